Source: an optimization exercise on an open RTL-to-GDS flow (aim: a short achievable clock period and few clock cycles). Production flows keep margins and buffers that such runs may drop.
Function was checked by simulation only, so behaviour that the tests miss may differ from the original.
The runs stand in the order in which they began. Some may have run side by side, so a run need not build on the results above it, and the first need not be the original design.
Some runs may be left out. An edit can pass the tests and still lose a function that they never use.
The clock input has no modelled driver; a real chip could not lean on it and would need a root buffer or a full tree.
Power and IR drop assume default switching activity.

### flow/constraint.sdc
create_clock -name core_clock -period 5.0 [get_ports {clock}]
set_input_delay 1.0000 -clock core_clock [delete_from_list [all_inputs] [get_ports {clock}]]
set_output_delay 1.0000 -clock core_clock [all_outputs]
set_load 0.01 [all_outputs]
### flow/design.v
module ALU(
    input [8 - 1:0] a,
    input [8 - 1:0] b,
    output reg [8 - 1:0] z,
    input [2:0] func,
    input enable
);
    always @(*) begin
        if (enable) begin
            case (func)
                3'b000: z = a + b;
                3'b100: z = a - b;
                3'b001: z = a << b;
                3'b101: z = a >> b;
                3'b010: z = a | b;
                3'b110: z = a & b;
                3'b011: z = a ^ b;
                3'b111: z = ~a;
                default: z = 0;
            endcase
        end else begin
            z = a;
        end
    end
endmodule
module Control(
    input [3:0] opcode,
    output reg_d_enable,
    output use_imm,
    output alu_enable,
    output [2:0] alu_func,
    output mem_read,
    output mem_write,
    output fire_starting
);
    assign alu_enable = opcode[0];
    assign alu_func = opcode[3:1];
    assign mem_write = opcode == 4'b1010;
    assign mem_read = opcode == 4'b0010;
    assign use_imm = opcode == 4'b0100;
    assign reg_d_enable = alu_enable
        || opcode == 4'b0010
        || opcode == 4'b0100 
        || opcode == 4'b1100;
    assign fire_starting = opcode == 4'b1000;
endmodule
module InstructionDecoder(
    input [16 - 1:0] instr,
    output [3:0] opcode,
    output [3:0] reg_d,
    output [3:0] reg_a,
    output [3:0] reg_b,
    output [8 - 1:0] imm
);
    assign opcode = instr[3:0];
    assign reg_d = instr[7:4];
    assign reg_a = instr[11:8];
    assign reg_b = instr[15:12];
    assign imm = instr[15:8];
endmodule
module InstructionFetcher(
    input [8 - 1:0] pc,
    output [16 - 1:0] instr,
    output [8 - 1:0] mem_addr,
    input [16 - 1:0] mem_value
);
    assign mem_addr = pc;
    assign instr = mem_value;
endmodule
module MemoryAccesser(
    input [8 - 1:0] addr,
    input read_enable,
    input write_enable,
    input [8 - 1:0] wvalue,
    output [8 - 1:0] rvalue,
    output [8 - 1:0] mem_addr,
    output mem_wenable,
    input [8 - 1:0] mem_rvalue,
    output [8 - 1:0] mem_wvalue
);
    assign mem_addr = (read_enable || write_enable) ? addr : 0;
    assign mem_wenable = write_enable;
    assign mem_wvalue = wvalue;
    assign rvalue = mem_rvalue;
endmodule
module ProgramCounter(
    output reg [8 - 1:0] pc,
    input clock,
    input nreset,
    input on_fire,
    input fire_starting
);
    always @(posedge clock) begin
        if (!nreset) begin
            pc <= 0;
        end else if (!on_fire && !fire_starting) begin
            pc <= pc + 1;
        end
    end
endmodule
module RegisterFile(
    input clock,
    input reg_d_enable,
    input [3:0] reg_d,
    input [8 - 1:0] reg_d_value,
    input [3:0] reg_a,
    output [8 - 1:0] reg_a_value,
    input [3:0] reg_b,
    output [8 - 1:0] reg_b_value
); 
    reg [8 - 1:0] r_regs [16 - 1:1];
    assign reg_a_value = reg_a == 0 ? 0 : r_regs[reg_a];
    assign reg_b_value = reg_b == 0 ? 0 : r_regs[reg_b];
    always @(posedge clock) begin
        if (reg_d_enable && reg_d != 0) begin
            r_regs[reg_d] <= reg_d_value;
        end
    end
endmodule
module WriteBacker(
    input [8 - 1:0] alu_z,
    input [8 - 1:0] mem_value,
    input mem_read,
    output [8 - 1:0] d_value
); 
    assign d_value = mem_read ? mem_value : alu_z;
endmodule
module MPSCPU(
    output [8 - 1:0] imem_addr,
    input [16 - 1:0] imem_value,
    output [8 - 1:0] dmem_addr,
    output dmem_wenable,
    input [8 - 1:0] dmem_rvalue,
    output [8 - 1:0] dmem_wvalue,
    input clock,
    input nreset,
    output halted
);
    reg r_on_fire;
    wire r_fire_starting;
    always @(posedge clock) begin
        if (!nreset) begin
            r_on_fire <= 0;
        end else if (r_fire_starting) begin
            r_on_fire <= 1;
        end
    end
    assign halted = r_on_fire;
    wire [8 - 1:0] r_pc;  
    ProgramCounter c_pc(
        .pc(r_pc),
        .clock(clock),
        .nreset(nreset),
        .on_fire(r_on_fire),
        .fire_starting(r_fire_starting)
    );
    wire [16 - 1:0] r_instr;
    InstructionFetcher c_if(
        .pc(r_pc),
        .instr(r_instr),
        .mem_addr(imem_addr),
        .mem_value(imem_value)
    );
    wire [3:0] r_opcode;
    wire [3:0] r_reg_d;
    wire [3:0] r_reg_a;
    wire [3:0] r_reg_b;
    wire [8 - 1:0] r_imm;
    InstructionDecoder c_id(
        .instr(r_instr),
        .opcode(r_opcode),
        .reg_d(r_reg_d),
        .reg_a(r_reg_a),
        .reg_b(r_reg_b),
        .imm(r_imm)
    );
    wire r_alu_enable;
    wire [2:0] r_alu_func;
    wire r_use_imm;
    wire r_reg_d_enable;
    wire r_mem_read; 
    wire r_mem_write; 
    Control c_c(
        .opcode(r_opcode),
        .reg_d_enable(r_reg_d_enable),
        .use_imm(r_use_imm),
        .alu_enable(r_alu_enable),
        .alu_func(r_alu_func),
        .mem_read(r_mem_read),
        .mem_write(r_mem_write),
        .fire_starting(r_fire_starting)
    );
    wire [8 - 1:0] r_reg_d_value;
    wire [8 - 1:0] r_reg_a_value;
    wire [8 - 1:0] r_reg_b_value;
    RegisterFile c_rf(
        .clock(clock),
        .reg_d_enable(r_reg_d_enable),
        .reg_d(r_reg_d),
        .reg_d_value(r_reg_d_value),
        .reg_a(r_reg_a),
        .reg_a_value(r_reg_a_value),
        .reg_b(r_reg_b),
        .reg_b_value(r_reg_b_value)
    );
    wire [8 - 1:0] r_alu_z;
    ALU c_alu(
        .a(r_use_imm ? r_imm : r_reg_a_value),
        .b(r_reg_b_value),
        .z(r_alu_z),
        .func(r_alu_func),
        .enable(r_alu_enable)
    );
    wire [8 - 1:0] r_mem_value;
    MemoryAccesser c_ma(
        .addr(r_reg_a_value),
        .read_enable(r_mem_read),
        .write_enable(r_mem_write),
        .wvalue(r_reg_b_value),
        .rvalue(r_mem_value),
        .mem_addr(dmem_addr),
        .mem_wenable(dmem_wenable),
        .mem_rvalue(dmem_rvalue),
        .mem_wvalue(dmem_wvalue)
    );
    WriteBacker c_wb(
        .alu_z(r_alu_z),
        .mem_value(r_mem_value),
        .mem_read(r_mem_read),
        .d_value(r_reg_d_value)
    );
endmodule
### flow/run.sh
#!/bin/bash
# synth_recipe.tcl (not shown) runs the flow's synth.tcl, then flattens the netlist and writes it again
# the make line also repeats each setting of config.mk as NAME=value (left out here)
make -C /OpenROAD-flow-scripts/flow DESIGN_CONFIG=/design/flow/config.mk WORK_HOME=/design/flow/orfs CLKGATE_MAP_FILE= SYNTH_SCRIPT=/design/flow/synth_recipe.tcl finish
### flow/config.mk
export PLATFORM = sky130hd
export DESIGN_NAME = MPSCPU
export DESIGN_NICKNAME = MPSCPU
export VERILOG_FILES = /design/flow/design.v
export SDC_FILE = /design/flow/constraint.sdc
export NUM_CORES = 4
export LEC_CHECK = 0
export CAP_MARGIN = 20
export CORE_MARGIN = 2
export CORE_UTILIZATION = 40
export SLEW_MARGIN = 20
==> reports/summary.md, run 1 <==
The run finished with no timing, DRC or antenna violations. For the final database, setup skew stands at 0.00979 ns. The cell count after synthesis came out at 718. The first TritonRoute pass finished after 5 iterations.

Combinational fraction of design power: 25.2%. For the area after detailed placement, the log shows 9610 um2. CTS saw 129 sinks. The H-tree was split into 4 levels. STA classifies the critical path startpoint as a primary input. Summed over all nets, the switching power comes to 0.967 mW. From left edge to right edge, the die measures 147 um. Across all register-to-register paths, the minimum setup slack is 0.94 ns.

The floorplan row count is 52. For the pin with the worst max-slew slack, the measured transition is 1.07 ns. For the number of global-route vias before repair, the log shows 6767. For the worst setup path, the data arrival time is 5.00 ns.

The routed length per instance was 24.1 um; the total power density per cell area was 322 nW/um2. The tools report the initial antenna violation count as 0. The commonest cells after synthesis are edfxtp_1, mux2i_1, nor2_1, nand2_1. In the synthesized netlist the dominant register cell turns out to be edfxtp_1. The root cell of the clock tree was clkbuf_16. The number of synthesized register bits is 129. The logs give 2 for the worst-case clock buffer depth and 0.331 mV for the peak ir drop on the vdd network.

On the final layout, the worst hold slack is 0.564 ns. The logs give 12.8 mm for the sum of met2 wire segment lengths after detailed routing and 21600 um2 for the floorplan die area. For this design the static power due to leakage is 3.87 nW. STA puts the critical path data required time at 5.17 ns. For the final setup violation count, the log shows 0.

The mapped netlist covers 8190 um2. The run gives 819 as the violation count after the first detailed-routing iteration. Among all cell types in the netlist, the one instantiated most often is edfxtp_1. Net switching is 29.1% of the power. During synthesis, Yosys emitted a total of 4 warnings. Effective utilization at floorplan: 40.6%. The fmax is 207 MHz, and the number of remaining DRC errors is 0. Counting cells, the worst reg-to-reg path comes to 18. The tools report the end of the worst register-to-register path as c_rf.r_regs[14][6]$_DFFE_PP_. The number of hold-slack violations in the final timing report is 0, and the vertical die dimension is 147 um. Total overflow reported by the global router: 0. The count of flip-flops with a built-in enable after synthesis came out at 120.

The tools report the endpoint kind of the worst setup timing path as a flip-flop. For the first-pass GRT wire length, the log shows 40.9 mm. TritonCTS built the clock tree. The most critical setup path has its endpoint at c_rf.r_regs[14][6]$_DFFE_PP_.

The tool flagged a number of max-cap violations equal to 0. After detailed routing, the wire length on met1 is 11.9 mm. The library cell with the largest summed area after synthesis was edfxtp_1. Walking the worst path, the cells encountered are clkdlybuf4s50_1, buf_4, nor3_2, buf_4, a221oi_1, o221ai_1, ha_1, nor2b_1, o21ai_0, a21boi_2, o21a_1, nor2_2, xnor2_1, a22o_1, o21ai_2, o221ai_4, buf_6.

For the relative contribution of the clock network to total power, the log shows 36.6%. The critical path is of the primary input to flip-flop type. The most numerous cell type found on the critical path is buf_4.

Clock slew at the register clock pins of the worst setup and hold paths: 0.06 ns. The pin count of the biggest net entering global routing was 23. Subtracting the final worst setup slack from the clock period gives 4.83 ns. The region available for standard cell placement spans 20200 um2.

The synthesized net count was 770. The later pin in the worst-skew pair is clocked with a latency of 0.42 ns. The mean cell area of the mapped netlist came out at 11.4 um2. In the routed layout, each cell is associated on average with a via count of 5.99.

In this design, the stage delay of the slowest critical-path cell is 0.61 ns. The vias after detailed routing was 6831; the overall fraction of global-route tracks in use was 25.4%. After synthesis, the cell types taking the most area are edfxtp_1, mux2i_1, mux4_2, ha_1, nor2_1.

The startpoint identified for the worst register-to-register timing path is c_rf.r_regs[14][0]$_DFFE_PP_. The synthesis-to-layout area growth came out at 26.0%. In this run the worst hold path is classified as flip-flop to flip-flop.

The top cell type by area accounts for 44.0% of the synthesized area. The half-perimeter wire length after placement was 20.6 mm. In this run, flip-flops and latches consume 38.2% of the power. In the detailed route, the total length drawn on met3 is 1.73 mm.

The worst pin sits at a relative slew slack of 28.6%. At the end of routability-driven placement, the weighted congestion stood at 0.959. Counting flops with an async set or reset pin after synthesis yields a share of 0%.

In the final layout, the share of cells above drive strength 1 is 23.3%. The total of buffers placed on input and output ports is 51, and the share of the clock period used by the worst path after layout is 96.7%. Setup repair after global routing left no endpoint under its margin.

The highest metal layer carrying signal wires in the routed design is met4. For this design, the CTS-stage hold fixing added 0 buffers. Start point of the critical path: imem_value[10]. The post-layout net count was 909. The largest individual stage delay along the critical path comes from the cell a221oi_1.

Internal power comes to 2.35 mW. The number of clock buffers inserted by TritonCTS was 17. 52 I/O pins were placed. The fraction of the yosys area taken by sequential cells is 46.2%.

The logs give 0 for the residual antenna-violating net count after detailed routing and 27.5 mm for the final wirelength. The count of pins over their slew limit came out at 0. The count of different cell masters after synthesis is 70, and the largest fanout on the critical path is 10. After routing the design area is 10300 um2.
per-stage QoR:
stage	util (%)	setup TNS (ns)	setup WS [ns]	cells	power, mW
after detailed placement	47.7	-17.54	-0.362	1104	2.08
after floorplan	-	0	0.000386	718	1.74
final	51.2	0	0.167	1141	3.32
after global placement	47.7	-13.48	-0.266	1104	2.07
after global routing	51.2	0	0.00750	1140	3.44
after CTS	50.6	0	0.0540	1136	3.29
how the worst min path moves through the flow:
stage | depth (start not counted) | startpoint | endpoint
floorplan | 2 | c_pc.pc[1]$_SDFFE_PN0P_ | c_pc.pc[1]$_SDFFE_PN0P_
global placement | 2 | c_pc.pc[1]$_SDFFE_PN0P_ | c_pc.pc[1]$_SDFFE_PN0P_
detailed placement | 2 | c_pc.pc[1]$_SDFFE_PN0P_ | c_pc.pc[1]$_SDFFE_PN0P_
CTS | 2 | c_pc.pc[1]$_SDFFE_PN0P_ | c_pc.pc[1]$_SDFFE_PN0P_
global route | 2 | c_pc.pc[1]$_SDFFE_PN0P_ | c_pc.pc[1]$_SDFFE_PN0P_
finish | 2 | c_pc.pc[1]$_SDFFE_PN0P_ | c_pc.pc[1]$_SDFFE_PN0P_
metal layers:
layer | up-vias | GRT usage (%)
li1 | 3060 | -
met1 | 3402 | 34.4
met2 | 306 | 40.5
met3 | 63 | 4.44
met4 | 0 | 10.9
met5 | - | 0
kinds of logic (layout without fill, tap and decap cells):
logic type	after synthesis	count (layout)	share of synthesized area, %
and+or+nand+nor	211	211	12.8
AOI/OAI and AO/OA	167	167	13.6
DFF	129	129	46.2
muxes	99	99	16.4
buffers and inverters	68	220	5.01
adders and majority gates	26	26	4.06
xor gates and xnor gates	18	18	1.92
other	0	1	0
flip-flops by register name, summed over array words and instances, names as in the netlist:
register / count
r_on_fire: 1
c_rf.r_regs: 120
c_pc.pc: 8
cell type report:
| class | count | area (um2) |
|---|---|---|
| clock inverter | 14 | 155 |
| antenna | 1 | 2.50 |
| fill | 1805 | 9850 |
| tap | 270 | 338 |
| multi-input combinational | 521 | 4090 |
| clock buffer | 18 | 429 |
| sequential | 129 | 3780 |
| inverter | 23 | 86.3 |
| timing repair buffer | 165 | 1430 |
cells in the final DEF (no fill, tap or decap), types with 6 or more instances in the layout:
cell type,instances
mux4_2,18
nand3_1,15
nor3_1,11
xnor2_1,14
o21ai_0,29
clkdlybuf4s50_1,48
ha_1,25
nand4_1,9
edfxtp_1,120
nor2b_1,12
a22oi_1,7
and2_1,11
a21oi_1,31
clkbuf_16,17
mux2_2,11
o21ai_1,6
nand2b_1,11
dfxtp_1,9
inv_1,23
mux2i_1,63
mux4_1,7
o22ai_1,20
buf_4,105
nor2_1,57
o221ai_1,8
a211oi_1,13
nand2_1,55
repair_timing:
action,CTS,global route
resized for setup,0,28
setup endpoints to repair,0,45
buffers inserted,0,3
power by group through the flow:
stage	logic, mW	registers (mW)	clock network (mW)
floorplan	0.454	1.29	0
global placement	0.786	1.29	0
detailed placement	0.793	1.29	0
CTS	0.798	1.27	1.23
global route	0.896	1.27	1.27
finish	0.837	1.27	1.21
critical path: cells and delay by family:
family                     cells  cell delay (ns)
buffers and inverters          4             1.20
and+or+nand+nor                3             0.31
adders and majority gates      1             0.37
xor gates and xnor gates       1             0.07
AOI/OAI and AO/OA              8             2.03
Testbench counts, summed over its fixed seeds: cycles 12,432.
==> run 2: changes to the inputs <==
==> flow/design.v (replaced) <==
module MPSCPU(
    output [8 - 1:0] imem_addr,
    input [16 - 1:0] imem_value,
    output [8 - 1:0] dmem_addr,
    output dmem_wenable,
    input [8 - 1:0] dmem_rvalue,
    output [8 - 1:0] dmem_wvalue,
    input clock,
    input nreset,
    output halted
);
    integer i;
    reg [7:0] r_pc;
    reg r_dead;       
    reg r_halted;
    reg [3:0] r1_d;
    reg [7:0] r1_imm;
    reg r1_wen;
    reg r1_st;
    reg r1_mem;       
    reg r1_add, r1_sub;
    reg r1_shl, r1_shr, r1_ld;
    reg [3:0] r1_tt;  
    reg [15:1] r1_sa;
    reg r1_sa_w, r1_sa_imm;
    reg [15:1] r1_sb;
    reg r1_sb_w;
    reg r1_fx_add, r1_fx_sub, r1_fx_oth, r1_fx_ld;    
    reg r1_fm_add, r1_fm_sub, r1_fm_oth, r1_fm_ld;    
    reg r1_fy_add, r1_fy_sub, r1_fy_oth, r1_fy_ld;    
    reg r1_fv_add, r1_fv_sub, r1_fv_oth, r1_fv_ld;    
    reg [7:0] r2_x;
    reg [7:0] r2_y;
    reg [7:0] r2_addr;
    reg [7:0] r2_wval;
    reg r2_st;
    reg r2_wen;
    reg [3:0] r2_d;
    reg r2_add, r2_sub, r2_shl, r2_shr, r2_ld;
    reg [3:0] r2_tt;
    reg [7:0] r3_res;
    reg [15:1] r3_we;
    reg [7:0] r_regs [1:15];
    assign imem_addr = r_pc;
    assign halted = r_halted;
    assign dmem_addr = r2_addr;
    assign dmem_wvalue = r2_wval;
    assign dmem_wenable = r2_st;
    wire [3:0] f_op = imem_value[3:0];
    wire [3:0] f_d = imem_value[7:4];
    wire [3:0] f_a = imem_value[11:8];
    wire [3:0] f_b = imem_value[15:12];
    wire f_live = !r_dead;
    wire f_hcf = f_op == 4'b1000;
    wire f_ld = f_op == 4'b0010;
    wire f_st = f_op == 4'b1010;
    wire f_set = f_op == 4'b0100;
    wire f_dup = f_op == 4'b1100;
    wire f_alu = f_op[0];
    wire f_mem = f_ld || f_st;
    wire f_wen = f_live && (f_alu || f_ld || f_set || f_dup) && f_d != 0;
    reg [3:0] f_tt;
    always @(*) begin
        case (f_op)
            4'b0101: f_tt = 4'b1110;
            4'b1101: f_tt = 4'b1000;
            4'b0111: f_tt = 4'b0110;
            4'b1111: f_tt = 4'b0011;
            4'b0100, 4'b1100: f_tt = 4'b1100;
            default: f_tt = 4'b0000;
        endcase
    end
    wire f_a_e = r1_wen && f_a == r1_d;
    wire f_a_w = r2_wen && f_a == r2_d && !f_a_e;
    wire f_use_b = (f_alu && f_op != 4'b1111) || f_st;
    wire f_b_e = f_use_b && r1_wen && f_b == r1_d;
    wire f_b_w = f_use_b && r2_wen && f_b == r2_d && !f_b_e;
    wire f_e_oth = !r1_add && !r1_sub && !r1_ld;
    wire [7:0] e_sum = r2_x + r2_y;
    wire [7:0] e_diff = r2_x - r2_y;
    wire e_big = |r2_y[7:3];
    wire [7:0] e_shl = r2_x << r2_y[2:0];
    wire [7:0] e_shr = r2_x >> r2_y[2:0];
    wire [7:0] e_lu;
    genvar g;
    generate
        for (g = 0; g < 8; g = g + 1) begin : g_lu
            assign e_lu[g] = r2_x[g] ? (r2_y[g] ? r2_tt[3] : r2_tt[2])
                : (r2_y[g] ? r2_tt[1] : r2_tt[0]);
        end
    endgenerate
    wire [7:0] e_oth = e_lu
        | ({8{r2_shl && !e_big}} & e_shl)
        | ({8{r2_shr && !e_big}} & e_shr);
    wire [7:0] e_res = ({8{r2_add}} & e_sum) | ({8{r2_sub}} & e_diff) | e_oth
        | ({8{r2_ld}} & dmem_rvalue);
    wire [7:0] d_rfa [0:15];
    wire [7:0] d_rfb [0:15];
    assign d_rfa[0] = {8{r1_sa_w}} & r3_res;
    assign d_rfb[0] = {8{r1_sb_w}} & r3_res;
    generate
        for (g = 1; g < 16; g = g + 1) begin : g_rf
            assign d_rfa[g] = d_rfa[g - 1] | ({8{r1_sa[g]}} & r_regs[g]);
            assign d_rfb[g] = d_rfb[g - 1] | ({8{r1_sb[g]}} & r_regs[g]);
        end
    endgenerate
    wire [7:0] d_rf_a = d_rfa[15];
    wire [7:0] d_rf_b = d_rfb[15];
    wire [7:0] d_x = d_rf_a | ({8{r1_sa_imm}} & r1_imm)
        | ({8{r1_fx_add}} & e_sum) | ({8{r1_fx_sub}} & e_diff)
        | ({8{r1_fx_oth}} & e_oth) | ({8{r1_fx_ld}} & dmem_rvalue);
    wire [7:0] d_addr = ({8{r1_mem}} & d_rf_a)
        | ({8{r1_fm_add}} & e_sum) | ({8{r1_fm_sub}} & e_diff)
        | ({8{r1_fm_oth}} & e_oth) | ({8{r1_fm_ld}} & dmem_rvalue);
    wire [7:0] d_y = d_rf_b
        | ({8{r1_fy_add}} & e_sum) | ({8{r1_fy_sub}} & e_diff)
        | ({8{r1_fy_oth}} & e_oth) | ({8{r1_fy_ld}} & dmem_rvalue);
    wire [7:0] d_wval = ({8{r1_st}} & d_rf_b)
        | ({8{r1_fv_add}} & e_sum) | ({8{r1_fv_sub}} & e_diff)
        | ({8{r1_fv_oth}} & e_oth) | ({8{r1_fv_ld}} & dmem_rvalue);
    always @(posedge clock) begin
        r1_d <= f_d;
        r1_imm <= imem_value[15:8];
        r1_mem <= f_mem;
        r1_add <= f_op == 4'b0001;
        r1_sub <= f_op == 4'b1001;
        r1_shl <= f_op == 4'b0011;
        r1_shr <= f_op == 4'b1011;
        r1_ld <= f_ld;
        r1_tt <= f_tt;
        for (i = 1; i < 16; i = i + 1) begin
            r1_sa[i] <= !f_set && f_a == i && !(r1_wen && r1_d == i)
                && !(r2_wen && r2_d == i);
            r1_sb[i] <= f_use_b && f_b == i && !(r1_wen && r1_d == i)
                && !(r2_wen && r2_d == i);
        end
        r1_sa_w <= f_a_w && !f_set;
        r1_sa_imm <= f_set;
        r1_sb_w <= f_b_w;
        r1_fx_add <= f_a_e && !f_set && r1_add;
        r1_fx_sub <= f_a_e && !f_set && r1_sub;
        r1_fx_oth <= f_a_e && !f_set && f_e_oth;
        r1_fx_ld <= f_a_e && !f_set && r1_ld;
        r1_fm_add <= f_a_e && f_mem && r1_add;
        r1_fm_sub <= f_a_e && f_mem && r1_sub;
        r1_fm_oth <= f_a_e && f_mem && f_e_oth;
        r1_fm_ld <= f_a_e && f_mem && r1_ld;
        r1_fy_add <= f_b_e && r1_add;
        r1_fy_sub <= f_b_e && r1_sub;
        r1_fy_oth <= f_b_e && f_e_oth;
        r1_fy_ld <= f_b_e && r1_ld;
        r1_fv_add <= f_b_e && f_st && r1_add;
        r1_fv_sub <= f_b_e && f_st && r1_sub;
        r1_fv_oth <= f_b_e && f_st && f_e_oth;
        r1_fv_ld <= f_b_e && f_st && r1_ld;
        r2_x <= d_x;
        r2_y <= d_y;
        r2_addr <= d_addr;
        r2_wval <= d_wval;
        r2_d <= r1_d;
        r2_add <= r1_add;
        r2_sub <= r1_sub;
        r2_shl <= r1_shl;
        r2_shr <= r1_shr;
        r2_ld <= r1_ld;
        r2_tt <= r1_tt;
        r3_res <= e_res;
        for (i = 1; i < 16; i = i + 1)
            r3_we[i] <= r2_wen && r2_d == i;
        for (i = 1; i < 16; i = i + 1)
            if (r3_we[i])
                r_regs[i] <= r3_res;
        if (!nreset) begin
            r_pc <= 0;
            r_dead <= 0;
            r_halted <= 0;
            r1_wen <= 0;
            r1_st <= 0;
            r2_wen <= 0;
            r2_st <= 0;
        end else begin
            r_pc <= r_pc + 1;
            r_dead <= r_dead || f_hcf;
            r_halted <= r_dead;
            r1_wen <= f_wen;
            r1_st <= f_live && f_st;
            r2_wen <= r1_wen;
            r2_st <= r1_st;
        end
    end
endmodule
--- a/flow/config.mk
+++ b/flow/config.mk
@@ -5,7 +5,9 @@
 export SDC_FILE = /design/flow/constraint.sdc
 export NUM_CORES = 4
 export LEC_CHECK = 0
+export ABC_CLOCK_PERIOD_IN_PS = 1800
 export CAP_MARGIN = 20
 export CORE_MARGIN = 2
 export CORE_UTILIZATION = 40
+export SETUP_SLACK_MARGIN = 3.2
 export SLEW_MARGIN = 20
==> run 2 against run 1 <==
Effect of this change: sequential power up 110%; combinational power up 12%; sequential share of layout area up 9.6 points; first-iteration DRC count up 79%; power up 75%; fmax up 120%; register-to-register slack better by 1.9 ns; wire length up 44%; largest cell class is now registers; highest routed layer unchanged.
==> reports/summary.md, run 2 <==
The antenna cell count came out at 0 (-1). For the initial antenna violation count, the log shows 0 (unchanged). The fmax was 458 MHz (+120%); the share of the clock period used by the worst path after layout was 43.7% (-53 points).

The tools report the post-layout utilization of the core as 50.7% (-0.51 points). The kind of critical path was flip-flop to flip-flop. The final setup violation count was 0 (unchanged); the count of pins over their slew limit was 0 (unchanged). The placer congestion estimate is 0.940 (-2.0%), and the first-pass detailed-route iteration total is 6 (+1).

The first-pass GRT wire length was 58.5 mm (+43%). The layout cell share with drive strength beyond 1 works out to 26.0% (+2.7 points). The violation count after the first detailed-routing iteration is 1464 (+79%), and the synthesis-to-layout area growth is 24.0%. The run gives 28900 um2 (+43%) as the core area. Setup repair after global routing could not meet its margin everywhere.

Multi-input logic area: 5330 um2 (+30%). The fraction of the yosys area taken by sequential cells was 56.5% (+10 points); the floorplan die area was 30900 um2 (+43%). The peak ir drop on the vdd network was 0.245 mV (-26%); the number of max-cap violations was 0 (unchanged).

The half-perimeter wire length after placement was 26.4 mm (+29%); the worst slack at placement was 2.06 ns (+2.42 ns). Yosys instantiated no cell more often than dfxtp_1. The clock slew at the register clock pins of the worst setup and hold paths is 0.06 ns (about the same).

The number of instances on the worst hold path is 0 (-2). Width of the chip: 176 um (+19%). The number of hold-slack violations in the final timing report was 0 (unchanged); the post-synthesis instance total was 1018 (+42%). The worst relative slew slack is 22.7% (-5.9 points). The final wirelength came out at 39.7 mm (+44%). The min-delay analysis places its worst path in the category flip-flop to flip-flop. The run gives 25.2% (-0.23 points) as the overall fraction of global-route tracks in use. Number of global-route vias before repair: 9170 (+36%). The top cell type's share of synthesized area works out to 30.6% (-13 points). The post-layout net count is 1125 (+24%), and the number of remaining DRC errors is 0 (unchanged). The logs give 2 (-2) for the count of yosys warnings during synthesis and 5.42 ns (+0.25 ns) for the worst endpoint required time.

The total power density per cell area came out at 396 nW/um2 (+23%). The library cell with the largest summed area after synthesis is edfxtp_1. The async set-or-reset flop fraction in the synthesized netlist is 0% (unchanged). The tools report the number of hold buffers added after CTS as 0 (unchanged). Sorting the synthesized cells by area gives the leading types as edfxtp_1, dfxtp_1, a221oi_1, a22o_1, a22oi_1.

The logs give 0 ns (unchanged) for the accumulated negative setup slack and 68 (-2.9%) for the count of different cell masters after synthesis. Leakage power of the design: 5.09 nW (+31%). Vertical die dimension: 176 um (+19%).

The synthesized net count is 1062 (+38%), and the actual slew at the worst max-slew pin is 1.14 ns (+0.0751 ns). Area after detailed placement: 12700 um2 (+32%). STA classifies the critical path endpoint as a flip-flop. The register with the most flip-flops in the final layout is r_regs. The run finished with no timing, DRC or antenna violations. The tools report the root cell of the clock tree as clkbuf_16.

The run gives 40.9% (+0.26 points) as the effective utilization at floorplan. TritonCTS built the clock tree. Total of buffers placed on input and output ports: 51 (unchanged). The mean cell area of the mapped netlist is 11.6 um2 (+1.6%), and the via-per-instance ratio is 6.39 (+6.7%). The time the final worst path needs with I/O delays and setup is 2.18 ns (-2.65 ns).

Most common cell after layout, fill and taps aside: edfxtp_1. The post-synth design cell area is 11800 um2 (+44%). The flip-flop count of the largest register after layout was 120 (unchanged); the number of clock buffers inserted by TritonCTS was 29 (+12).

The count of flip-flops with a built-in enable after synthesis is 120 (unchanged). The pin count of the biggest net entering global routing is 18 (-22%), and the number of fillers in the final layout is 2543 (+41%). Power after layout: 5.80 mW (+75%). The routed length per instance was 26.7 um (+11%). Among all flip-flop cells after synthesis, the most frequent one is dfxtp_1.

The number of synthesized register bits was 273 (+110%); the number of top-level design ports was 52 (unchanged). The floorplan row count was 62 (+19%); the clock skew was 0.0151 ns (+0.00535 ns). For the smallest setup slack after layout, the log shows 2.82 ns (+2.65 ns). The library cells used most frequently in the layout, excluding fill and tap cells, are edfxtp_1, dfxtp_1, a221oi_1. The worst-case clock buffer depth was 3 (+1). The largest fanout on the critical path was 8 (-2); the source-to-sink clock delay at the later pin of the worst-skew pair was 0.55 ns (+0.13 ns). The tools report the worst endpoint data arrival time as 2.60 ns (-2.40 ns). The total overflow reported by the global router came out at 0 (unchanged).

The worst setup path is launched from a flip-flop. The register cell area after layout was 6760 um2 (+79%). The cell count of the worst reg-to-reg path was 5 (-13). Final standard cell area without fillers: 14600 um2 (+42%). Ranked by instance count, the synthesized netlist is headed by dfxtp_1, edfxtp_1, nand2_1, a221oi_1, a22o_1.

The number of levels in the clock H-tree is 1 (-3), and the clock sink count is 273 (+110%). Vias after detailed routing: 9496 (+39%). The residual antenna-violating net count after detailed routing came out at 0 (unchanged).
-- run 2: where the power goes --
part           leakage [nW]  switching (mW)  internal, mW
Sequential             2.37           0.185          2.45
Combinational          2.22           0.501         0.439
Clock                 0.498           0.906          1.32
Total                  5.09            1.59          4.20
-- run 2: path summary, 6_finish.rpt --
path | slack (ns) | end | start
min reg2reg | 0.33 | r2_shr$_DFF_P_ | r1_shr$_DFF_P_
max reg2reg | 2.82 | r2_y[5]$_DFF_P_ | r1_sb_w$_DFF_P_
max | 2.82 | r2_y[5]$_DFF_P_ | r1_sb_w$_DFF_P_
min | 0.33 | r2_shr$_DFF_P_ | r1_shr$_DFF_P_
-- run 2: kinds of logic after synthesis --
logic type	Yosys count	share of synthesized area (%)
AO/OA/AOI/OAI	291	19.5
AND/OR/NAND/NOR	273	12.2
flip-flops	273	56.5
buffers and inverters	107	3.64
XOR/XNOR	28	2.08
multiplexers	28	3.95
adder cells (fa/ha/maj)	18	2.04
-- run 2: critical path: stages, from the launching register on --
cell	delay, ns
dfxtp_1	0.54
a22oi_1	0.29
nand2_1	0.10
nor4_1	0.61
o311ai_4	0.19
a221o_1	0.32
-- run 2: per-layer routing --
| metal | part of all wire (%) | GRT usage [%] | vias to the layer above | wire [um] |
|---|---|---|---|---|
| met5 | 0 | 0 | - | 0 |
| met1 | 41 | 34.9 | 4580 | 16100 |
| met4 | 3.8 | 8.99 | 0 | 1500 |
| li1 | - | - | 4134 | - |
| met3 | 12 | 6.43 | 108 | 4720 |
| met2 | 44 | 38.2 | 674 | 17300 |
-- run 2: timing repair --
item,4_1_cts,5_1_grt
resized for setup,230,77
pin swaps,36,24
cloned,0,0
setup endpoints to repair,116,78
setup buffers,37,12
-- run 2: layout make-up --
| type | instances | area share [%] |
|---|---|---|
| Clock buffer | 39 | 5.86 |
| Clock inverter | 14 | 1.02 |
| Inverter | 39 | 1.06 |
| Multi-Input combinational cell | 638 | 36.5 |
| Sequential cell | 273 | 46.3 |
| Tap cell | 384 | 3.29 |
| Timing Repair Buffer | 100 | 6.04 |
-- run 2: metrics by stage --
step                      hold WS, ns  instances
after floorplan                 0.310       1018
after global placement          0.312       1385
after detailed placement        0.312       1385
after CTS                       0.327       1475
after global routing            0.336       1487
final                           0.328       1487
Testbench counts for the RTL of run 2, summed over its fixed seeds: cycles 12,480.
==> run 3: changes to the inputs <==
--- a/flow/design.v
+++ b/flow/design.v
@@ -17,7 +17,6 @@
     reg [7:0] r1_imm;
     reg r1_wen;
     reg r1_st;
-    reg r1_mem;       
     reg r1_add, r1_sub;
     reg r1_shl, r1_shr, r1_ld;
     reg [3:0] r1_tt;  
@@ -25,14 +24,10 @@
     reg r1_sa_w, r1_sa_imm;
     reg [15:1] r1_sb;
     reg r1_sb_w;
-    reg r1_fx_add, r1_fx_sub, r1_fx_oth, r1_fx_ld;    
-    reg r1_fm_add, r1_fm_sub, r1_fm_oth, r1_fm_ld;    
-    reg r1_fy_add, r1_fy_sub, r1_fy_oth, r1_fy_ld;    
-    reg r1_fv_add, r1_fv_sub, r1_fv_oth, r1_fv_ld;    
+    reg r1_fx_as, r1_fx_oth, r1_fx_ld;    
+    reg r1_fy_as, r1_fy_oth, r1_fy_ld;    
     reg [7:0] r2_x;
     reg [7:0] r2_y;
-    reg [7:0] r2_addr;
-    reg [7:0] r2_wval;
     reg r2_st;
     reg r2_wen;
     reg [3:0] r2_d;
@@ -43,8 +38,8 @@
     reg [7:0] r_regs [1:15];
     assign imem_addr = r_pc;
     assign halted = r_halted;
-    assign dmem_addr = r2_addr;
-    assign dmem_wvalue = r2_wval;
+    assign dmem_addr = r2_x;
+    assign dmem_wvalue = r2_y;
     assign dmem_wenable = r2_st;
     wire [3:0] f_op = imem_value[3:0];
     wire [3:0] f_d = imem_value[7:4];
@@ -76,8 +71,19 @@
     wire f_b_e = f_use_b && r1_wen && f_b == r1_d;
     wire f_b_w = f_use_b && r2_wen && f_b == r2_d && !f_b_e;
     wire f_e_oth = !r1_add && !r1_sub && !r1_ld;
-    wire [7:0] e_sum = r2_x + r2_y;
-    wire [7:0] e_diff = r2_x - r2_y;
+    wire [7:0] e_yb = r2_y ^ {8{r2_sub}};
+    wire [7:0] e_p = r2_x ^ e_yb;
+    wire [8:0] e_kg0 = {r2_x & e_yb, r2_sub};    
+    wire [8:0] e_kp0 = {e_p, 1'b0};
+    wire [8:0] e_kg1, e_kp1, e_kg2, e_kp2, e_kg3, e_kp3;
+    assign e_kg1 = e_kg0 | (e_kp0 & {e_kg0[7:0], 1'b0});
+    assign e_kp1 = e_kp0 & {e_kp0[7:0], 1'b0};
+    assign e_kg2 = e_kg1 | (e_kp1 & {e_kg1[6:0], 2'b0});
+    assign e_kp2 = e_kp1 & {e_kp1[6:0], 2'b0};
+    assign e_kg3 = e_kg2 | (e_kp2 & {e_kg2[4:0], 4'b0});
+    assign e_kp3 = e_kp2 & {e_kp2[4:0], 4'b0};
+    wire [7:0] e_c = e_kg3[7:0];                  
+    wire e_as_en = r2_add || r2_sub;
     wire e_big = |r2_y[7:3];
     wire [7:0] e_shl = r2_x << r2_y[2:0];
     wire [7:0] e_shr = r2_x >> r2_y[2:0];
@@ -92,8 +98,10 @@
     wire [7:0] e_oth = e_lu
         | ({8{r2_shl && !e_big}} & e_shl)
         | ({8{r2_shr && !e_big}} & e_shr);
-    wire [7:0] e_res = ({8{r2_add}} & e_sum) | ({8{r2_sub}} & e_diff) | e_oth
-        | ({8{r2_ld}} & dmem_rvalue);
+    wire [7:0] e_rest = e_oth | ({8{r2_ld}} & dmem_rvalue);
+    wire [7:0] e_res1 = ({8{e_as_en}} & ~e_p) | e_rest;
+    wire [7:0] e_res0 = ({8{e_as_en}} & e_p) | e_rest;
+    wire [7:0] e_res = (e_c & e_res1) | (~e_c & e_res0);
     wire [7:0] d_rfa [0:15];
     wire [7:0] d_rfb [0:15];
     assign d_rfa[0] = {8{r1_sa_w}} & r3_res;
@@ -106,22 +114,19 @@
     endgenerate
     wire [7:0] d_rf_a = d_rfa[15];
     wire [7:0] d_rf_b = d_rfb[15];
-    wire [7:0] d_x = d_rf_a | ({8{r1_sa_imm}} & r1_imm)
-        | ({8{r1_fx_add}} & e_sum) | ({8{r1_fx_sub}} & e_diff)
+    wire [7:0] d_x_rest = d_rf_a | ({8{r1_sa_imm}} & r1_imm)
         | ({8{r1_fx_oth}} & e_oth) | ({8{r1_fx_ld}} & dmem_rvalue);
-    wire [7:0] d_addr = ({8{r1_mem}} & d_rf_a)
-        | ({8{r1_fm_add}} & e_sum) | ({8{r1_fm_sub}} & e_diff)
-        | ({8{r1_fm_oth}} & e_oth) | ({8{r1_fm_ld}} & dmem_rvalue);
-    wire [7:0] d_y = d_rf_b
-        | ({8{r1_fy_add}} & e_sum) | ({8{r1_fy_sub}} & e_diff)
+    wire [7:0] d_x1 = ({8{r1_fx_as}} & ~e_p) | d_x_rest;
+    wire [7:0] d_x0 = ({8{r1_fx_as}} & e_p) | d_x_rest;
+    wire [7:0] d_x = (e_c & d_x1) | (~e_c & d_x0);
+    wire [7:0] d_y_rest = d_rf_b
         | ({8{r1_fy_oth}} & e_oth) | ({8{r1_fy_ld}} & dmem_rvalue);
-    wire [7:0] d_wval = ({8{r1_st}} & d_rf_b)
-        | ({8{r1_fv_add}} & e_sum) | ({8{r1_fv_sub}} & e_diff)
-        | ({8{r1_fv_oth}} & e_oth) | ({8{r1_fv_ld}} & dmem_rvalue);
+    wire [7:0] d_y1 = ({8{r1_fy_as}} & ~e_p) | d_y_rest;
+    wire [7:0] d_y0 = ({8{r1_fy_as}} & e_p) | d_y_rest;
+    wire [7:0] d_y = (e_c & d_y1) | (~e_c & d_y0);
     always @(posedge clock) begin
         r1_d <= f_d;
         r1_imm <= imem_value[15:8];
-        r1_mem <= f_mem;
         r1_add <= f_op == 4'b0001;
         r1_sub <= f_op == 4'b1001;
         r1_shl <= f_op == 4'b0011;
@@ -137,26 +142,14 @@
         r1_sa_w <= f_a_w && !f_set;
         r1_sa_imm <= f_set;
         r1_sb_w <= f_b_w;
-        r1_fx_add <= f_a_e && !f_set && r1_add;
-        r1_fx_sub <= f_a_e && !f_set && r1_sub;
+        r1_fx_as <= f_a_e && !f_set && (r1_add || r1_sub);
         r1_fx_oth <= f_a_e && !f_set && f_e_oth;
         r1_fx_ld <= f_a_e && !f_set && r1_ld;
-        r1_fm_add <= f_a_e && f_mem && r1_add;
-        r1_fm_sub <= f_a_e && f_mem && r1_sub;
-        r1_fm_oth <= f_a_e && f_mem && f_e_oth;
-        r1_fm_ld <= f_a_e && f_mem && r1_ld;
-        r1_fy_add <= f_b_e && r1_add;
-        r1_fy_sub <= f_b_e && r1_sub;
+        r1_fy_as <= f_b_e && (r1_add || r1_sub);
         r1_fy_oth <= f_b_e && f_e_oth;
         r1_fy_ld <= f_b_e && r1_ld;
-        r1_fv_add <= f_b_e && f_st && r1_add;
-        r1_fv_sub <= f_b_e && f_st && r1_sub;
-        r1_fv_oth <= f_b_e && f_st && f_e_oth;
-        r1_fv_ld <= f_b_e && f_st && r1_ld;
         r2_x <= d_x;
         r2_y <= d_y;
-        r2_addr <= d_addr;
-        r2_wval <= d_wval;
         r2_d <= r1_d;
         r2_add <= r1_add;
         r2_sub <= r1_sub;
==> run 3 against run 2 <==
Effect of this change: non-clock buffer count down 7; design area decreased by 14%; clock power shrank 5%; sequential power shrank 9.5%; combinational power is 26% lower; critical path depth is 2 higher; critical path type unchanged; largest power group unchanged.
==> reports/summary.md, run 3 <==
The violation count after the first detailed-routing iteration came out at 1322 (-9.7%). The internal power summed over all cells is 3.89 mW (-7.6%), and the total power density per cell area is 412 nW/um2 (+4.0%). In the post-synthesis netlist, the cell with the most instances is dfxtp_1. Clock sink count: 246 (-9.9%). TritonCTS built the clock tree.

The count of flip-flops with a built-in enable after synthesis came out at 120 (unchanged). The total overflow reported by the global router is 0 (unchanged), and the multiplexer fraction of the synthesized cell area is 4.51% (+0.56 points). The slowest cell on the critical path is or4_4. For the initial antenna violation count, the log shows 0 (unchanged). In the layout the commonest cells are edfxtp_1, dfxtp_1, a22oi_1. The number of top-level design ports was 52 (unchanged); the number of hold-slack violations in the final timing report was 0 (unchanged). The floorplan row count was 58 (-6.5%). Half-perimeter wire length after placement: 22.1 mm (-17%). The via-per-instance ratio was 6.44 (+0.80%).

Among all flip-flop cells after synthesis, the most frequent one is dfxtp_1. The tools report the number of fillers in the final layout as 2179 (-14%). The effective utilization at floorplan was 40.8% (-0.057 points); the xor/xnor share of the synthesized area was 3.24% (+1.2 points). The post-synthesis instance total is 846 (-17%). The synthesized-area fraction occupied by adder cells is 0.974% (-1.1 points), and the top cell type's share of synthesized area is 35.1% (+4.5 points). The tools report the switching power summed over all nets as 1.31 mW (-18%). For the number of global-route vias before repair, the log shows 7813 (-15%).

The sequential power share was 45.9% (+0.4 points). The startpoint identified for the worst register-to-register timing path is r2_sub$_DFF_P_. The actual slew at the worst max-slew pin was 0.841 ns (-0.300 ns). The synthesized-area fraction occupied by ao, oa, aoi and oai cells was 17.4% (-2.1 points). The vias after detailed routing was 8053 (-15%); the peak ir drop on the vdd network was 0.299 mV (+22%).

In the post-synthesis netlist, the biggest area contributors are edfxtp_1, dfxtp_1, a22oi_1, mux4_2, a221oi_1. Layout cell share with drive strength beyond 1: 23.3% (-2.7 points). Start point of the critical path: r2_sub$_DFF_P_.

The leakage power of the design is 4.46 nW (-12%). The dominant combinational cell family by area after synthesis is compound AO/OA/AOI/OAI gates. The mean cell area of the mapped netlist was 12.1 um2 (+4.9%).

The async set-or-reset flop fraction in the synthesized netlist is 0% (unchanged), and the fmax is 462 MHz (+0.77%). The final standard cell area without fillers was 12600 um2 (-14%); the vertical die dimension was 164 um (-6.5%). The root cell of the clock tree was clkbuf_16.

The residual antenna-violating net count after detailed routing was 0 (unchanged); the relative contribution of the clock network to total power was 40.6% (+2.3 points). The run gives 0 (unchanged) as the final setup violation count. The run gives 0 (unchanged) as the number of hold buffers added after CTS.

The number of levels in the clock H-tree was 1 (unchanged); the total of buffers placed on input and output ports was 51 (unchanged). Number of remaining DRC errors: 0 (unchanged). The tools report the launch instance of the worst min-delay path as r1_tt[3]$_DFF_P_. The net switching fraction of the power is 25.2% (-2.2 points). The width of the chip was 164 um (-6.5%); the routed length per instance was 28.1 um (+5.3%). The core area was 25200 um2 (-13%). The commonest cells after synthesis are dfxtp_1, edfxtp_1, a22oi_1, clkbuf_1, nor3_1. The tools report the post-layout utilization of the core as 50.0% (-0.62 points). Accumulated negative setup slack: 0 ns (unchanged). The signal on the critical path passes through buf_6, xor2_1, ha_2, or4_4, o22ai_2, xor2_2, a221o_1.

The tools report the antenna cell count as 0 (unchanged). The kind of critical path is flip-flop to flip-flop. The run gives 0 (unchanged) as the count of pins over their slew limit.

For the final hold slack, the log shows 0.327 ns (-0.00137 ns). The run gives 43.8% (+21 points) as the worst relative slew slack. The time the final worst path needs with I/O delays and setup is 2.17 ns (-0.0167 ns). The share of the clock period used by the worst path after layout works out to 43.3% (-0.33 points). For the post-synth design cell area, the log shows 10300 um2 (-13%).

The count of different cell masters after synthesis was 60 (-12%). The clock slew at the register clock pins of the worst setup and hold paths was 0.06 ns (about the same). The number of max-cap violations is 0 (unchanged), and the fraction of the yosys area taken by sequential cells is 59.6% (+3.1 points). The source-to-sink clock delay at the later pin of the worst-skew pair is 0.55 ns (about the same). The library cell with the largest summed area after synthesis is edfxtp_1.

The clock skew came out at 0.0235 ns (+0.00832 ns). The top register by number of flip-flops was r_regs. The endpoint kind of the worst setup timing path is a flip-flop. The tools report the synthesized net count as 880 (-17%). From synthesis to final layout, the design area changed by 22.6%. The floorplan die area is 27000 um2 (-13%), and the final non-filler cell total is 1251 (-16%). The simple logic cell fraction of the synthesized area was 11.3% (-0.94 points).

The number of synthesized register bits works out to 246 (-9.9%). For the overall fraction of global-route tracks in use, the log shows 25.9% (+0.66 points). The worst-case clock buffer depth was 3 (unchanged). The first-pass GRT wire length is 50.4 mm (-14%). The flow ran to the end and the layout has no timing, DRC or antenna violations.

The flip-flop count of the largest register after layout was 120 (unchanged). The first-pass detailed-route iteration total was 9 (+3). Leaving out fill and tap cells, the most frequent cell in the layout is edfxtp_1. The tools report the final wirelength as 35.1 mm (-11%).

The number of clock buffers inserted by TritonCTS came out at 26 (-10%). The largest fanout on the critical path is 7 (-1). The count of yosys warnings during synthesis was 2 (unchanged); the post-layout net count was 936 (-17%).

Setup repair after global routing could not meet its margin everywhere. STA classifies the critical path startpoint as a flip-flop. The worst hold path belongs to the class flip-flop to flip-flop. The area after detailed placement was 11000 um2 (-13%); the worst endpoint required time was 5.41 ns (about the same).

The combinational fraction of design power was 13.4% (-2.8 points); the placed cell count was 1162 (-16%). For the placer congestion estimate, the log shows 0.954 (+1.5%). The pin count of the biggest net entering global routing came out at 18 (unchanged). For the worst endpoint data arrival time, the log shows 2.58 ns (-0.02 ns). Delay contributed by the slowest stage of the critical path: 0.43 ns (-0.18 ns).
[run 3: area by class of cell]
type,instances,area (um2),share of cell area (%)
clock buffer,39,833,6.61
sequential,246,6210,49.3
multi-input combinational,526,4090,32.5
clock inverter,8,148,1.17
inverter,9,33.8,0.268
tap,330,413,3.28
timing repair buffer,93,872,6.92
[run 3: timing repair]
action                                  4_1_cts  5_1_grt
cloned                                        0        0
buffers inserted                             40        2
endpoints found under the setup margin       88       68
pin swaps                                    20       18
resized for setup                           234       34
[run 3: metrics by stage]
step,setup WS [ns],power (mW)
floorplan,2.88,2.74
global placement,2.31,2.96
detailed placement,2.25,2.96
CTS,2.90,5.17
global route,2.81,5.35
finish,2.83,5.20
[run 3: routing by layer]
layer	track usage, %	up-vias	wire [um]
met5	0	-	0
met4	11.6	0	1610
met1	35.3	3893	13700
met3	6.49	133	4330
met2	38.8	577	15500
li1	-	3450	-
[run 3: power by group through the flow]
| stage | clock [mW] | sequential, mW | combinational [mW] |
|---|---|---|---|
| floorplan | 0 | 2.36 | 0.389 |
| global placement | 0 | 2.46 | 0.498 |
| detailed placement | 0 | 2.46 | 0.497 |
| CTS | 2.13 | 2.38 | 0.663 |
| global route | 2.22 | 2.40 | 0.742 |
| finish | 2.11 | 2.39 | 0.699 |
[run 3: cells by family (layout without fill, tap and decap cells)]
| kind of cell | count (synthesis) | in the layout |
|---|---|---|
| xor gates and xnor gates | 38 | 38 |
| muxes | 32 | 32 |
| and+or+nand+nor | 221 | 221 |
| AOI/OAI and AO/OA | 227 | 227 |
| buffers and inverters | 74 | 149 |
| DFF | 246 | 246 |
| adders and majority gates | 8 | 8 |
[run 3: worst paths after layout]
path                                          to  slack (ns)  depth (start not counted)
worst max-delay path             r2_y[7]$_DFF_P_        2.83                          7
worst min-delay path            r2_tt[3]$_DFF_P_        0.33                          0
worst max register to register   r2_y[7]$_DFF_P_        2.83                          7
worst min register to register  r2_tt[3]$_DFF_P_        0.33                          0
[run 3: critical path, delay by kind of cell (launching register included)]
family                     cells  cell delay (ns)
AOI/OAI and AO/OA              2             0.56
and+or+nand+nor                1             0.43
DFF                            1             0.40
xor gates and xnor gates       2             0.30
adders and majority gates      1             0.20
buffers and inverters          1             0.15
Testbench counts for the RTL of run 3, summed over its fixed seeds: cycles 12,480.
==> run 4: changes to the inputs <==
==> flow/design.v: back to that of run 2 <==
==> flow/flow/run.sh (new file) <==
#!/bin/bash
# Layout flow: the standard flow (standard.sh), with one change: ABC maps
# the synthesized logic with flow/abc_speed.script instead of ORFS's
# scripts/abc_speed.script. Yosys's synthesis steps, the register names and
# cells, and every later step are the standard ones.
set -euo pipefail
W=$PWD
rm -rf "$W/scripts_mod"
cp -r "$FLOW_HOME/scripts" "$W/scripts_mod"
cp "$W/flow/abc_speed.script" "$W/scripts_mod/abc_speed.script"
bash "$W/standard.sh" "SCRIPTS_DIR=$W/scripts_mod" finish > "$W/make_finish.log" 2>&1
==> flow/flow/abc_speed.script (new file) <==
&get -n
&st
&dch
&nf
&put
strash
dch
map -D 1200
&get -n
&st
&syn2
&if -g -K 6
&synch2
&nf -p
&put
buffer -c
topo
stime -c
upsize -c
dnsize -c
==> flow/standard.sh (new file) <==
#!/bin/bash
# synth_recipe.tcl (not shown) runs the flow's synth.tcl, then flattens the netlist and writes it again
# the make line also repeats each setting of config.mk as NAME=value (left out here)
make -C /OpenROAD-flow-scripts/flow DESIGN_CONFIG=/design/flow/config.mk WORK_HOME=/design/flow/orfs CLKGATE_MAP_FILE= SYNTH_SCRIPT=/design/flow/synth_recipe.tcl "${@:-finish}"
removed: flow/run.sh
==> run 4 against run 3 <==
Effect of this change: register-to-register slack better by 0.21 ns; count of clock-buffer cells in the layout down 3; sequential cell count up 27; fmax up 7.1%; power up 12%; first-iteration DRC count down 16%; non-clock buffer count up 1; worst hold slack worse by 0.0049 ns; synthesized cell count up 47%; critical path depth down 6; critical path type is now flip-flop to output pin.
==> reports/summary.md, run 4 <==
For the half-perimeter wire length after placement, the log shows 27.7 mm (+25%). Fraction of the yosys area taken by sequential cells: 53.5% (-6.1 points). The number of global-route vias before repair is 10000 (+28%), and the number of top-level design ports is 52 (unchanged). The number of hold buffers added after CTS is 0 (unchanged), and the synthesized net count is 1289 (+46%). The tools report the effective utilization at floorplan as 40.7% (-0.093 points). The endpoint kind of the worst setup timing path is an output pin. The number of clock buffers inserted by TritonCTS was 29 (+12%). The sum of met2 wire segment lengths after detailed routing is 17.6 mm (+14%), and the clock skew is 0.0292 ns (+0.00574 ns). Setup repair after global routing could not meet its margin everywhere. The tools report the final setup violation count as 0 (unchanged). The number of max-cap violations was 0 (unchanged); the vias after detailed routing was 10400 (+29%). The width of the chip came out at 180 um (+9.8%). The post-synth design cell area is 12500 um2 (+21%), and the first-pass detailed-route iteration total is 7 (-2).

The placer congestion estimate was 0.922 (-3.4%). The count of different cell masters after synthesis is 79 (+32%). The final non-filler cell total is 1706 (+36%), and the source-to-sink clock delay at the later pin of the worst-skew pair is 0.57 ns (+0.02 ns).

The initial antenna violation count was 0 (unchanged); the layout cell share with drive strength beyond 1 was 21.9% (-1.4 points). The buffering stage count on the worst path with inverters included was 1 (unchanged). Overall fraction of global-route tracks in use: 24.3% (-1.6 points).

The register with the most flip-flops in the final layout is r_regs. The run gives 64 (+10%) as the floorplan row count. Cell class contributing the biggest share of worst-path delay: flip-flops. The number of synthesized register bits is 273 (+11%), and the wire length on met3 is 4.24 mm (-2.1%). The count of flip-flops with a built-in enable after synthesis works out to 120 (unchanged). The vertical die dimension was 180 um (+9.8%).

In the synthesized netlist the dominant register cell turns out to be dfxtp_1. The run gives 3 (unchanged) as the worst-case clock buffer depth. The library cell with the largest summed area after synthesis is edfxtp_1.

By area the synthesized netlist is led by edfxtp_1, dfxtp_1, nand2_1, a22oi_1, nand4_1. The number of hold-slack violations in the final timing report is 0 (unchanged), and the total overflow reported by the global router is 0 (unchanged). By count the netlist is led by nand2_1, dfxtp_1, edfxtp_1, a22oi_1, nor2_1.

Among all stages on the critical path, the largest delay is contributed by dfxtp_4. The clock sink count is 273 (+11%). The largest fanout on the critical path was 4 (-3); the count of yosys warnings during synthesis was 2 (unchanged). The run gives 4.00 ns (-1.41 ns) as the worst endpoint required time.

The tightest min-delay check is of the flip-flop to flip-flop type. Kind of critical path: flip-flop to output pin. The fmax is 494 MHz (+7.1%).

The accumulated negative setup slack is 0 ns (unchanged). The uppermost metal layer occupied by signal nets was met4. The most common cell in the synthesized netlist is nand2_1. Final wirelength: 41.0 mm (+17%).

The first-pass GRT wire length was 60.9 mm (+21%). The total power density per cell area is 392 nW/um2 (-5.0%), and the flip-flop count of the largest register after layout is 120 (unchanged). The top cell type's share of synthesized area was 28.9% (-6.1 points). The library cell used most frequently in the layout, excluding fill and tap cells, is nand2_1.

Peak ir drop on the vdd network: 0.288 mV (-3.6%). The run finished with no timing, DRC or antenna violations. STA classifies the critical path startpoint as a flip-flop. Walking the worst path, the cells encountered are buf_6. The post-synthesis instance total was 1245 (+47%); the pin count of the biggest net entering global routing was 18 (unchanged). The library cells used most frequently in the layout, excluding fill and tap cells, are nand2_1, edfxtp_1, dfxtp_1. Worst relative slew slack: 47.1% (+3.2 points). Root cell of the clock tree: clkbuf_16. The run gives 17.5 mm (+28%) as the wire length on met1. Placed cell count: 1608 (+38%). TritonCTS built the clock tree. The run gives 5.44 nW (+22%) as the leakage power of the design. From synthesis to final layout, the design area changed by 19.7%. The number of remaining DRC errors is 0 (unchanged). The clock slew at the register clock pins of the worst setup and hold paths is 0.06 ns (about the same).

The mean cell area of the mapped netlist was 10.0 um2 (-18%). The number of fillers in the final layout was 2846 (+31%); the delay contributed by the slowest stage of the critical path was 0.36 ns (-0.07 ns). The logs give 1331 (+42%) for the post-layout net count and 30600 um2 (+21%) for the core area. The via-per-instance ratio is 6.07 (-5.7%). The total of buffers placed on input and output ports came out at 51 (unchanged). The antenna cell count is 0 (unchanged), and the async set-or-reset flop fraction in the synthesized netlist is 0% (unchanged). The violation count after the first detailed-routing iteration was 1106 (-16%); the worst endpoint data arrival time was 1.02 ns (-1.56 ns). The share of the clock period used by the worst path after layout is 40.5% (-2.9 points), and the actual slew at the worst max-slew pin is 0.793 ns (-0.0487 ns). The floorplan die area was 32600 um2 (+21%). For the number of levels in the clock H-tree, the log shows 1 (unchanged).

The count of pins over their slew limit was 0 (unchanged). For the residual antenna-violating net count after detailed routing, the log shows 0 (unchanged). The routed length per instance is 24.0 um (-14%), and the time the final worst path needs with I/O delays and setup is 2.02 ns (-0.143 ns).
-- run 4: area by class of cell --
class	count	area, um2	area share [%]
Sequential cell	273	6760	45.4
Multi-Input combinational cell	852	5600	37.6
Clock buffer	36	867	5.82
Timing Repair Buffer	94	840	5.63
Tap cell	396	495	3.32
Clock inverter	18	175	1.18
Inverter	37	165	1.11
-- run 4: where the power goes --
group          internal, mW  switching, mW
Combinational         0.386          0.532
Sequential             2.45          0.187
Clock                  1.35          0.933
-- run 4: routing by layer --
metal | global-route usage (%) | up-vias
met5 | 0 | -
met4 | 9.58 | 0
met3 | 4.14 | 97
met2 | 36.7 | 631
met1 | 34.7 | 4969
li1 | - | 4656
-- run 4: what timing repair did --
| action | 4_1_cts | 5_1_grt |
|---|---|---|
| setup buffers | 28 | 15 |
| resized for setup | 215 | 73 |
| cloned | 1 | 0 |
| endpoints found under the setup margin | 114 | 83 |
| pin swaps | 26 | 34 |
-- run 4: per-stage QoR --
step	util, %	worst slack, ns	hold slack [ns]	power [mW]	cell area [um2]
after floorplan	-	3.09	0.310	3.17	12600
after global placement	42.8	2.36	0.316	3.39	13100
after detailed placement	42.8	2.29	0.312	3.39	13100
after CTS	47.5	2.96	0.324	5.74	14500
after global routing	48.7	2.95	0.336	6.03	14900
final	48.7	2.98	0.322	5.84	14900
-- run 4: logic make-up after synthesis --
group | Yosys count | synth area share (%)
AND/OR/NAND/NOR | 529 | 20.9
XOR/XNOR | 22 | 1.55
multiplexers | 5 | 0.402
adder cells (fa/ha/maj) | 18 | 1.93
buffers and inverters | 121 | 4.67
AO/OA/AOI/OAI | 277 | 17.0
flip-flops | 273 | 53.5
-- run 4: path summary, 6_finish.rpt --
check,depth (start not counted),startpoint,slack [ns],end
worst min register to register,0,r1_shl$_DFF_P_,0.32,r2_shl$_DFF_P_
worst min-delay path,0,r1_shl$_DFF_P_,0.32,r2_shl$_DFF_P_
worst max register to register,10,r2_x[0]$_DFF_P_,3.04,r2_wval[4]$_DFF_P_
worst max-delay path,1,r_pc[6]$_SDFF_PN0_,2.98,imem_addr[6]
Testbench counts for the RTL of run 4, summed over its fixed seeds: cycles 12,480.
==> run 5: changes to the inputs <==
==> flow/flow/run.sh (replaced) <==
#!/bin/bash
# Layout flow: the standard flow (standard.sh) with these changes:
# - ABC maps the synthesized logic with flow/abc_speed.script instead of
#   ORFS's scripts/abc_speed.script (Yosys's steps, register names and cells
#   are the standard ones);
# - the port buffers are buf_4 cells instead of the default delay buffers;
# - clock tree synthesis clusters the registers in groups of up to 18 under
#   clkbuf_16 buffers, and flow/flatten_clock.tcl then removes the H-tree's
#   branching level so that the root buffer drives the cluster buffers.
set -euo pipefail
W=$PWD
rm -rf "$W/scripts_mod"
cp -r "$FLOW_HOME/scripts" "$W/scripts_mod"
cp "$W/flow/abc_speed.script" "$W/scripts_mod/abc_speed.script"
bash "$W/standard.sh" "SCRIPTS_DIR=$W/scripts_mod" \
    "BUFFER_PORTS_ARGS=-buffer_cell sky130_fd_sc_hd__buf_4" \
    "CTS_ARGS=-sink_clustering_enable -repair_clock_nets -sink_clustering_size 18 -sink_clustering_max_diameter 100 -buf_list sky130_fd_sc_hd__clkbuf_16 -root_buf sky130_fd_sc_hd__clkbuf_16" \
    "POST_CTS_TCL=$W/flow/flatten_clock.tcl" \
    finish > "$W/make_finish.log" 2>&1
==> flow/flow/flatten_clock.tcl (new file) <==
# Collapse the clock tree's branching level: the root buffer drives the leaf
# (sink cluster) buffers directly. Runs after CTS (POST_CTS_TCL).
set block [ord::get_db_block]
set port_net [$block findNet clock]
set root ""
foreach it [$port_net getITerms] {
  set root [$it getInst]
}
set root_out [[$root findITerm X] getNet]
# Branching buffers: every clock buffer on the root's net, each of which must
# drive only clock buffers; otherwise the tree is left as it is.
set branches {}
set ok 1
foreach it [$root_out getITerms] {
  set inst [$it getInst]
  if {$inst == $root} { continue }
  set m [[$inst getMaster] getName]
  if {![string match "sky130_fd_sc_hd__clkbuf_*" $m]} { set ok 0; continue }
  set out_net [[$inst findITerm X] getNet]
  set loads {}
  set all_buf 1
  foreach l [$out_net getITerms] {
    if {[$l getInst] == $inst} { continue }
    lappend loads $l
    if {![string match "sky130_fd_sc_hd__clkbuf_*" [[[$l getInst] getMaster] getName]]} { set all_buf 0 }
  }
  if {!$all_buf} { set ok 0 }
  lappend branches [list $it $inst $out_net $loads]
}
set removed 0
if {$ok} {
  foreach b $branches {
    lassign $b it inst out_net loads
    foreach l $loads { $l disconnect; $l connect $root_out }
    $it disconnect
    [$inst findITerm X] disconnect
    odb::dbInst_destroy $inst
    odb::dbNet_destroy $out_net
    incr removed
  }
}
puts "flatten_clock: removed $removed branching clock buffers"
estimate_parasitics -placement
report_clock_latency
==> run 5 against run 4 <==
Effect of this change: still clean on timing, DRC and antenna; critical path depth did not move; setup slack improved by 0.070 ns; global-route usage rose by 1.0 points; synthesized cell count did not move; clock power fell by about 40%; highest routed layer unchanged.
==> reports/summary.md, run 5 <==
The flip-flop count of the largest register after layout is 120 (unchanged), and the total overflow reported by the global router is 0 (unchanged). Final setup violation count: 0 (unchanged). The most used standard cell by instance count after synthesis is nand2_1. Share of the clock period used by the worst path after layout: 39.1% (-1.4 points). STA classifies the critical path endpoint as an output pin. The run gives 12500 um2 (unchanged) as the post-synth design cell area. The slowest cell on the critical path was dfxtp_2. Placer congestion estimate: 0.913 (-0.91%). For the leakage power of the design, the log shows 5.17 nW (-4.9%). The largest fanout on the critical path came out at 1 (-3). The logs give 1315 (-1.2%) for the post-layout net count and 0 (unchanged) for the residual antenna-violating net count after detailed routing. More flip-flops sit in one register than any other, and that register is r_regs. The run gives 8 (+1) as the first-pass detailed-route iteration total.

The tools report the floorplan row count as 64 (unchanged). The routed length per instance is 24.8 um (+3.4%). The actual slew at the worst max-slew pin works out to 0.801 ns (+0.00856 ns).

The tools report the source-to-sink clock delay at the later pin of the worst-skew pair as 0.48 ns (-0.09 ns). The fraction of the yosys area taken by sequential cells was 53.5% (unchanged). The antenna cell count was 0 (unchanged). The core area came out at 30600 um2 (unchanged). Number of remaining DRC errors: 0 (unchanged). The synthesized net count was 1289 (unchanged); the vertical die dimension was 180 um (unchanged). Ranked by total cell area, the synthesized netlist is headed by edfxtp_1, dfxtp_1, nand2_1, a22oi_1, nand4_1. Setup repair after global routing could not meet its margin everywhere. The count of flip-flops with a built-in enable after synthesis came out at 120 (unchanged). On the critical path the largest part of the delay comes from flip-flops. The buffering stage count on the worst path with inverters included came out at 1 (unchanged). The floorplan die area is 32600 um2 (unchanged), and the fmax is 512 MHz (+3.6%). The mean cell area of the mapped netlist was 10.0 um2 (unchanged); the width of the chip was 180 um (unchanged). The tools report the accumulated negative setup slack as 0 ns (unchanged).

The tools report the count of pins over their slew limit as 0 (unchanged). The endpoint of the worst hold path is r2_shl$_DFF_P_. The total of buffers placed on input and output ports came out at 51 (unchanged). TritonCTS built the clock tree. The number of synthesized register bits came out at 273 (unchanged). The synthesis-to-layout area growth was 14.6%; the delay contributed by the slowest stage of the critical path was 0.37 ns (about the same). The number of top-level design ports came out at 52 (unchanged). The total power density per cell area is 345 nW/um2 (-12%), and the async set-or-reset flop fraction in the synthesized netlist is 0% (unchanged). The tools report the worst endpoint required time as 4.00 ns (about the same). End of the worst register-to-register path: r2_x[2]$_DFF_P_. The logs give 9719 (-2.9%) for the number of global-route vias before repair and 0.323 ns (+0.00154 ns) for the final hold slack. The final wirelength is 41.6 mm (+1.6%). The tools report the peak ir drop on the vdd network as 0.295 mV (+2.4%). The worst endpoint data arrival time is 0.95 ns (-0.07 ns). The worst hold path belongs to the class flip-flop to flip-flop. The overall fraction of global-route tracks in use came out at 25.3% (+1.0 points). The final non-filler cell total is 1677 (-1.7%), and the clock skew is 0.0135 ns (-0.0157 ns). For the half-perimeter wire length after placement, the log shows 28.2 mm (+1.9%). The initial antenna violation count was 0 (unchanged).

The logs give 1245 (unchanged) for the post-synthesis instance total and 0 (unchanged) for the number of hold-slack violations in the final timing report. The top cell type's share of synthesized area came out at 28.9% (unchanged). The tools report the start of the worst register-to-register path as r1_sa[5]$_DFF_P_. The worst setup path is launched from a flip-flop.

The startpoint identified for the worst hold timing path is r1_shl$_DFF_P_. The flow ran to the end and the layout has no timing, DRC or antenna violations. The signal on the critical path passes through buf_6. The time the final worst path needs with I/O delays and setup came out at 1.95 ns (-0.0695 ns). The library cell with the largest summed area after synthesis was edfxtp_1. The clock slew at the register clock pins of the worst setup and hold paths came out at 0.08 ns (+0.02 ns). The kind of critical path is flip-flop to output pin.

For the count of different cell masters after synthesis, the log shows 79 (unchanged). The most used flip-flop cell after synthesis is dfxtp_1. Number of instances on the worst hold path: 0 (unchanged).

The first-pass GRT wire length is 61.7 mm (+1.3%). The number of max-cap violations is 0 (unchanged), and the cell count of the worst reg-to-reg path is 5 (-5). The count of yosys warnings during synthesis was 2 (unchanged); the power after layout was 4.92 mW (-16%). The run gives 3.15 ns (+0.11 ns) as the setup slack of the worst register-to-register path. The top cell types in the final layout, fill and taps aside, are nand2_1, edfxtp_1, dfxtp_1.

For the violation count after the first detailed-routing iteration, the log shows 1538 (+39%). The effective utilization at floorplan was 40.7% (unchanged). The logs give 10300 (-0.087%) for the vias after detailed routing and 20 (+2) for the pin count of the biggest net entering global routing.

The commonest cells after synthesis are nand2_1, dfxtp_1, edfxtp_1, a22oi_1, nor2_1. The via-per-instance ratio came out at 6.17 (+1.6%). The layout cell share with drive strength beyond 1 is 20.8% (-1.1 points).

The clock sink count is 273 (unchanged), and the worst relative slew slack is 46.5% (-0.57 points). The most common cell after layout, fill and taps aside was nand2_1. The placed cell count came out at 1608 (unchanged).
[run 5: cell counts after synthesis]
No cell type changed its count.
[run 5: per-stage QoR]
| stage | cell area, um2 | setup WS [ns] | util [%] |
|---|---|---|---|
| detailed placement | 13000 | 2.44 | 42.4 |
| finish | 14300 | 3.05 | 46.7 |
| floorplan | 12600 | 3.09 | - |
| global route | 14300 | 3.02 | 46.7 |
| global placement | 13000 | 2.48 | 42.4 |
[run 5: cell families after synthesis]
| logic type | count (synthesis) | share of synthesized area (%) |
|---|---|---|
| buffers and inverters | 121 | 4.67 |
| multiplexers | 5 | 0.402 |
| AND/OR/NAND/NOR | 529 | 20.9 |
| AO/OA/AOI/OAI | 277 | 17.0 |
| XOR/XNOR | 22 | 1.55 |
| flip-flops | 273 | 53.5 |
| adder cells (fa/ha/maj) | 18 | 1.93 |
[run 5: final cells by class]
| cell class | count | area (um2) |
|---|---|---|
| flip-flops and latches | 273 | 6760 |
| repair buffers | 91 | 821 |
| multi-input cells | 851 | 5560 |
| well taps | 396 | 495 |
| inverters | 37 | 163 |
| clock inverters | 12 | 55.1 |
| clock buffers | 17 | 425 |
| fillers | 2865 | 16300 |
[run 5: worst max path at each step]
stage	depth (start not counted)	endpoint	startpoint
final	1	dmem_addr[4]	r2_addr[4]$_DFF_P_
after global routing	10	r3_res[6]$_DFF_P_	r2_x[0]$_DFF_P_
after detailed placement	8	r3_res[7]$_DFF_P_	r2_y[1]$_DFF_P_
after global placement	8	r3_res[7]$_DFF_P_	r2_y[1]$_DFF_P_
after floorplan	5	r1_sb[1]$_DFF_P_	imem_value[3]
[run 5: report_power, final]
group	internal, mW	switching, mW
sequential	2.45	0.191
clock	0.616	0.740
combinational	0.383	0.537
total	3.45	1.47
[run 5: worst register-to-register path: stages, from the launching register on]
cell     delay (ns)
dfxtp_1        0.53
a22oi_1        0.29
nand2_1        0.11
nor4_2         0.47
nand3_1        0.16
a21o_1         0.19
[run 5: metal layers]
layer | GRT usage (%) | wire [um] | up-vias
met2 | 37.0 | 18200 | 672
li1 | - | - | 4594
met5 | 0 | 0 | -
met4 | 11.0 | 1400 | 0
met1 | 36.6 | 17700 | 4992
met3 | 4.67 | 4420 | 86
==> run 6: changes to the inputs <==
==> flow/flow/run.sh (replaced) <==
#!/bin/bash
# Layout flow: the standard flow (standard.sh) with these changes:
# - ABC maps the synthesized logic with flow/abc_speed.script instead of
#   ORFS's scripts/abc_speed.script (Yosys's steps, register names and cells
#   are the standard ones);
# - the port buffers are buf_4 cells instead of the default delay buffers;
# - clock tree synthesis clusters the registers in groups of up to 18 under
#   clkbuf_16 buffers, and flow/flatten_clock.tcl then removes the H-tree's
#   branching level and splits the root buffer in two, each driving the
#   cluster buffers of one half of the die.
set -euo pipefail
W=$PWD
rm -rf "$W/scripts_mod"
cp -r "$FLOW_HOME/scripts" "$W/scripts_mod"
cp "$W/flow/abc_speed.script" "$W/scripts_mod/abc_speed.script"
bash "$W/standard.sh" "SCRIPTS_DIR=$W/scripts_mod" \
    "BUFFER_PORTS_ARGS=-buffer_cell sky130_fd_sc_hd__buf_4" \
    "CTS_ARGS=-sink_clustering_enable -repair_clock_nets -sink_clustering_size 18 -sink_clustering_max_diameter 100 -buf_list sky130_fd_sc_hd__clkbuf_16 -root_buf sky130_fd_sc_hd__clkbuf_16 -dont_use_dummy_load" \
    "POST_CTS_TCL=$W/flow/flatten_clock.tcl" \
    finish > "$W/make_finish.log" 2>&1
--- a/flow/flow/flatten_clock.tcl
+++ b/flow/flow/flatten_clock.tcl
@@ -1,5 +1,6 @@
 # Collapse the clock tree's branching level: the root buffer drives the leaf
-# (sink cluster) buffers directly. Runs after CTS (POST_CTS_TCL).
+# (sink cluster) buffers directly; then split the root buffer in two. Runs
+# after CTS (POST_CTS_TCL).
 set block [ord::get_db_block]
 set port_net [$block findNet clock]
 set root ""
@@ -10,6 +11,7 @@
 # Branching buffers: every clock buffer on the root's net, each of which must
 # drive only clock buffers; otherwise the tree is left as it is.
 set branches {}
+set dummies {}
 set ok 1
 foreach it [$root_out getITerms] {
   set inst [$it getInst]
@@ -21,6 +23,11 @@
   set all_buf 1
   foreach l [$out_net getITerms] {
     if {[$l getInst] == $inst} { continue }
+    # a dummy load that CTS added to balance this branch goes with it
+    if {[string match "clkload*" [[$l getInst] getName]]} {
+      lappend dummies [$l getInst]
+      continue
+    }
     lappend loads $l
     if {![string match "sky130_fd_sc_hd__clkbuf_*" [[[$l getInst] getMaster] getName]]} { set all_buf 0 }
   }
@@ -38,7 +45,54 @@
     odb::dbNet_destroy $out_net
     incr removed
   }
+  foreach d $dummies {
+    foreach t [$d getITerms] { $t disconnect }
+    odb::dbInst_destroy $d
+  }
 }
 puts "flatten_clock: removed $removed branching clock buffers"
+
+# Split the root: a second root buffer, also driven by the clock port,
+# drives the half of the cluster buffers that lie to the right of the
+# median; each root buffer sits at the centre of its half.
+if {$removed > 0} {
+  set leaves {}
+  foreach it [$root_out getITerms] {
+    if {[$it getInst] == $root} { continue }
+    set b [[$it getInst] getBBox]
+    lappend leaves [list [expr {([$b xMin] + [$b xMax]) / 2}] [expr {([$b yMin] + [$b yMax]) / 2}] $it]
+  }
+  set leaves [lsort -integer -index 0 $leaves]
+  set n [llength $leaves]
+  set half [expr {$n / 2}]
+  if {$half >= 2} {
+    set master [$root getMaster]
+    set root2 [odb::dbInst_create $block $master clkbuf_0b_clock]
+    set net2 [odb::dbNet_create $block clknet_0b_clock]
+    $net2 setSigType CLOCK
+    [$root2 findITerm A] connect $port_net
+    [$root2 findITerm X] connect $net2
+    set sx0 0; set sy0 0; set sx1 0; set sy1 0
+    set i 0
+    foreach l $leaves {
+      lassign $l x y it
+      if {$i < $half} {
+        incr sx0 $x; incr sy0 $y
+      } else {
+        incr sx1 $x; incr sy1 $y
+        $it disconnect
+        $it connect $net2
+      }
+      incr i
+    }
+    $root setLocation [expr {$sx0 / $half}] [expr {$sy0 / $half}]
+    $root setPlacementStatus PLACED
+    $root2 setLocation [expr {$sx1 / ($n - $half)}] [expr {$sy1 / ($n - $half)}]
+    $root2 setPlacementStatus PLACED
+    global_connect
+    detailed_placement
+    puts "flatten_clock: split the root buffer, $half and [expr {$n - $half}] cluster buffers"
+  }
+}
 estimate_parasitics -placement
-report_clock_latency
+
==> run 6 against run 5 <==
Effect of this change: still clean on timing, DRC and antenna; final cell count is 0.89% lower; setup slack better by 0.057 ns; critical path depth is 8 higher; via count is 1.4% lower; synthesized cell count stayed put; clock skew is 0.010 ns higher; largest cell class unchanged; largest power group unchanged.
==> reports/summary.md, run 6 <==
The flow ran to the end and the layout has no timing, DRC or antenna violations. The tools report the count of yosys warnings during synthesis as 2 (unchanged). The via-per-instance ratio is 6.14 (-0.53%). Peak ir drop on the vdd network: 0.178 mV (-40%). The tools report the kind of launch point of the worst setup path as a flip-flop. Setup repair after global routing could not meet its margin everywhere. The flip-flop count of the largest register after layout was 120 (unchanged); the post-synth design cell area was 12500 um2 (unchanged). The most common cell in the synthesized netlist is nand2_1.

The initial antenna violation count is 0 (unchanged). The run gives 0 (unchanged) as the antenna cell count. The post-synthesis instance total is 1245 (unchanged). The total power density per cell area came out at 343 nW/um2 (-0.32%). For the worst relative slew slack, the log shows 49.3% (+2.7 points). The run gives 1312 (-0.23%) as the post-layout net count.

The register with the most flip-flops in the final layout is r_regs. The power after layout was 4.85 mW (-1.3%). Ranked by instance count, the synthesized netlist is headed by nand2_1, dfxtp_1, edfxtp_1, a22oi_1, nor2_1. The synthesis-to-layout area growth was 13.5%; the clock skew was 0.0240 ns (+0.0105 ns). The number of fillers in the final layout was 2874 (+0.31%); the accumulated negative setup slack was 0 ns (unchanged).

The min-delay analysis places its worst path in the category flip-flop to flip-flop. Effective utilization at floorplan: 40.7% (unchanged). For the number of top-level design ports, the log shows 52 (unchanged). In the layout the commonest cells are nand2_1, edfxtp_1, dfxtp_1. Final wirelength: 41.3 mm (-0.89%).

The mean cell area of the mapped netlist is 10.0 um2 (unchanged), and the leakage power of the design is 5.09 nW (-1.5%). The layout cell share with drive strength beyond 1 was 19.7% (-1.1 points); the count of different cell masters after synthesis was 79 (unchanged). The internal power summed over all cells is 3.45 mW (-0.13%), and the async set-or-reset flop fraction in the synthesized netlist is 0% (unchanged). The combinational fraction of design power is 17.8% (-0.9 points).

For the number of max-cap violations, the log shows 0 (unchanged). The total overflow reported by the global router is 0 (unchanged), and the total of buffers placed on input and output ports is 51 (unchanged). The tools report the switching power summed over all nets as 1.41 mW (-4.1%). The most used flip-flop cell after synthesis was dfxtp_1.

The logs give 273 (unchanged) for the clock sink count and 25.0% (-0.29 points) for the overall fraction of global-route tracks in use. The number of synthesized register bits was 273 (unchanged). The critical path starts at r2_y[4]$_DFF_P_. For the fraction of the yosys area taken by sequential cells, the log shows 53.5% (unchanged). The clock slew at the register clock pins of the worst setup and hold paths came out at 0.07 ns (about the same).

The net switching fraction of the power is 29.0% (-0.85 points), and the synthesized net count is 1289 (unchanged). The smallest setup slack after layout is 3.10 ns (+0.0567 ns). The top cell type's share of synthesized area was 28.9% (unchanged); the worst slack at placement was 2.44 ns (unchanged).

The placer congestion estimate was 0.913 (unchanged); the time the final worst path needs with I/O delays and setup was 1.90 ns (-0.0567 ns). The number of remaining DRC errors is 0 (unchanged), and the share of the clock period used by the worst path after layout is 37.9% (-1.1 points). The width of the chip was 180 um (unchanged); the core area was 30600 um2 (unchanged). Ranked by total cell area, the synthesized netlist is headed by edfxtp_1, dfxtp_1, nand2_1, a22oi_1, nand4_1. The source-to-sink clock delay at the later pin of the worst-skew pair came out at 0.37 ns (-0.11 ns). The endpoint kind of the worst setup timing path was a flip-flop. The count of pins over their slew limit came out at 0 (unchanged).

The count of flip-flops with a built-in enable after synthesis was 120 (unchanged). The residual antenna-violating net count after detailed routing is 0 (unchanged). The half-perimeter wire length after placement was 28.2 mm (unchanged); the final setup violation count was 0 (unchanged). The vias after detailed routing was 10200 (-1.4%). The start of the worst register-to-register path is r2_y[4]$_DFF_P_. The fmax was 527 MHz (+3.0%).

The tools report the relative contribution of the clock network to total power as 27.7% (about the same). Largest fanout on the critical path: 6 (+5). The tools report the launch instance of the worst min-delay path as r1_shl$_DFF_P_. The floorplan die area came out at 32600 um2 (unchanged). The actual slew at the worst max-slew pin is 0.760 ns (-0.0411 ns).

The run gives 5.30 ns (+1.30 ns) as the worst endpoint required time. Kind of critical path: flip-flop to flip-flop. The first-pass detailed-route iteration total came out at 6 (-2). Most common cell after layout, fill and taps aside: nand2_1. The largest total area in the synthesized netlist belongs to edfxtp_1. The vertical die dimension was 180 um (unchanged). The first-pass GRT wire length is 61.6 mm (-0.20%), and the number of global-route vias before repair is 9701 (-0.19%).

Sequential power share: 54.5% (+0.8 points). The worst endpoint data arrival time was 2.19 ns (+1.24 ns). The floorplan row count is 64 (unchanged), and the pin count of the biggest net entering global routing is 19 (-5.0%).

The violation count after the first detailed-routing iteration was 1390 (-9.6%). The number of hold-slack violations in the final timing report is 0 (unchanged), and the routed length per instance is 24.8 um (about the same).
[run 6: cell counts after synthesis]
No cell type changed its count.
[run 6: routing by layer]
layer  part of all wire [%]  track usage (%)  vias up
li1                       -                -     4579
met1                     43             36.2     4933
met2                     44             37.1      603
met3                     10             4.75       82
met4                    3.3             9.45        0
met5                      0                0        -
[run 6: kinds of logic after synthesis]
logic type,Yosys count,share of synthesized area [%]
compound gates,277,17.0
xor+xnor,22,1.55
fa+ha+maj,18,1.93
buf+inv,121,4.67
flops,273,53.5
mux,5,0.402
simple gates,529,20.9
[run 6: final cells by class, without the clock buffers]
class / instances / area (um2) / area share [%]
plain buffers: 1 / 25.0 / 0.177
flip-flops and latches: 273 / 6760 / 47.8
well taps: 396 / 495 / 3.51
multi-input cells: 851 / 5490 / 38.9
inverters: 37 / 155 / 1.10
repair buffers: 87 / 785 / 5.55
[run 6: worst max-delay path, stage by stage (launching register included)]
cell and delay [ns]:
dfxtp_4 0.35, inv_2 0.10, ha_4 0.23, buf_2 0.16
nor3_2 0.26, o21ai_4 0.12, a311oi_2 0.25, buf_4 0.17
o21ai_0 0.09, nand3_1 0.10
[run 6: power groups by stage]
stage,Clock [mW],Combinational (mW),Sequential [mW]
6_report,1.34,0.866,2.64
5_1_grt,1.44,0.945,2.66
3_5_place_dp,0,0.693,2.71
3_3_place_gp,0,0.695,2.70
2_1_floorplan,0,0.594,2.58
[run 6: final timing paths]
path | endpoint | slack [ns] | depth (start not counted)
worst min-delay path | r2_shl$_DFF_P_ | 0.33 | 0
worst max register to register | r3_res[7]$_DFF_P_ | 3.10 | 9
worst min register to register | r2_shl$_DFF_P_ | 0.33 | 0
worst max-delay path | r3_res[7]$_DFF_P_ | 3.10 | 9
[run 6: per-stage QoR]
| step | utilization, % | std cells | area [um2] | hold WS [ns] |
|---|---|---|---|---|
| 3_3_place_gp | 42.4 | 1608 | 13000 | 0.315 |
| 6_report | 46.2 | 1662 | 14100 | 0.329 |
| 5_1_grt | 46.2 | 1662 | 14100 | 0.333 |
| 3_5_place_dp | 42.4 | 1608 | 13000 | 0.314 |
| 2_1_floorplan | - | 1245 | 12600 | 0.310 |
==> run 7: changes to the inputs <==
--- a/flow/design.v
+++ b/flow/design.v
@@ -17,7 +17,6 @@
     reg [7:0] r1_imm;
     reg r1_wen;
     reg r1_st;
-    reg r1_mem;       
     reg r1_add, r1_sub;
     reg r1_shl, r1_shr, r1_ld;
     reg [3:0] r1_tt;  
@@ -25,14 +24,10 @@
     reg r1_sa_w, r1_sa_imm;
     reg [15:1] r1_sb;
     reg r1_sb_w;
-    reg r1_fx_add, r1_fx_sub, r1_fx_oth, r1_fx_ld;    
-    reg r1_fm_add, r1_fm_sub, r1_fm_oth, r1_fm_ld;    
-    reg r1_fy_add, r1_fy_sub, r1_fy_oth, r1_fy_ld;    
-    reg r1_fv_add, r1_fv_sub, r1_fv_oth, r1_fv_ld;    
+    reg r1_fx_as, r1_fx_oth, r1_fx_ld;    
+    reg r1_fy_as, r1_fy_oth, r1_fy_ld;    
     reg [7:0] r2_x;
     reg [7:0] r2_y;
-    reg [7:0] r2_addr;
-    reg [7:0] r2_wval;
     reg r2_st;
     reg r2_wen;
     reg [3:0] r2_d;
@@ -43,8 +38,8 @@
     reg [7:0] r_regs [1:15];
     assign imem_addr = r_pc;
     assign halted = r_halted;
-    assign dmem_addr = r2_addr;
-    assign dmem_wvalue = r2_wval;
+    assign dmem_addr = r2_x;
+    assign dmem_wvalue = r2_y;
     assign dmem_wenable = r2_st;
     wire [3:0] f_op = imem_value[3:0];
     wire [3:0] f_d = imem_value[7:4];
@@ -76,8 +71,8 @@
     wire f_b_e = f_use_b && r1_wen && f_b == r1_d;
     wire f_b_w = f_use_b && r2_wen && f_b == r2_d && !f_b_e;
     wire f_e_oth = !r1_add && !r1_sub && !r1_ld;
-    wire [7:0] e_sum = r2_x + r2_y;
-    wire [7:0] e_diff = r2_x - r2_y;
+    wire [8:0] e_as9 = {r2_x, r2_sub} + {r2_y ^ {8{r2_sub}}, r2_sub};
+    wire [7:0] e_as = e_as9[8:1];
     wire e_big = |r2_y[7:3];
     wire [7:0] e_shl = r2_x << r2_y[2:0];
     wire [7:0] e_shr = r2_x >> r2_y[2:0];
@@ -92,7 +87,7 @@
     wire [7:0] e_oth = e_lu
         | ({8{r2_shl && !e_big}} & e_shl)
         | ({8{r2_shr && !e_big}} & e_shr);
-    wire [7:0] e_res = ({8{r2_add}} & e_sum) | ({8{r2_sub}} & e_diff) | e_oth
+    wire [7:0] e_res = ({8{r2_add || r2_sub}} & e_as) | e_oth
         | ({8{r2_ld}} & dmem_rvalue);
     wire [7:0] d_rfa [0:15];
     wire [7:0] d_rfb [0:15];
@@ -107,21 +102,14 @@
     wire [7:0] d_rf_a = d_rfa[15];
     wire [7:0] d_rf_b = d_rfb[15];
     wire [7:0] d_x = d_rf_a | ({8{r1_sa_imm}} & r1_imm)
-        | ({8{r1_fx_add}} & e_sum) | ({8{r1_fx_sub}} & e_diff)
+        | ({8{r1_fx_as}} & e_as)
         | ({8{r1_fx_oth}} & e_oth) | ({8{r1_fx_ld}} & dmem_rvalue);
-    wire [7:0] d_addr = ({8{r1_mem}} & d_rf_a)
-        | ({8{r1_fm_add}} & e_sum) | ({8{r1_fm_sub}} & e_diff)
-        | ({8{r1_fm_oth}} & e_oth) | ({8{r1_fm_ld}} & dmem_rvalue);
     wire [7:0] d_y = d_rf_b
-        | ({8{r1_fy_add}} & e_sum) | ({8{r1_fy_sub}} & e_diff)
+        | ({8{r1_fy_as}} & e_as)
         | ({8{r1_fy_oth}} & e_oth) | ({8{r1_fy_ld}} & dmem_rvalue);
-    wire [7:0] d_wval = ({8{r1_st}} & d_rf_b)
-        | ({8{r1_fv_add}} & e_sum) | ({8{r1_fv_sub}} & e_diff)
-        | ({8{r1_fv_oth}} & e_oth) | ({8{r1_fv_ld}} & dmem_rvalue);
     always @(posedge clock) begin
         r1_d <= f_d;
         r1_imm <= imem_value[15:8];
-        r1_mem <= f_mem;
         r1_add <= f_op == 4'b0001;
         r1_sub <= f_op == 4'b1001;
         r1_shl <= f_op == 4'b0011;
@@ -137,26 +125,14 @@
         r1_sa_w <= f_a_w && !f_set;
         r1_sa_imm <= f_set;
         r1_sb_w <= f_b_w;
-        r1_fx_add <= f_a_e && !f_set && r1_add;
-        r1_fx_sub <= f_a_e && !f_set && r1_sub;
+        r1_fx_as <= f_a_e && !f_set && (r1_add || r1_sub);
         r1_fx_oth <= f_a_e && !f_set && f_e_oth;
         r1_fx_ld <= f_a_e && !f_set && r1_ld;
-        r1_fm_add <= f_a_e && f_mem && r1_add;
-        r1_fm_sub <= f_a_e && f_mem && r1_sub;
-        r1_fm_oth <= f_a_e && f_mem && f_e_oth;
-        r1_fm_ld <= f_a_e && f_mem && r1_ld;
-        r1_fy_add <= f_b_e && r1_add;
-        r1_fy_sub <= f_b_e && r1_sub;
+        r1_fy_as <= f_b_e && (r1_add || r1_sub);
         r1_fy_oth <= f_b_e && f_e_oth;
         r1_fy_ld <= f_b_e && r1_ld;
-        r1_fv_add <= f_b_e && f_st && r1_add;
-        r1_fv_sub <= f_b_e && f_st && r1_sub;
-        r1_fv_oth <= f_b_e && f_st && f_e_oth;
-        r1_fv_ld <= f_b_e && f_st && r1_ld;
         r2_x <= d_x;
         r2_y <= d_y;
-        r2_addr <= d_addr;
-        r2_wval <= d_wval;
         r2_d <= r1_d;
         r2_add <= r1_add;
         r2_sub <= r1_sub;
==> run 7 against run 6 <==
Effect of this change: setup slack better by 0.037 ns; power decreased by 12%; first-iteration DRC count increased by 0.50%; synthesized cell count down 21%; wire length is 12% lower; clock power fell by about 10%; via count shrank 16%; clock skew is 0.016 ns higher; combinational power fell by 22%; sequential cell count down 27; sequential power decreased by 9.1%; critical endpoint is now dmem_wvalue[1]; largest power group unchanged.
==> reports/summary.md, run 7 <==
The logs give 23.5 mm (-17%) for the half-perimeter wire length after placement and 44.6% (-4.7 points) for the worst relative slew slack. The count of flip-flops with a built-in enable after synthesis came out at 120 (unchanged). The run gives 1397 (+0.50%) as the violation count after the first detailed-routing iteration.

The final non-filler cell total is 1360 (-18%), and the post-synth design cell area is 10600 um2 (-15%). The multiplexer fraction of the synthesized cell area works out to 0.378% (-0.024 points). The vias after detailed routing is 8592 (-16%). The residual antenna-violating net count after detailed routing is 0 (unchanged), and the total of buffers placed on input and output ports is 51 (unchanged). The number of top-level design ports came out at 52 (unchanged).

The number of max-cap violations is 0 (unchanged). The top cell type's share of synthesized area was 34.0% (+5.1 points); the synthesized-area fraction occupied by ao, oa, aoi and oai cells was 16.8% (-0.28 points). Setup repair after global routing could not meet its margin everywhere. The routed length per instance was 26.8 um (+7.9%); the post-layout net count was 1061 (-19%). The width of the chip came out at 167 um (-7.6%).

The number of synthesized register bits was 246 (-9.9%). The count of pins over their slew limit was 0 (unchanged). The total power density per cell area was 348 nW/um2 (+1.3%).

The worst endpoint data arrival time is 0.86 ns (-1.33 ns), and the register cell area after layout is 6210 um2 (-8.1%). The logs give 538 MHz (+2.0%) for the fmax and 15.7 mm (-13%) for the sum of met2 wire segment lengths after detailed routing. After detailed routing, no signal wire sits above met4. The tightest min-delay check is of the flip-flop to flip-flop type. The run gives 66 (-16%) as the count of different cell masters after synthesis. The initial antenna violation count is 0 (unchanged). For the floorplan row count, the log shows 59 (-7.8%). The time the final worst path needs with I/O delays and setup works out to 1.86 ns (-0.0370 ns). The run gives 0.0403 ns (+0.0164 ns) as the clock skew. The clock sink count was 246 (-9.9%); the final hold slack was 0.329 ns (+0.000944 ns). The overall fraction of global-route tracks in use is 25.7% (+0.65 points), and the peak ir drop on the vdd network is 0.206 mV (+16%). The count of yosys warnings during synthesis is 2 (unchanged).

The flip-flop count of the largest register after layout is 120 (unchanged). The largest fanout on the critical path works out to 2 (-4). The synthesized net count came out at 1019 (-21%). By startpoint and endpoint, the worst setup path is classified as flip-flop to output pin.

The worst endpoint required time came out at 4.00 ns (-1.30 ns). The synthesized-area fraction occupied by adder cells is 0.945% (-0.98 points). Relative to the synthesized area, the layout overhead comes to 15.9%. The floorplan die area was 27800 um2 (-15%). By area the synthesized netlist is led by edfxtp_1, dfxtp_1, a22oi_1, nand2_1, nand3_1. The share of the clock period used by the worst path after layout was 37.2% (-0.74 points).

The cell class contributing the biggest share of worst-path delay was flip-flops. The tools report the accumulated negative setup slack as 0 ns (unchanged). The first-pass detailed-route iteration total was 7 (+1). The run gives 8260 (-15%) as the number of global-route vias before repair. The pin count of the biggest net entering global routing was 19 (unchanged); the via-per-instance ratio was 6.32 (+3.0%).

The xor/xnor share of the synthesized area came out at 2.91% (+1.4 points). The final wirelength is 36.4 mm (-12%), and the layout cell share with drive strength beyond 1 is 20.2% (+0.45 points). The final setup violation count is 0 (unchanged), and the buffering stage count on the worst path with inverters included is 1 (-2).

The vertical die dimension is 167 um (-7.6%), and the mean cell area of the mapped netlist is 10.8 um2 (+7.5%). Walking the worst path, the cells encountered are buf_6. By count the netlist is led by dfxtp_1, edfxtp_1, a22oi_1, nand2_1, nand3_1.

The simple logic cell fraction of the synthesized area was 17.4% (-3.5 points); the total overflow reported by the global router was 0 (unchanged). The run gives 4.35 nW (-15%) as the leakage power of the design. Dominant combinational cell family by area after synthesis: simple AND/OR/NAND/NOR gates. Library cell with the largest summed area after synthesis: edfxtp_1. Async set-or-reset flop fraction in the synthesized netlist: 0% (unchanged). The run gives 2348 (-18%) as the number of fillers in the final layout. The actual slew at the worst max-slew pin is 0.830 ns (+0.0703 ns). For this run, the leading register cell type out of synthesis is dfxtp_1. Most common cell after layout, fill and taps aside: edfxtp_1. Placer congestion estimate: 0.890 (-2.5%). Post-synthesis instance total: 985 (-21%). STA classifies the critical path startpoint as a flip-flop. The run gives 0 (unchanged) as the number of remaining DRC errors. More flip-flops sit in one register than any other, and that register is r_regs. In the layout the commonest cells are edfxtp_1, a22oi_1, dfxtp_1.

The placed cell count is 1299 (-19%), and the core area is 26100 um2 (-15%). dfxtp_1 is the most common cell in the netlist. The effective utilization at floorplan came out at 40.6% (-0.075 points). The fraction of the yosys area taken by sequential cells was 57.8% (+4.3 points); the wire length on met1 was 14.5 mm (-18%). The logs give 4300 um2 (-22%) for the multi-input logic area and 4.49 mm (+5.8%) for the wire length on met3.

The first-pass GRT wire length is 53.0 mm (-14%). The antenna cell count is 0 (unchanged). The slowest stage of the critical path belongs to the cell dfxtp_4. The clock slew at the register clock pins of the worst setup and hold paths came out at 0.08 ns (about the same). The number of hold-slack violations in the final timing report was 0 (unchanged); the delay contributed by the slowest stage of the critical path was 0.37 ns (+0.02 ns).

The worst setup path is captured at an output pin. The tools report the source-to-sink clock delay at the later pin of the worst-skew pair as 0.37 ns (about the same). The run finished with no timing, DRC or antenna violations.
==> run 7: cell count changes in the layout (fill, tap and decap cells not counted), moves of 7 or more <==
cell     before  now
buf_4        55   62
nand4_1      46   24
dfxtp_2      32   10
dfxtp_1     108   98
nor2_1       61   44
o21ai_1      13    6
inv_1        28   15
a21oi_1      20   12
nand2_1     223   93
xor2_1        3   11
and3_1       11    2
==> run 7: area by class of cell, without the clock buffers <==
type,instances,share of cell area (%)
repair buffers,96,7.11
plain buffers,1,0.204
well taps,335,3.41
flip-flops and latches,246,50.6
inverters,19,0.642
multi-input cells,648,35.0
==> run 7: worst paths after layout <==
check / from / cells past startpoint / slack (ns) / endpoint
worst max-delay path: r2_y[1]$_DFF_P_ / 1 / 3.14 / dmem_wvalue[1]
worst min-delay path: r1_tt[3]$_DFF_P_ / 0 / 0.33 / r2_tt[3]$_DFF_P_
worst max register to register: r2_y[1]$_DFF_P_ / 8 / 3.15 / r2_y[7]$_DFF_P_
worst min register to register: r1_tt[3]$_DFF_P_ / 0 / 0.33 / r2_tt[3]$_DFF_P_
==> run 7: routing by layer <==
metal | vias up | global-route usage, %
li1 | 3782 | -
met1 | 4071 | 35.0
met2 | 606 | 37.8
met3 | 133 | 7.77
met4 | 0 | 11.3
met5 | - | 0
==> run 7: power breakdown <==
group | total, mW | leakage, nW | switching [mW] | internal, mW
clock | 1.20 | 0.197 | 0.628 | 0.571
combinational | 0.678 | 2.01 | 0.380 | 0.298
sequential | 2.40 | 2.14 | 0.159 | 2.24
==> run 7: kinds of logic (layout without fill, tap and decap cells) <==
group                      count (synthesis)  count (layout)
and+or+nand+nor                          360             360
DFF                                      246             246
AOI/OAI and AO/OA                        244             244
buffers and inverters                     91             131
xor gates and xnor gates                  32              32
adders and majority gates                  8               8
muxes                                      4               4
==> run 7: through the flow <==
stage	area [um2]	setup WS, ns	total power [mW]	utilization (%)
after floorplan	10700	3.05	2.75	-
final	12300	3.14	4.27	47.1
after detailed placement	11100	2.70	2.95	42.7
after global routing	12300	3.05	4.42	47.1
after global placement	11100	2.76	2.95	42.7
Testbench counts for the RTL of run 7, summed over its fixed seeds: cycles 12,480.
==> run 8: changes to the inputs <==
==> flow/design.v: back to that of run 2 <==
--- a/flow/config.mk
+++ b/flow/config.mk
@@ -9,5 +9,5 @@
 export CAP_MARGIN = 20
 export CORE_MARGIN = 2
 export CORE_UTILIZATION = 40
-export SETUP_SLACK_MARGIN = 3.2
+export SETUP_SLACK_MARGIN = 3.4
 export SLEW_MARGIN = 20
==> run 8 against run 7 <==
Effect of this change: highest routed layer unchanged; clock skew down 0.0058 ns; clock power up 12%; largest power group unchanged; wire length up 17%; design area up 23%; final cell count up 25%; setup slack worse by 0.041 ns; critical endpoint is now r2_x[2]$_DFF_P_.
==> reports/summary.md, run 8 <==
The routed length per instance came out at 25.1 um (-6.3%). The fraction of the yosys area taken by sequential cells was 53.5% (-4.3 points). Traced cell by cell, the critical path runs through ha_4, fa_2, xnor2_4, a222oi_1, nand3_1, a21o_1. The run gives 0.912 (+2.4%) as the placer congestion estimate.

The count of flip-flops with a built-in enable after synthesis is 120 (unchanged). In the layout the commonest cells are nand2_1, edfxtp_1, a22oi_1. The logs give 0 (unchanged) for the initial antenna violation count and 0 (unchanged) for the number of max-cap violations. Setup repair after global routing could not meet its margin everywhere. The number of fillers in the final layout is 2816 (+20%). The run finished with no timing, DRC or antenna violations. The final setup violation count came out at 0 (unchanged).

The worst relative slew slack was 41.5% (-3.1 points); the peak ir drop on the vdd network was 0.211 mV (+2.3%). Via-per-instance ratio: 6.18 (-2.3%). In the post-synthesis netlist, the cell with the most instances is nand2_1. The run gives 2.18 ns (+1.32 ns) as the worst endpoint data arrival time. The clock slew at the register clock pins of the worst setup and hold paths is 0.08 ns (about the same), and the time the final worst path needs with I/O delays and setup is 1.90 ns (+0.0412 ns). STA classifies the critical path endpoint as a flip-flop. The vias after detailed routing is 10500 (+22%), and the number of hold-slack violations in the final timing report is 0 (unchanged).

For the residual antenna-violating net count after detailed routing, the log shows 0 (unchanged). The post-synthesis instance total is 1245 (+26%). The floorplan die area was 32600 um2 (+17%); the share of the clock period used by the worst path after layout was 38.0% (+0.82 points). The delay contributed by the slowest stage of the critical path is 0.42 ns (+0.05 ns).

The number of synthesized register bits was 273 (+11%); the first-pass GRT wire length was 61.9 mm (+17%). By area the synthesized netlist is led by edfxtp_1, dfxtp_1, nand2_1, a22oi_1, nand4_1. The run gives 7 (unchanged) as the first-pass detailed-route iteration total. The total of buffers placed on input and output ports came out at 51 (unchanged). The actual slew at the worst max-slew pin is 0.877 ns (+0.0461 ns), and the largest fanout on the critical path is 5 (+3). Async set-or-reset flop fraction in the synthesized netlist: 0% (unchanged). The top cell type's share of synthesized area was 28.9% (-5.1 points).

Leaving out fill and tap cells, the most frequent cell in the layout is nand2_1. The floorplan row count came out at 64 (+8.5%). The final wirelength was 42.7 mm (+17%); the worst endpoint required time was 5.28 ns (+1.28 ns). The logs give 28.0 mm (+19%) for the half-perimeter wire length after placement and 1350 (+27%) for the post-layout net count.

The accumulated negative setup slack was 0 ns (unchanged); the count of pins over their slew limit was 0 (unchanged). The tools report the antenna cell count as 0 (unchanged). The leakage power of the design is 5.45 nW (+25%). The mean cell area of the mapped netlist was 10.0 um2 (-7.0%). The number of global-route vias before repair was 9851 (+19%). The vertical die dimension came out at 180 um (+8.2%).

The width of the chip came out at 180 um (+8.2%). Clock skew: 0.0345 ns (-0.00578 ns). The kind of launch point of the worst setup path is a flip-flop. The slowest stage of the critical path belongs to the cell fa_2.

For the violation count after the first detailed-routing iteration, the log shows 1625 (+16%). r_regs holds more flip-flops than any other register. The tightest min-delay check is of the flip-flop to flip-flop type. Of all cell types, the one taking the most synthesized area is edfxtp_1. Count of different cell masters after synthesis: 79 (+20%). The logs give 0 (unchanged) for the total overflow reported by the global router and 40.7% (+0.075 points) for the effective utilization at floorplan. The fmax is 526 MHz (-2.2%), and the source-to-sink clock delay at the later pin of the worst-skew pair is 0.38 ns (about the same). The total power density per cell area is 334 nW/um2 (-4.0%). Compared with the post-synthesis result, the final layout area differs by 21.2%. Layout cell share with drive strength beyond 1: 29.0% (+8.8 points). The tools report the final standard cell area without fillers as 15100 um2 (+23%). Counting instances in the post-synthesis netlist gives the leading cell types as nand2_1, dfxtp_1, edfxtp_1, a22oi_1, nor2_1. The logs give 30600 um2 (+17%) for the core area and 0 (unchanged) for the number of remaining DRC errors.

The flip-flop count of the largest register after layout came out at 120 (unchanged). The run gives 52 (unchanged) as the number of top-level design ports. The clock sink count is 273 (+11%). Kind of critical path: flip-flop to flip-flop. In the synthesized netlist the dominant register cell turns out to be dfxtp_1.

For the overall fraction of global-route tracks in use, the log shows 25.2% (-0.47 points). The count of yosys warnings during synthesis is 2 (unchanged), and the post-synth design cell area is 12500 um2 (+18%). The pin count of the biggest net entering global routing is 19 (unchanged). The area after detailed placement is 13100 um2 (+17%).

Synthesized net count: 1289 (+26%).
==> run 8: changes by cell type after synthesis, moves of 15 or more <==
cell     before  now
nand2_1     101  228
dfxtp_1     126  153
nand4_1      24   46
nor2_1       46   62
buf_2        14   29
inv_1        18   33
==> run 8: critical path: cells and delay by family, from the launching register on <==
family,cells,cell delay (ns)
adders and majority gates,2,0.59
AOI/OAI and AO/OA,2,0.48
DFF,1,0.39
xor gates and xnor gates,1,0.19
and+or+nand+nor,1,0.15
==> run 8: stage by stage <==
stage / total power [mW] / hold slack [ns] / utilization, % / std cells / worst slack, ns
2_1_floorplan: 3.19 / 0.310 / - / 1245 / 3.09
5_1_grt: 5.22 / 0.343 / 49.4 / 1700 / 3.05
3_3_place_gp: 3.41 / 0.313 / 42.8 / 1608 / 2.86
6_report: 5.04 / 0.332 / 49.4 / 1700 / 3.10
3_5_place_dp: 3.42 / 0.318 / 42.8 / 1608 / 2.84
==> run 8: cells by family (layout without fill, tap and decap cells) <==
family / count (synthesis) / count (layout) / share of synthesized area [%]
and+or+nand+nor: 529 / 530 / 20.9
buffers and inverters: 121 / 179 / 4.67
DFF: 273 / 273 / 53.5
xor gates and xnor gates: 22 / 22 / 1.55
muxes: 5 / 5 / 0.402
AOI/OAI and AO/OA: 277 / 277 / 17.0
adders and majority gates: 18 / 18 / 1.93
==> run 8: final timing paths <==
path	from	end	slack [ns]	cells past startpoint
min reg2reg	r1_tt[1]$_DFF_P_	r2_tt[1]$_DFF_P_	0.33	0
min	r1_tt[1]$_DFF_P_	r2_tt[1]$_DFF_P_	0.33	0
max	r2_y[0]$_DFF_P_	r2_x[2]$_DFF_P_	3.10	6
max reg2reg	r2_y[0]$_DFF_P_	r2_x[2]$_DFF_P_	3.10	6
==> run 8: area by class of cell, without the clock buffers <==
class / instances / area (um2) / share of cell area, %
Sequential cell: 273 / 6800 / 45.0
Multi-Input combinational cell: 852 / 5950 / 39.4
Timing Repair Buffer: 124 / 1230 / 8.14
Tap cell: 396 / 495 / 3.28
Inverter: 37 / 176 / 1.17
Buffer: 1 / 25.0 / 0.166
==> run 8: report_power, final <==
part / total [mW] / switching, mW / internal [mW]
registers: 2.64 / 0.182 / 2.45
logic: 1.07 / 0.595 / 0.479
clock network: 1.34 / 0.695 / 0.640
==> run 8: layer usage <==
metal | wire length [um] | GRT usage, %
met1 | 17600 | 35.6
met4 | 1880 | 10.9
met2 | 18100 | 36.6
met5 | 0 | 0
met3 | 5050 | 6.20
Testbench counts for the RTL of run 8, summed over its fixed seeds: cycles 12,480.
==> run 9: changes to the inputs <==
--- a/flow/design.v
+++ b/flow/design.v
@@ -17,7 +17,6 @@
     reg [7:0] r1_imm;
     reg r1_wen;
     reg r1_st;
-    reg r1_mem;       
     reg r1_add, r1_sub;
     reg r1_shl, r1_shr, r1_ld;
     reg [3:0] r1_tt;  
@@ -25,14 +24,11 @@
     reg r1_sa_w, r1_sa_imm;
     reg [15:1] r1_sb;
     reg r1_sb_w;
-    reg r1_fx_add, r1_fx_sub, r1_fx_oth, r1_fx_ld;    
-    reg r1_fm_add, r1_fm_sub, r1_fm_oth, r1_fm_ld;    
-    reg r1_fy_add, r1_fy_sub, r1_fy_oth, r1_fy_ld;    
-    reg r1_fv_add, r1_fv_sub, r1_fv_oth, r1_fv_ld;    
+    reg r1_fx_as, r1_fx_oth, r1_fx_ld;    
+    reg r1_fy_as, r1_fy_oth, r1_fy_ld;    
     reg [7:0] r2_x;
     reg [7:0] r2_y;
-    reg [7:0] r2_addr;
-    reg [7:0] r2_wval;
+    reg [7:0] r2_yb;    
     reg r2_st;
     reg r2_wen;
     reg [3:0] r2_d;
@@ -43,8 +39,8 @@
     reg [7:0] r_regs [1:15];
     assign imem_addr = r_pc;
     assign halted = r_halted;
-    assign dmem_addr = r2_addr;
-    assign dmem_wvalue = r2_wval;
+    assign dmem_addr = r2_x;
+    assign dmem_wvalue = r2_y;
     assign dmem_wenable = r2_st;
     wire [3:0] f_op = imem_value[3:0];
     wire [3:0] f_d = imem_value[7:4];
@@ -76,8 +72,8 @@
     wire f_b_e = f_use_b && r1_wen && f_b == r1_d;
     wire f_b_w = f_use_b && r2_wen && f_b == r2_d && !f_b_e;
     wire f_e_oth = !r1_add && !r1_sub && !r1_ld;
-    wire [7:0] e_sum = r2_x + r2_y;
-    wire [7:0] e_diff = r2_x - r2_y;
+    wire [8:0] e_as9 = {r2_x, r2_sub} + {r2_yb, r2_sub};
+    wire [7:0] e_as = e_as9[8:1];
     wire e_big = |r2_y[7:3];
     wire [7:0] e_shl = r2_x << r2_y[2:0];
     wire [7:0] e_shr = r2_x >> r2_y[2:0];
@@ -92,7 +88,7 @@
     wire [7:0] e_oth = e_lu
         | ({8{r2_shl && !e_big}} & e_shl)
         | ({8{r2_shr && !e_big}} & e_shr);
-    wire [7:0] e_res = ({8{r2_add}} & e_sum) | ({8{r2_sub}} & e_diff) | e_oth
+    wire [7:0] e_res = ({8{r2_add || r2_sub}} & e_as) | e_oth
         | ({8{r2_ld}} & dmem_rvalue);
     wire [7:0] d_rfa [0:15];
     wire [7:0] d_rfb [0:15];
@@ -107,21 +103,14 @@
     wire [7:0] d_rf_a = d_rfa[15];
     wire [7:0] d_rf_b = d_rfb[15];
     wire [7:0] d_x = d_rf_a | ({8{r1_sa_imm}} & r1_imm)
-        | ({8{r1_fx_add}} & e_sum) | ({8{r1_fx_sub}} & e_diff)
+        | ({8{r1_fx_as}} & e_as)
         | ({8{r1_fx_oth}} & e_oth) | ({8{r1_fx_ld}} & dmem_rvalue);
-    wire [7:0] d_addr = ({8{r1_mem}} & d_rf_a)
-        | ({8{r1_fm_add}} & e_sum) | ({8{r1_fm_sub}} & e_diff)
-        | ({8{r1_fm_oth}} & e_oth) | ({8{r1_fm_ld}} & dmem_rvalue);
     wire [7:0] d_y = d_rf_b
-        | ({8{r1_fy_add}} & e_sum) | ({8{r1_fy_sub}} & e_diff)
+        | ({8{r1_fy_as}} & e_as)
         | ({8{r1_fy_oth}} & e_oth) | ({8{r1_fy_ld}} & dmem_rvalue);
-    wire [7:0] d_wval = ({8{r1_st}} & d_rf_b)
-        | ({8{r1_fv_add}} & e_sum) | ({8{r1_fv_sub}} & e_diff)
-        | ({8{r1_fv_oth}} & e_oth) | ({8{r1_fv_ld}} & dmem_rvalue);
     always @(posedge clock) begin
         r1_d <= f_d;
         r1_imm <= imem_value[15:8];
-        r1_mem <= f_mem;
         r1_add <= f_op == 4'b0001;
         r1_sub <= f_op == 4'b1001;
         r1_shl <= f_op == 4'b0011;
@@ -137,26 +126,15 @@
         r1_sa_w <= f_a_w && !f_set;
         r1_sa_imm <= f_set;
         r1_sb_w <= f_b_w;
-        r1_fx_add <= f_a_e && !f_set && r1_add;
-        r1_fx_sub <= f_a_e && !f_set && r1_sub;
+        r1_fx_as <= f_a_e && !f_set && (r1_add || r1_sub);
         r1_fx_oth <= f_a_e && !f_set && f_e_oth;
         r1_fx_ld <= f_a_e && !f_set && r1_ld;
-        r1_fm_add <= f_a_e && f_mem && r1_add;
-        r1_fm_sub <= f_a_e && f_mem && r1_sub;
-        r1_fm_oth <= f_a_e && f_mem && f_e_oth;
-        r1_fm_ld <= f_a_e && f_mem && r1_ld;
-        r1_fy_add <= f_b_e && r1_add;
-        r1_fy_sub <= f_b_e && r1_sub;
+        r1_fy_as <= f_b_e && (r1_add || r1_sub);
         r1_fy_oth <= f_b_e && f_e_oth;
         r1_fy_ld <= f_b_e && r1_ld;
-        r1_fv_add <= f_b_e && f_st && r1_add;
-        r1_fv_sub <= f_b_e && f_st && r1_sub;
-        r1_fv_oth <= f_b_e && f_st && f_e_oth;
-        r1_fv_ld <= f_b_e && f_st && r1_ld;
         r2_x <= d_x;
         r2_y <= d_y;
-        r2_addr <= d_addr;
-        r2_wval <= d_wval;
+        r2_yb <= d_y ^ {8{r1_sub}};
         r2_d <= r1_d;
         r2_add <= r1_add;
         r2_sub <= r1_sub;
--- a/flow/config.mk
+++ b/flow/config.mk
@@ -9,5 +9,5 @@
 export CAP_MARGIN = 20
 export CORE_MARGIN = 2
 export CORE_UTILIZATION = 40
-export SETUP_SLACK_MARGIN = 3.4
+export SETUP_SLACK_MARGIN = 3.2
 export SLEW_MARGIN = 20
==> run 9 against run 8 <==
Effect of this change: synthesized area fell by 11%; sequential power fell by 6%; still clean on timing, DRC and antenna; register-to-register slack improved by 0.09 ns; critical endpoint is now dmem_addr[3]; via count fell by 11%; sequential cell count fell by 19; global-route usage rose by 1.9 points; largest cell class unchanged.
==> reports/summary.md, run 9 <==
The run gives 0.88 ns (-1.30 ns) as the worst endpoint data arrival time. The run gives 29100 um2 (-11%) as the floorplan die area. The startpoint identified for the worst register-to-register timing path is r2_y[6]$_DFF_P_. The post-synth design cell area was 11100 um2 (-11%); the routed length per instance was 26.6 um (+6.1%). In this run the most critical hold path is launched from r1_tt[2]$_DFF_P_. The async set-or-reset flop fraction in the synthesized netlist works out to 0% (unchanged).

The worst setup path is captured at an output pin. Antenna cell count: 0 (unchanged). edfxtp_1 takes more of the synthesized area than any other cell. Most used flip-flop cell after synthesis: dfxtp_1. Number of global-route vias before repair: 8703 (-12%).

The flow ran to the end and the layout has no timing, DRC or antenna violations. The top cell type's share of synthesized area was 32.4% (+3.5 points). The count of flip-flops with a built-in enable after synthesis is 120 (unchanged), and the time the final worst path needs with I/O delays and setup is 1.88 ns (-0.0230 ns). The count of different cell masters after synthesis was 67 (-15%).

For the first-pass detailed-route iteration total, the log shows 6 (-1). The run gives 0 (unchanged) as the number of max-cap violations. The total of buffers placed on input and output ports was 51 (unchanged). The final wirelength came out at 40.1 mm (-5.9%). The half-perimeter wire length after placement is 26.5 mm (-5.3%), and the mean cell area of the mapped netlist is 10.2 um2 (+1.6%). The most common cell after layout, fill and taps aside is nand2_1. The run gives 27.1% (+1.9 points) as the overall fraction of global-route tracks in use.

The slowest stage of the critical path is the dfxtp_4 cell. The placer congestion estimate is 0.959 (+5.1%), and the final setup violation count is 0 (unchanged). The synthesized-area fraction occupied by adder cells is 1.08% (-0.85 points), and the clock sink count is 254 (-7.0%). The critical path goes through buf_6.

The path class of the tightest hold or removal check is flip-flop to flip-flop. The violation count after the first detailed-routing iteration is 1340 (-18%), and the count of yosys warnings during synthesis is 2 (unchanged). Number of synthesized register bits: 254 (-7.0%). The residual antenna-violating net count after detailed routing was 0 (unchanged).

The largest fanout on the critical path was 3 (-2). The floorplan row count is 61 (-4.7%). The area after detailed placement is 11700 um2 (-11%). The tools report the worst endpoint required time as 4.00 ns (-1.28 ns). The tools report the number of hold-slack violations in the final timing report as 0 (unchanged). The buffering stage count on the worst path with inverters included is 1 (+1), and the simple logic cell fraction of the synthesized area is 20.0% (-0.93 points). The via-per-instance ratio was 6.22 (+0.71%). The initial antenna violation count was 0 (unchanged). The total overflow reported by the global router was 0 (unchanged). The delay contributed by the slowest stage of the critical path works out to 0.40 ns (-0.02 ns). The vias after detailed routing came out at 9378 (-11%). The start point of the critical path was r2_x[3]$_DFF_P_.

The library cells used most frequently in the layout, excluding fill and tap cells, are nand2_1, edfxtp_1, dfxtp_1. The run gives 0.0634 ns (+0.0288 ns) as the clock skew. The number of top-level design ports is 52 (unchanged).

Layout cell share with drive strength beyond 1: 20.6% (-8.4 points). The share of the clock period used by the worst path after layout was 37.6% (-0.46 points); the number of remaining DRC errors was 0 (unchanged). The worst relative slew slack was 38.2% (-3.3 points).

The multiplexer fraction of the synthesized cell area works out to 0.0901% (-0.31 points). Post-synthesis instance total: 1093 (-12%). The run gives 4.54 nW (-17%) as the leakage power of the design. After synthesis, the largest family of logic cells by area is simple AND/OR/NAND/NOR gates. The fmax is 532 MHz (+1.2%), and the final hold slack is 0.333 ns (+0.00133 ns). For the synthesized net count, the log shows 1128 (-12%). The worst setup path is of the flip-flop to output pin kind.

After synthesis, the cell types taking the most area are edfxtp_1, dfxtp_1, a22oi_1, nand2_1, nand4_1. The xor/xnor share of the synthesized area was 2.13% (+0.58 points); the peak ir drop on the vdd network was 0.188 mV (-11%). In the synthesized netlist, the cells that appear most often are nand2_1, dfxtp_1, edfxtp_1, a22oi_1, nor2_1. Among cell families on the critical path, the largest total delay comes from flip-flops. The count of pins over their slew limit is 0 (unchanged). The synthesized-area fraction occupied by ao, oa, aoi and oai cells works out to 16.6% (-0.43 points). Source-to-sink clock delay at the later pin of the worst-skew pair: 0.37 ns (about the same). The flip-flop count of the largest register after layout was 120 (unchanged); the vertical die dimension was 171 um (-5.4%). The actual slew at the worst max-slew pin works out to 0.919 ns (+0.0424 ns). The accumulated negative setup slack is 0 ns (unchanged). For the post-layout net count, the log shows 1167 (-14%). For the core area, the log shows 27600 um2 (-9.9%). The fraction of the yosys area taken by sequential cells is 56.6% (+3.1 points). The worst setup path is launched from a flip-flop. The clock slew at the register clock pins of the worst setup and hold paths was 0.08 ns (about the same). The tools report the first-pass GRT wire length as 57.0 mm (-7.9%). Effective utilization at floorplan: 40.3% (-0.39 points).

The width of the chip was 171 um (-5.4%); the final standard cell area without fillers was 13100 um2 (-13%). The number of fillers in the final layout was 2571 (-8.7%); the power after layout was 4.52 mW (-10%). By instance count, the leading cell after synthesis is nand2_1.

Compared with the post-synthesis result, the final layout area differs by 17.7%. The pin count of the biggest net entering global routing was 19 (unchanged). Setup repair after global routing could not meet its margin everywhere. The total power density per cell area is 346 nW/um2 (+3.6%). Counting flops per register, the top entry is r_regs.
-- run 9: changes by cell type in the layout (fill, tap and decap cells not counted), sizes merged, moves of 7 or more --
cell,delta
a221oi,-7
dfxtp,-19
a22oi,-12
o21ai,-16
ha,-8
nand2,-73
inv,-16
nand3b,+7
xor2,+7
nand3,-8
buf,-30
-- run 9: cell families after synthesis --
group,Yosys count
buffers and inverters,95
adder cells (fa/ha/maj),9
multiplexers,1
XOR/XNOR,27
AND/OR/NAND/NOR,455
AO/OA/AOI/OAI,252
flip-flops,254
-- run 9: routing by layer --
layer	track usage, %	routed length, um
met1	35.6	15700
met2	43.6	18500
met5	0	0
met4	11.6	1740
met3	5.39	4210
-- run 9: path summary, 6_finish.rpt --
check | end | slack [ns] | cells after the start
worst max-delay path | dmem_addr[3] | 3.12 | 1
worst max register to register | r2_x[2]$_DFF_P_ | 3.19 | 7
worst min-delay path | r2_tt[2]$_DFF_P_ | 0.33 | 0
worst min register to register | r2_tt[2]$_DFF_P_ | 0.33 | 0
-- run 9: stage by stage --
step | utilization (%) | setup slack [ns] | std cells
after global placement | 42.4 | 2.69 | 1449
after global routing | 47.5 | 3.10 | 1508
after floorplan | - | 2.92 | 1093
after detailed placement | 42.4 | 2.67 | 1449
final | 47.5 | 3.12 | 1508
-- run 9: where the power goes --
group / internal (mW) / switching [mW] / leakage [nW]
sequential: 2.31 / 0.173 / 2.21
combinational: 0.334 / 0.449 / 2.12
clock: 0.605 / 0.651 / 0.209
total: 3.25 / 1.27 / 4.54
-- run 9: final cells by class, without the clock buffers --
cell class,instances,area [um2],area share (%)
buffer,1,25.0,0.191
inverter,22,88.8,0.679
multi-input combinational,744,4900,37.5
sequential,254,6370,48.7
tap,378,473,3.62
timing repair buffer,92,816,6.24
timing repair inverter,1,7.51,0.0574
Testbench counts for the RTL of run 9, summed over its fixed seeds: cycles 12,480.
==> run 10: changes to the inputs <==
--- a/flow/design.v
+++ b/flow/design.v
@@ -28,7 +28,6 @@
     reg r1_fy_as, r1_fy_oth, r1_fy_ld;    
     reg [7:0] r2_x;
     reg [7:0] r2_y;
-    reg [7:0] r2_yb;    
     reg r2_st;
     reg r2_wen;
     reg [3:0] r2_d;
@@ -72,7 +71,7 @@
     wire f_b_e = f_use_b && r1_wen && f_b == r1_d;
     wire f_b_w = f_use_b && r2_wen && f_b == r2_d && !f_b_e;
     wire f_e_oth = !r1_add && !r1_sub && !r1_ld;
-    wire [8:0] e_as9 = {r2_x, r2_sub} + {r2_yb, r2_sub};
+    wire [8:0] e_as9 = {r2_x, r2_sub} + {r2_y ^ {8{r2_sub}}, r2_sub};
     wire [7:0] e_as = e_as9[8:1];
     wire e_big = |r2_y[7:3];
     wire [7:0] e_shl = r2_x << r2_y[2:0];
@@ -134,7 +133,6 @@
         r1_fy_ld <= f_b_e && r1_ld;
         r2_x <= d_x;
         r2_y <= d_y;
-        r2_yb <= d_y ^ {8{r1_sub}};
         r2_d <= r1_d;
         r2_add <= r1_add;
         r2_sub <= r1_sub;
--- a/flow/flow/run.sh
+++ b/flow/flow/run.sh
@@ -7,7 +7,8 @@
 # - clock tree synthesis clusters the registers in groups of up to 18 under
 #   clkbuf_16 buffers, and flow/flatten_clock.tcl then removes the H-tree's
 #   branching level and splits the root buffer in two, each driving the
-#   cluster buffers of one half of the die.
+#   cluster buffers of one half of the die;
+# - gate sizing may change a cell's footprint (MATCH_CELL_FOOTPRINT=0).
 set -euo pipefail
 W=$PWD
 rm -rf "$W/scripts_mod"
@@ -17,4 +18,5 @@
     "BUFFER_PORTS_ARGS=-buffer_cell sky130_fd_sc_hd__buf_4" \
     "CTS_ARGS=-sink_clustering_enable -repair_clock_nets -sink_clustering_size 18 -sink_clustering_max_diameter 100 -buf_list sky130_fd_sc_hd__clkbuf_16 -root_buf sky130_fd_sc_hd__clkbuf_16 -dont_use_dummy_load" \
     "POST_CTS_TCL=$W/flow/flatten_clock.tcl" \
+    "MATCH_CELL_FOOTPRINT=0" \
     finish > "$W/make_finish.log" 2>&1
==> run 10 against run 9 <==
Effect of this change: setup slack gained 0.0092 ns; sequential cell count down 8; combinational power is 9.8% lower; die area decreased by 4.6%; synthesized cell count shrank 9.9%.
==> reports/summary.md, run 10 <==
The flow ran to the end and the layout has no timing, DRC or antenna violations. Among cell families on the critical path, the largest total delay comes from flip-flops. The tools report the setup slack of the worst register-to-register path as 3.18 ns (about the same). The count of pins over their slew limit was 0 (unchanged).

The tools report the count of different cell masters after synthesis as 66 (-1.5%). Async set-or-reset flop fraction in the synthesized netlist: 0% (unchanged). The actual slew at the worst max-slew pin was 0.898 ns (-0.0212 ns).

In this run the critical register-to-register path is launched from r2_y[0]$_DFF_P_. The global-route track usage on met3 was 5.89% (+0.50 points). Initial antenna violation count: 0 (unchanged). The run gives 0 ns (unchanged) as the accumulated negative setup slack. The total of buffers placed on input and output ports came out at 51 (unchanged). The count of flip-flops with a built-in enable after synthesis works out to 120 (unchanged).

Via-per-instance ratio: 6.31 (+1.4%). The core area was 26100 um2 (-5.4%); the source-to-sink clock delay at the later pin of the worst-skew pair was 0.36 ns (about the same). For the overall fraction of global-route tracks in use, the log shows 25.4% (-1.7 points). The tools report the met1 routing resource usage after global routing as 34.0% (-1.6 points). The most used flip-flop cell after synthesis was dfxtp_1.

The number of hold-slack violations in the final timing report came out at 0 (unchanged). The peak ir drop on the vdd network was 0.226 mV (+20%). The path type of the worst min-delay path was flip-flop to flip-flop. Routed length per instance: 26.5 um (-0.36%). The largest fanout on the critical path is 5 (+2). For the synthesized net count, the log shows 1019 (-9.7%).

The clock skew was 0.0334 ns (-0.0299 ns); the total power density per cell area was 345 nW/um2 (-0.27%). The logs give 40.1% (+1.9 points) for the worst relative slew slack and 52.6 mm (-7.6%) for the first-pass GRT wire length. The final wirelength is 36.3 mm (-9.5%), and the first-pass detailed-route iteration total is 6 (unchanged).

The time the final worst path needs with I/O delays and setup came out at 1.87 ns (-0.00918 ns). Share of the clock period used by the worst path after layout: 37.4% (-0.18 points). The floorplan row count is 59 (-3.3%). The biggest area contributor in the post-synthesis netlist is edfxtp_1.

Leaving out fill and tap cells, the most frequent cell in the layout is edfxtp_1. For the post-synthesis instance total, the log shows 985 (-9.9%). The most used standard cell by instance count after synthesis was dfxtp_1. Following the worst setup path forward leads to its endpoint at dmem_wvalue[1]. The layer carrying the most global-route usage was met2. For the clock sink count, the log shows 246 (-3.1%).

The pin count of the biggest net entering global routing was 19 (unchanged). The run gives 0 (unchanged) as the antenna cell count. The top register by number of flip-flops is r_regs.

The critical path depth was 1 (unchanged); the effective utilization at floorplan was 40.6% (+0.31 points). STA classifies the critical path endpoint as an output pin. The clock slew at the register clock pins of the worst setup and hold paths works out to 0.08 ns (about the same). The post-synth design cell area is 10600 um2 (-4.7%), and the placed cell count is 1299 (-10%). The number of top-level design ports was 52 (unchanged); the top cell type's share of synthesized area was 34.0% (+1.6 points). The synthesis-to-layout area growth works out to 17.2%.

The vertical die dimension is 167 um (-2.3%). The worst endpoint required time is 4.00 ns (about the same), and the vias after detailed routing is 8636 (-7.9%). On the critical path, the stage with the largest delay is an instance of dfxtp_4. For the fraction of the yosys area taken by sequential cells, the log shows 57.8% (+1.3 points).

The run gives 0 (unchanged) as the residual antenna-violating net count after detailed routing. Sorting the synthesized cells by how often they occur yields dfxtp_1, edfxtp_1, a22oi_1, nand2_1, nand3_1. The cell count of the worst reg-to-reg path came out at 10 (+3). For the final setup violation count, the log shows 0 (unchanged). Tracing the worst setup path back leads to its startpoint at r2_y[1]$_DFF_P_. Violation count after the first detailed-routing iteration: 1291 (-3.7%). End of the worst register-to-register path: r2_x[6]$_DFF_P_.

The number of synthesized register bits was 246 (-3.1%). Sorting the synthesized cells by area gives the leading types as edfxtp_1, dfxtp_1, a22oi_1, nand2_1, nand3_1. Leaving out fill and tap cells, the most frequent cells in the layout are edfxtp_1, a22oi_1, dfxtp_1. Half-perimeter wire length after placement: 23.1 mm (-13%). The buffering stage count on the worst path with inverters included came out at 1 (unchanged). The final non-filler cell total came out at 1369 (-9.2%). The leakage power of the design is 4.38 nW (-3.4%), and the flip-flop count of the largest register after layout is 120 (unchanged). Worst endpoint data arrival time: 0.87 ns (about the same). The layout cell share with drive strength beyond 1 came out at 21.1% (+0.46 points).

The mean cell area of the mapped netlist works out to 10.8 um2 (+5.8%). For the placer congestion estimate, the log shows 0.959 (unchanged). The total overflow reported by the global router came out at 0 (unchanged).

The signal on the critical path passes through buf_6. The kind of critical path is flip-flop to output pin. For the number of global-route vias before repair, the log shows 8372 (-3.8%). STA classifies the critical path startpoint as a flip-flop. The width of the chip is 167 um (-2.3%). The delay contributed by the slowest stage of the critical path was 0.40 ns (about the same); the fmax was 535 MHz (+0.49%).

The count of yosys warnings during synthesis is 2 (unchanged), and the post-layout net count is 1070 (-8.3%). The tools report the number of max-cap violations as 0 (unchanged). Floorplan die area: 27800 um2 (-4.6%).

The number of remaining DRC errors came out at 0 (unchanged). Setup repair after global routing could not meet its margin everywhere. For the global-route met2 utilization, the log shows 38.6% (-5.0 points).
-- run 10: report_power, final --
group / leakage, nW / internal [mW] / switching (mW) / total [mW]
Clock: 0.197 / 0.571 / 0.609 / 1.18
Sequential: 2.14 / 2.24 / 0.158 / 2.40
Combinational: 2.04 / 0.316 / 0.390 / 0.706
-- run 10: metrics by stage --
step	instance area [um2]	hold slack (ns)	util [%]	total power, mW	setup slack [ns]
floorplan	10700	0.310	-	2.75	3.05
global placement	11100	0.314	42.7	2.95	2.82
detailed placement	11100	0.312	42.7	2.95	2.75
global route	12400	0.337	47.6	4.44	3.10
finish	12400	0.328	47.6	4.28	3.13
-- run 10: how the worst min path moves through the flow --
| stage | from | endpoint | slack, ns | cells past startpoint |
|---|---|---|---|---|
| 3_5_place_dp | r1_tt[0]$_DFF_P_ | r2_tt[0]$_DFF_P_ | 0.31 | 0 |
| 5_1_grt | r1_shr$_DFF_P_ | r2_shr$_DFF_P_ | 0.34 | 0 |
| 6_report | r1_tt[0]$_DFF_P_ | r2_tt[0]$_DFF_P_ | 0.33 | 0 |
| 3_3_place_gp | r1_tt[0]$_DFF_P_ | r2_tt[0]$_DFF_P_ | 0.31 | 0 |
| 2_1_floorplan | r1_shl$_DFF_P_ | r2_shl$_DFF_P_ | 0.31 | 0 |
-- run 10: cell families (layout without fill, tap and decap cells) --
group	after synthesis	count (layout)	synth area share [%]
AND/OR/NAND/NOR	360	360	17.4
flip-flops	246	246	57.8
XOR/XNOR	32	32	2.91
adder cells (fa/ha/maj)	8	8	0.945
multiplexers	4	4	0.378
AO/OA/AOI/OAI	244	244	16.8
buffers and inverters	91	140	3.73
-- run 10: area by class of cell, without the clock buffers --
cell class	instances	area, um2
fillers	2335	13700
flip-flops and latches	246	6210
multi-input cells	648	4360
repair buffers	104	935
well taps	335	419
inverters	19	78.8
plain buffers	1	25.0
repair inverters	1	7.51
-- run 10: layer usage --
metal,part of all wire [%],up-vias
met4,5.5,0
met1,39,4121
met3,12,131
li1,-,3797
met5,0,-
met2,44,587
Testbench counts for the RTL of run 10, summed over its fixed seeds: cycles 12,480.

afterwards: timing with drivers on the ports:
The flow's constraints put no driver on any port. The routed layouts listed below were extracted and timed again, unchanged, in two steps.
Step 1: set_driving_cell puts a clkbuf_16 on clock and a buf_2 on each other input, an assumption about the parent block.
Step 2, shift: input delay + t, output delay - t, t = (earliest + latest rising clock arrival at the registers) / 2. This alone moves slack from input paths to output paths.
Three values: ideal ports, drivers, drivers and shift; two values: the first two.
run | t, ns | setup WS [ns] | cell pins on the clock port's net
run 1 | 0.466 | 0.167 / 0.188 / -0.277 | 1
run 2 | 0.589 | 2.817 / 2.817 / 2.434 | 1
run 3 | 0.587 | 2.833 / 2.833 / 2.435 | 1
run 4 | 0.603 | 2.977 / 2.926 / 2.642 | 1
run 5 | 0.522 | 3.046 / 2.994 / 2.845 | 1
run 6 | 0.430 | 3.103 / 3.094 / 2.858 | 2
run 7 | 0.414 | 3.140 / 3.077 / 2.865 | 2
run 8 | 0.435 | 3.099 / 3.061 / 2.852 | 2
run 9 | 0.407 | 3.122 / 3.056 / 2.828 | 2
run 10 | 0.404 | 3.131 / 3.067 / 2.849 | 2
Met with ideal ports but missed after step 2: setup timing in run 1. For run 1, which loses most, drivers alone change the setup slack by +0.021 ns; drivers and shift together by -0.444 ns.
